This design comes from an exercise in tuning for small area on the open sky130 flow, not from production work.
RTL that was checked went through simulation tests only; none was proved equivalent to the original.
Runs are listed by start time; runs that overlapped did not see each other's results, and the first one shown may already differ from the original design.
Some runs may be left out. An edit can pass the tests and still lose a function that they never use.
The RTL of runs 1 and 5 was laid out without a check of its function.
The clock port is modelled as an ideal driver; clocking choices that lean on that would not hold on a real chip.
Power is estimated from default activity; no workload was simulated.

### flow/run.sh
#!/bin/bash
# synth_recipe.tcl (not shown) runs the flow's synth.tcl, then flattens the netlist and writes it again
# the make line also repeats each setting of config.mk as NAME=value (left out here)
make -C /OpenROAD-flow-scripts/flow DESIGN_CONFIG=/design/flow/config.mk WORK_HOME=/design/flow/orfs CLKGATE_MAP_FILE= SYNTH_SCRIPT=/design/flow/synth_recipe.tcl finish
### flow/config.mk
export PLATFORM = sky130hd
export DESIGN_NAME = ev20registerBank
export DESIGN_NICKNAME = ev20registerBank
export VERILOG_FILES = /design/flow/design.v
export SDC_FILE = /design/flow/constraint.sdc
export NUM_CORES = 4
export LEC_CHECK = 0
export CAP_MARGIN = 20
export CORE_MARGIN = 2
export CORE_UTILIZATION = 40
export SLEW_MARGIN = 20
### flow/constraint.sdc
create_clock -name core_clock -period 12.0 [get_ports {CK5}]
set_input_delay 2.4000 -clock core_clock [delete_from_list [all_inputs] [get_ports {CK5}]]
set_output_delay 2.4000 -clock core_clock [all_outputs]
set_load 0.01 [all_outputs]
### flow/design.v
module ev20B3BUSA( input [4:0] inSel,
                   input [16*32-1:0] regs,
                   output [15:0] outputA );
	wire [15:0] l0 [0:15];
	wire [15:0] l1 [0:7];
	wire [15:0] l2 [0:3];
	wire [15:0] l3 [0:1];
	genvar i;
	generate
		for (i = 0; i < 16; i = i + 1) begin : lvl0
			assign l0[i] = inSel[0] ? regs[16*(2*i+1) +: 16] : regs[16*(2*i) +: 16];
		end
		for (i = 0; i < 8; i = i + 1) begin : lvl1
			assign l1[i] = inSel[1] ? l0[2*i+1] : l0[2*i];
		end
		for (i = 0; i < 4; i = i + 1) begin : lvl2
			assign l2[i] = inSel[2] ? l1[2*i+1] : l1[2*i];
		end
		for (i = 0; i < 2; i = i + 1) begin : lvl3
			assign l3[i] = inSel[3] ? l2[2*i+1] : l2[2*i];
		end
	endgenerate
	assign outputA = inSel[4] ? l3[1] : l3[0];
endmodule
module ev20B3BUSB( input [5:0] inSel,
                   input [16*36-1:0] regs,
                   output reg [15:0] outputB );
	always @(*) begin
		if (inSel < 6'd36)
			outputB = regs[16*inSel +: 16];
		else
			outputB = 16'h0000;
	end
endmodule
module ev20registerBank( input CK5,
                         input [4:0] selA,
                         input [5:0] selB,
                         input [5:0] selC,
                         input [15:0] Cbus,
                         input [15:0] ToW,
                         input MR,
                         output [15:0] toA,
                         output [15:0] toB,
                         output [15:0] FromW );
	wire [63:0] eq = 64'd1 << selC;
	wire enableW = MR | eq[34];
	wire [15:0] Win = MR ? ToW : Cbus;
	wire [16*36-1:0] regs;
	genvar i;
	generate
		for (i = 0; i < 36; i = i + 1) begin : r
			wire en = (i == 34) ? enableW : eq[i];
			wire [15:0] d = (i == 34) ? Win : Cbus;
			reg [15:0] first;
			reg [15:0] second;
			always @(posedge CK5)
				if (en) first <= d;
			always @(negedge CK5)
				if (en) second <= first;
			assign regs[16*i +: 16] = second;
		end
	endgenerate
	ev20B3BUSA busA( .inSel(selA), .regs(regs[16*32-1:0]), .outputA(toA) );
	ev20B3BUSB busB( .inSel(selB), .regs(regs), .outputB(toB) );
	assign FromW = regs[16*34 +: 16];
endmodule
==> impl_metrics.csv, run 1 <==
group,metric,value,unit
status,status,"timing/DRC/antenna clean",
clock_network,cts_resized,0,
synthesis,synthArstFlopShare,0,%
sta,setup_slack,0.308,ns
critical_path,slowest_stage,"a221oi_1",
sta,worst_pin_slew,1.17,ns
critical_path,crit_required,9.60,ns
synthesis,synth_warnings,3,
synthesis,synth_cell_types,40,
layout,area_growth,21.1,%
sta,hold_viol,0,
floorplan,rows,121,
floorplan,ios,99,
synthesis,syn_inst,1870,
synthesis,ys_seq_area_share,78.8,%
critical_path,startpoint_type,"flip-flop",
sta,drv_slew,0,
power,leakage,19.0,nW
grt,grt_max_degree,87,
grt,track_usage,19.6,%
power,pwr_density_cell,178,nW/um^2
clock_network,numCtsBuffers,118,
critical_path,criticalPathCategory,"reg2out",
grt,grt-busiest-layer,"met2",
synthesis,synth_area_per_cell,23.5,um^2
synthesis,synth_edf_count,1152,
grt,antenna_found_initial,5,
critical_path,critPathMaxStageDelay,0.63,ns
synthesis,synth.cell_area,43900,um^2
layout,nets,2672,
layout,drive_above_1_share,24.1,%
place,port_buffers,98,
sta,tns,0,ns
power,ir_drop,113,uV
drt,drt_iter0_markers,2522,
sta,rsz0062_at_grt,"no",
sta,slew_headroom,22.1,%
floorplan,die_y,335,um
critical_path,path_delay_family,"compound AO/OA/AOI/OAI gates",
grt,globalRouteMet1Util,27.6,%
grt,use_met3,3.93,%
clock_network,clkSlewWorstSetupHoldPaths,0.06,ns
flow_run,max-cap-violations,0,
clock_network,h-tree-depth,3,
critical_path,crit_fanout,2,
clock_network,cts_buffer_depth,3,
clock_network,clkLatencyLatePin,0.72,ns
hold_path,hold_class,"in2reg",
clock_network,cts_root_buffer,"clkbuf_16",
grt,grt_pass1_wl,158000,um
drt,drc,0,
floorplan,start_util,40.3,%
critical_path,cp_data_arrival_time,9.29,ns
grt,grt_pass1_vias,22500,
critical_path,path_cells,"mux4_2 > mux2_2 > a221oi_1 > o31ai_1 > clkdlybuf4s50_1",
sta,setup_viol,0,
drt,vias,22400,
drt,firstDrtPassIters,6,
place,dp_hpwl,65600,um
place,post-place-ws,0.938,ns
synthesis,ys_dominant_reg_cell,"edfxtp_1",
clock_network,clock_sinks,1152,
synthesis,synth-seq-cells,1152,
sta,clock-skew-final,0.0280,ns
floorplan,die_area,112000,um^2
clock_network,cts_setup_buffers,0,
drt,wl,109000,um
floorplan,dieWidth,335,um
layout,diodes,0,
drt,via_per_inst,5.41,
critical_path,critPathCaptureType,"primary output",
drt,wl_per_cell,26.4,um
grt,grt_use_met2,31.3,%
grt,grt.overflow.total,0,
drt,ant_nets,0,
floorplan,core-area,109000,um^2
critical_path,critPathBufInv,1,
clock_network,cts_hold_buf,0,
place,place_congestion,0.824,
clock_network,tritoncts,"yes",
## path summary, 6_finish.rpt
kind	startpoint	endpoint	slack (ns)	cells past startpoint
worst max-delay path	r[10].second[9]	toB[9]	0.31	5
worst min-delay path	Cbus[5]	r[32].first[5]	2.28	1
worst max register to register	r[7].first[9]	r[7].second[9]	5.32	0
worst min register to register	r[12].first[7]	r[12].second[7]	6.41	0
## cells by family (layout without fill, tap and decap cells)
logic type | count (synthesis) | in the layout | synth area share [%]
buffers and inverters | 118 | 974 | 1.36
flip-flops | 1152 | 1152 | 78.8
AO/OA/AOI/OAI | 101 | 101 | 1.81
AND/OR/NAND/NOR | 111 | 111 | 1.25
multiplexers | 388 | 388 | 16.8
## Yosys cell counts, types with 9 or more instances
cell / count / area (um^2)
edfxtp_1: 1152 / 34600
mux2_2: 62 / 698
clkbuf_1: 42 / 158
nor3_1: 11 / 55.1
o221ai_1: 16 / 140
mux2i_1: 52 / 521
o22ai_1: 10 / 62.6
mux4_2: 274 / 6170
buf_2: 30 / 150
o211a_1: 9 / 90.1
buf_4: 25 / 188
buf_1: 13 / 48.8
nand2b_1: 15 / 93.8
nor2_1: 32 / 120
a221oi_1: 12 / 105
nand2_1: 25 / 93.8
o21ai_0: 10 / 50.1
## report_power, final
| part | switching (mW) | internal (mW) |
|---|---|---|
| clock | 2.05 | 2.52 |
| combinational | 0.263 | 0.176 |
| sequential | 0.0107 | 4.46 |
## cell type report
type                    instances  area [um^2]
inverters                       4         15.0
multi-input cells             600         8990
clock buffers                 154         3400
repair buffers                169         1540
fillers                      8809        55600
clock inverters               647         2900
flip-flops and latches       1152        34600
well taps                    1414         1770
## registers in the layout, summed over array words and instances, names as in the netlist
| signal | cells |
|---|---|
| r.second | 576 |
| r.first | 576 |
## stage by stage
stage | total power [mW] | cell area, um^2 | std cells | hold slack, ns | util (%)
2_1_floorplan | 5.05 | 43900 | 1870 | 2.50 | -
3_3_place_gp | 5.26 | 46900 | 3340 | 3.02 | 43.1
3_5_place_dp | 5.27 | 46900 | 3340 | 3.04 | 43.1
4_1_cts | 9.55 | 53200 | 4140 | 2.27 | 48.9
5_1_grt | 9.87 | 53200 | 4140 | 2.32 | 48.9
6_report | 9.48 | 53200 | 4140 | 2.28 | 48.9
## cells in the final DEF, fill, tap and decap left out, types with 12 or more instances in the layout
cell type	netlist	layout
inv_1	4	589
clkbuf_1	42	16
mux2_2	62	62
buf_4	25	66
nand2b_1	15	15
clkdlybuf4s50_1	0	85
nand2_1	25	25
edfxtp_1	1152	1152
clkbuf_16	0	128
o221ai_1	16	16
bufinv_16	0	12
nor2_4	0	26
clkinv_2	0	13
mux4_2	274	274
mux2i_1	52	52
a221oi_1	12	12
## layer usage
| layer | vias up | wire length [um] |
|---|---|---|
| li1 | 9518 | - |
| met3 | 151 | 8600 |
| met4 | 4 | 2260 |
| met2 | 908 | 52600 |
| met5 | - | 29 |
| met1 | 11800 | 45900 |
==> run 2, diff against run 1 <==
==> flow/design.v (replaced) <==
module ev20aoi222( input a0, input s0, input a1, input s1, input a2, input s2,
                   output y );
	assign y = ~((a0 & s0) | (a1 & s1) | (a2 & s2));
endmodule
module ev20B3BUSA( input [4:0] inSel,
                   input [16*32-1:0] regs,
                   output [15:0] outputA );
	wire [32:0] sel;
	genvar i, b;
	generate
		for (i = 0; i < 32; i = i + 1) begin : dec
			assign sel[i] = (inSel == i);
		end
	endgenerate
	assign sel[32] = 1'b0;
	generate
		for (b = 0; b < 16; b = b + 1) begin : bt
			wire [32:0] d;
			wire [10:0] g;
			for (i = 0; i < 32; i = i + 1) begin : in
				assign d[i] = regs[16*i + b];
			end
			assign d[32] = 1'b0;
			for (i = 0; i < 11; i = i + 1) begin : grp
				ev20aoi222 u( .a0(d[3*i]), .s0(sel[3*i]), .a1(d[3*i+1]), .s1(sel[3*i+1]),
				              .a2(d[3*i+2]), .s2(sel[3*i+2]), .y(g[i]) );
			end
			assign outputA[b] = ~&g;
		end
	endgenerate
endmodule
module ev20B3BUSB( input [5:0] inSel,
                   input [16*36-1:0] regs,
                   output [15:0] outputB );
	wire [35:0] sel;
	genvar i, b;
	generate
		for (i = 0; i < 36; i = i + 1) begin : dec
			assign sel[i] = (inSel == i);
		end
		for (b = 0; b < 16; b = b + 1) begin : bt
			wire [35:0] d;
			wire [11:0] g;
			for (i = 0; i < 36; i = i + 1) begin : in
				assign d[i] = regs[16*i + b];
			end
			for (i = 0; i < 12; i = i + 1) begin : grp
				ev20aoi222 u( .a0(d[3*i]), .s0(sel[3*i]), .a1(d[3*i+1]), .s1(sel[3*i+1]),
				              .a2(d[3*i+2]), .s2(sel[3*i+2]), .y(g[i]) );
			end
			assign outputB[b] = ~&g;
		end
	endgenerate
endmodule
module ev20hold( input d, input en, input q, input en_n, output y );
	assign y = (d & en) | (q & en_n);
endmodule
module ev20registerBank( input CK5,
                         input [4:0] selA,
                         input [5:0] selB,
                         input [5:0] selC,
                         input [15:0] Cbus,
                         input [15:0] ToW,
                         input MR,
                         output [15:0] toA,
                         output [15:0] toB,
                         output [15:0] FromW );
	wire [16*36-1:0] regs;
	genvar i, b;
	generate
		for (i = 0; i < 36; i = i + 1) begin : r
			wire en = (i == 34) ? (MR | (selC == i)) : (selC == i);
			wire en_n = (i == 34) ? ~(MR | (selC == i)) : (selC != i);
			wire [15:0] d = (i == 34) ? (MR ? ToW : Cbus) : Cbus;
			wire [15:0] nx;
			reg [15:0] q;
			for (b = 0; b < 16; b = b + 1) begin : bt
				ev20hold h( .d(d[b]), .en(en), .q(q[b]), .en_n(en_n), .y(nx[b]) );
			end
			always @(negedge CK5)
				q <= nx;
			assign regs[16*i +: 16] = q;
		end
	endgenerate
	ev20B3BUSA busA( .inSel(selA), .regs(regs[16*32-1:0]), .outputA(toA) );
	ev20B3BUSB busB( .inSel(selB), .regs(regs), .outputB(toB) );
	assign FromW = regs[16*34 +: 16];
endmodule
--- a/flow/config.mk
+++ b/flow/config.mk
@@ -9,3 +9,4 @@
 export CORE_MARGIN = 2
 export CORE_UTILIZATION = 40
 export SLEW_MARGIN = 20
+export SYNTH_HIERARCHICAL = 1
==> run 2 against run 1 <==
  * Still clean on timing, DRC and antenna
  * Routed wire length decreased by 4.2%
  * First-iteration DRC count grew 110%
  * Non-clock buffer count grew 45
  * Synthesized cell count grew 0.37%
  * Core utilization up 4.7 points
  * Total power is 34% lower
  * Global-route usage is 16 points higher
  * Clock skew shrank 0.028 ns
  * Die area fell by 49%
  * Largest cell class unchanged
==> impl_metrics.csv, run 2 <==
group,metric,value,unit
power,pwr_density_cell,210,nW/um^2
sta,setup_viol,0,
critical_path,r2r-start,"r[8].q[6]",
power,power_frac_clock,47.5,%
drt,via_per_inst,7.05,
clock_network,h-tree-depth,3,
power,intPower,4.20,mW
critical_path,timing.rr.end,"r[8].q[6]",
layout,top_regs,"r.q x576",
power,p_sw,2.01,mW
grt,antenna_found_initial,4,
grt,grt.overflow.total,0,
sta,drv_slew,0,
drt,drt_iter0_markers,5275,
hold_path,holdPathEnd,"r[35].q[7]",
layout,stdcell_area,29500,um^2
synthesis,synth_commonest_cells,"576 x a22o_1, 576 x dfxtp_1, 368 x a222oi_1, 104 x nor2_1, 80 x nand4_1",
synthesis,synth-seq-cells,576,
clock_network,clock_sinks,576,
clock_network,cts_buffer_depth,3,
power,sequentialPowerShare,42.1,%
synthesis,synth.cell_area,22300,um^2
drt,wl_per_cell,29.6,um
synthesis,synth_top_area_cell,"dfxtp_1",
sta,worst_pin_slew,1.22,ns
clock_network,clkLatencyLatePin,0.64,ns
critical_path,critPathCaptureType,"primary output",
floorplan,dieWidth,240,um
grt,use_met3,15.3,%
critical_path,crit_fanout,3,
grt,track_usage,35.3,%
place,place_congestion,1.00,
place,port_buffers,98,
grt,grt-busiest-layer,"met2",
clock_network,tritoncts,"yes",
floorplan,core-area,55100,um^2
clock_network,cts_setup_buffers,0,
sta,tns,0,ns
hold_path,whs_path_depth,1,
critical_path,rr_worst_depth,1,
hold_path,min-delay-start,"r[35].q[7]",
synthesis,synth_warnings,7,
power,p_comb_share,10.4,%
floorplan,start_util,40.5,%
clock_network,clkSlewWorstSetupHoldPaths,0.04,ns
layout,fillers,5096,
grt,grt_pass1_wl,153000,um
status,status,"timing/DRC/antenna clean",
clock_network,cts_resized,0,
synthesis,ys_seq_area_share,51.7,%
layout,largest-register,"r.q",
floorplan,ios,99,
flow_run,max-cap-violations,0,
place,placed_area,25100,um^2
layout,largest_reg_flops,576,
synthesis,synthArstFlopShare,0,%
power,ir_drop,141,uV
floorplan,die_area,57700,um^2
sta,hold_viol,0,
synthesis,synth_area_per_cell,11.9,um^2
synthesis,synth_edf_count,0,
synthesis,yosys-top-cells-area,"dfxtp_1 52%, a22o_1 23%, a222oi_1 17%, nand4_1 2.2%, nor2_1 1.7%",
layout,final_common_cell,"inv_1",
drt,vias,24900,
critical_path,cp_data_arrival_time,9.48,ns
hold_path,hold_class,"reg2reg",
sta,rsz0062_at_grt,"no",
place,dp_hpwl,65500,um
drt,ant_nets,0,
critical_path,criticalPathCategory,"reg2out",
sta,clock-skew-final,0,ns
grt,grt_max_degree,37,
drt,drc,0,
grt,globalRouteMet1Util,46.2,%
floorplan,die_y,240,um
clock_network,cts_root_buffer,"clkbuf_16",
clock_network,numCtsBuffers,67,
layout,diodes,0,
clock_network,cts_hold_buf,0,
layout,area_growth,32.3,%
layout,final_cell_mix,"582 x inv_1, 576 x a22o_1, 576 x dfxtp_1",
synthesis,syn_inst,1877,
power,power.share.switching,32.4,%
sta,slew_headroom,18.8,%
drt,wl,105000,um
layout,nets,2797,
floorplan,rows,86,
grt,grt_use_met2,47.0,%
layout,drive_above_1_share,10.3,%
critical_path,crit_required,9.60,ns
synthesis,synth_top_area_share,51.7,%
synthesis,ys_dominant_reg_cell,"dfxtp_1",
drt,firstDrtPassIters,14,
power,leakage,14.0,nW
critical_path,startpoint_type,"flip-flop",
synthesis,synth_cell_types,31,
grt,grt_pass1_vias,24500,
critical_path,r2r_slack,11.32,ns
==> run 2: kinds of logic after synthesis <==
| group | Yosys count | share of synthesized area (%) |
|---|---|---|
| simple gates | 317 | 7.96 |
| mux | 16 | 0.807 |
| compound gates | 946 | 39.2 |
| flops | 576 | 51.7 |
| buf+inv | 21 | 0.387 |
| other cells | 1 | 0.0168 |
==> run 2: Yosys stat by module (local to each module, per instance) <==
module	times used	flip-flops and latches	cells inside
ev20B3BUSA	1	0	112
ev20hold	576	0	1
ev20aoi222	368	0	1
ev20registerBank	1	576	705
ev20B3BUSB	1	0	116
==> run 2: cell type report <==
| class | instances | area [um^2] | area share, % |
|---|---|---|---|
| clock buffer | 69 | 1730 | 5.85 |
| tap | 748 | 936 | 3.17 |
| timing repair buffer | 214 | 1780 | 6.01 |
| clock inverter | 617 | 2680 | 9.09 |
| sequential | 576 | 11500 | 39.1 |
| multi-input combinational | 1311 | 10900 | 36.8 |
==> run 2: stage by stage <==
step	total power [mW]	setup slack (ns)	util [%]	cells	hold WS, ns
2_1_floorplan	3.21	2.15	-	1908	0.442
3_3_place_gp	3.49	1.16	45.5	2849	0.456
3_5_place_dp	3.52	1.08	45.6	2850	0.456
4_1_cts	6.22	0.449	53.6	3535	0.471
5_1_grt	6.54	0.146	53.6	3535	0.484
6_report	6.21	0.125	53.6	3535	0.472
==> run 2: routing by layer <==
metal  share of wire, %  routed length (um)
met2                 41               42800
met4                5.6                5900
met5              0.020                  21
met1                 39               41000
met3                 14               15100
==> run 2: worst max-delay path by stage <==
stage	startpoint	end	slack (ns)	cells past startpoint
after floorplan	selC[0]	r[0].q[0]	2.15	5
after global placement	r[12].q[13]	toA[13]	1.16	4
after detailed placement	selC[5]	r[32].q[5]	1.08	4
after CTS	r[15].q[1]	toA[1]	0.45	4
after global routing	r[9].q[15]	toA[15]	0.15	4
final	r[9].q[15]	toA[15]	0.12	4
==> run 2: power groups by stage <==
stage / sequential [mW] / clock, mW / combinational, mW
final: 2.61 / 2.95 / 0.648
after global routing: 2.65 / 3.21 / 0.680
after CTS: 2.60 / 2.99 / 0.626
after detailed placement: 2.61 / 0.290 / 0.623
after global placement: 2.60 / 0.290 / 0.603
after floorplan: 2.54 / 0.290 / 0.388
==> run 2: critical path, cell delays in order (launching register included) <==
cell	delay (ns)
dfxtp_1	0.32
a222oi_1	1.01
nand4_1	0.43
or3_1	0.55
clkdlybuf4s50_1	0.53
==> run 3, diff against run 2 <==
--- a/flow/config.mk
+++ b/flow/config.mk
@@ -7,6 +7,8 @@
 export LEC_CHECK = 0
 export CAP_MARGIN = 20
 export CORE_MARGIN = 2
-export CORE_UTILIZATION = 40
+export CORE_UTILIZATION = 60
+export CTS_BUF_LIST = sky130_fd_sc_hd__clkbuf_4 sky130_fd_sc_hd__clkbuf_8
+export CTS_CLUSTER_SIZE = 30
 export SLEW_MARGIN = 20
 export SYNTH_HIERARCHICAL = 1
==> run 3 against run 2 <==
  * Non-clock buffer count decreased by 7
  * Final cell count decreased by 6.4%
  * Clock-buffer cell count increased by 29
  * Critical path depth unchanged
  * Largest cell class unchanged
  * Total power decreased by 6.8%
  * Core utilization increased by 25 points
  * Cell area decreased by 3.0%
  * Worst hold slack about the same
  * Global-route usage increased by 16 points
  * Sequential share of layout area increased by 1.2 points
  * Die area decreased by 33%
  * Worst setup slack improved by 0.0052 ns
==> impl_metrics.csv, run 3 <==
group,metric,value,unit
synthesis,yosys-top-cells-area,"dfxtp_1 52%, a22o_1 23%, a222oi_1 17%, nand4_1 2.2%, nor2_1 1.7%",
drt,drt_iter0_markers,6948,
place,place_congestion,1.04,
sta,drv_slew,0,
critical_path,path_cells,"a222oi_1 > nand4_1 > or3_1 > clkdlybuf4s50_1",
grt,grt_max_degree,37,
floorplan,core-area,36600,um^2
synthesis,synth_commonest_cells,"576 x a22o_1, 576 x dfxtp_1, 368 x a222oi_1, 104 x nor2_1, 80 x nand4_1",
place,port_buffers,98,
synthesis,synth.cell_area,22300,um^2
critical_path,critPathMaxStageDelay,0.88,ns
synthesis,syn_inst,1877,
status,status,"timing/DRC/antenna clean",
layout,final_common_cell,"inv_1",
synthesis,synth_area_per_cell,11.9,um^2
critical_path,criticalPathCategory,"reg2out",
drt,ant_nets,0,
critical_path,worst-path-stages,4,
layout,largest-register,"r.q",
flow_run,max-cap-violations,0,
clock_network,cts_resized,0,
place,dp_hpwl,61800,um
synthesis,synthArstFlopShare,0,%
synthesis,ys_dominant_reg_cell,"dfxtp_1",
layout,largest_reg_flops,576,
floorplan,ios,99,
clock_network,clock_sinks,576,
clock_network,clkLatencyLatePin,0.70,ns
clock_network,cts_root_buffer,"clkbuf_8",
floorplan,dieWidth,197,um
synthesis,synth_cell_types,31,
grt,grt.overflow.total,0,
drt,via_per_inst,7.85,
synthesis,yosys.area_share.simple,7.96,%
critical_path,timing.rr.end,"r[24].q[4]",
sta,worst_pin_slew,1.28,ns
critical_path,critPathCaptureType,"primary output",
grt,grt_pass1_wl,150000,um
synthesis,synth_top_area_share,51.7,%
power,pwr_density_cell,202,nW/um^2
critical_path,cp_data_arrival_time,9.47,ns
sta,setup_viol,0,
critical_path,critPathBufInv,1,
layout,drive_above_1_share,10.8,%
synthesis,synth_compound_area_share,39.2,%
critical_path,startpoint,"r[9].q[8]",
synthesis,synth-seq-cells,576,
synthesis,ys_seq_area_share,51.7,%
layout,final_util,78.2,%
synthesis,synth_top_family_by_area,"compound AO/OA/AOI/OAI gates",
layout,area_growth,28.2,%
grt,track_usage,51.7,%
grt,grt_pass1_vias,25300,
drt,firstDrtPassIters,22,
critical_path,crit_fanout,3,
clock_network,numCtsBuffers,96,
layout,nets,2819,
critical_path,startpoint_type,"flip-flop",
grt,antenna_found_initial,7,
sta,slew_headroom,14.5,%
sta,hold_viol,0,
sta,tns,0,ns
synthesis,synth_warnings,7,
floorplan,start_util,61.0,%
layout,top_regs,"r.q x576",
critical_path,rr_worst_depth,1,
critical_path,path_delay_family,"simple AND/OR/NAND/NOR gates",
clock_network,tritoncts,"yes",
synthesis,synthXorXnorAreaFrac,0,%
drt,drc,0,
layout,fillers,2451,
clock_network,h-tree-depth,3,
floorplan,die_y,197,um
clock_network,cts_hold_buf,0,
critical_path,r2r-start,"r[24].q[4]",
drt,wl,104000,um
critical_path,cp-endpoint,"toA[8]",
critical_path,slowest_stage,"a222oi_1",
sta,rsz0062_at_grt,"no",
critical_path,crit_required,9.60,ns
synthesis,synthAdderAreaFrac,0,%
clock_network,cts_setup_buffers,0,
floorplan,rows,70,
drt,wl_per_cell,31.6,um
clock_network,cts_buffer_depth,3,
power,leakage,13.8,nW
sta,clock-skew-final,0,ns
synthesis,synth_edf_count,0,
power,ir_drop,166,uV
layout,final_cell_mix,"617 x inv_1, 576 x a22o_1, 576 x dfxtp_1",
synthesis,synthMuxAreaShare,0.807,%
floorplan,die_area,38800,um^2
hold_path,hold_class,"reg2reg",
synthesis,synth_top_area_cell,"dfxtp_1",
critical_path,r2r_slack,11.32,ns
clock_network,clkSlewWorstSetupHoldPaths,0.05,ns
drt,vias,26000,
## run 3: layout make-up
type | count | area [um^2] | share of cell area [%]
Antenna cell | 4 | 10.0 | 0.0350
Clock buffer | 98 | 1350 | 4.71
Sequential cell | 576 | 11500 | 40.3
Tap cell | 468 | 586 | 2.05
Clock inverter | 643 | 2560 | 8.95
Multi-Input combinational cell | 1311 | 10900 | 38.0
Timing Repair Buffer | 207 | 1700 | 5.95
## run 3: routing by layer
layer	vias to the layer above	track usage, %	part of all wire, %
li1	10400	-	-
met1	12200	62.9	34
met2	2779	69.6	40
met3	544	27.4	19
met4	6	35.6	7.5
met5	-	1.53	0.065
## run 3: how the worst min path moves through the flow
stage	startpoint	end	depth (start not counted)	slack, ns
after floorplan	r[33].q[0]	r[33].q[0]	1	0.44
after global placement	r[33].q[11]	r[33].q[11]	1	0.46
after detailed placement	r[32].q[3]	r[32].q[3]	1	0.46
after CTS	r[32].q[6]	r[32].q[6]	1	0.47
after global routing	r[33].q[5]	r[33].q[5]	1	0.48
final	r[32].q[10]	r[32].q[10]	1	0.47
## run 3: Yosys stat by module, one instance, submodules excluded
module,copies in the design,cells inside,flip-flops and latches
ev20B3BUSA,1,112,0
ev20hold,576,1,0
ev20registerBank,1,705,576
ev20B3BUSB,1,116,0
ev20aoi222,368,1,0
## run 3: stage by stage
stage          setup slack [ns]  instance area [um^2]  cells  hold WS (ns)  total power, mW
2_1_floorplan              2.15                 22400   1908         0.442             3.21
3_3_place_gp               1.04                 24600   2552         0.456             3.47
3_5_place_dp              0.947                 24600   2555         0.457             3.51
4_1_cts                   0.434                 28500   3295         0.470             5.72
5_1_grt                   0.209                 28600   3304         0.482             6.05
6_report                  0.130                 28600   3307         0.472             5.79
## run 3: cell families after synthesis
kind of cell           after synthesis
AO/OA/AOI/OAI                      946
flip-flops                         576
AND/OR/NAND/NOR                    317
buffers and inverters               21
multiplexers                        16
other                                1
## run 3: where the power goes
group          total (mW)  leakage [nW]  switching [mW]  internal [mW]
sequential           2.62          4.80           0.313           2.31
clock                2.51          4.06            1.41           1.10
combinational       0.654          4.97           0.306          0.348
total                5.79          13.8            2.03           3.75
==> run 4, diff against run 3 <==
==> flow/flow/run.sh (new file) <==
#!/bin/bash
# Own flow: the standard layout (standard.sh) with these changes:
#  - the clock inverter is not cloned per register (pre_cts.tcl); CTS builds the
#    tree below the one inverter, with clkbuf_16 and no dummy loads;
#  - ports are buffered with buf_1.
# Every tool's output is in orfs/logs/...; make's own output goes to flow_make.log.
set -euo pipefail
W=$PWD
F=$W/flow
bash standard.sh \
  PRE_CTS_TCL=$F/pre_cts.tcl \
  "BUFFER_PORTS_ARGS=-buffer_cell sky130_fd_sc_hd__buf_1" \
  "CTS_ARGS=-sink_clustering_enable -repair_clock_nets -dont_use_dummy_load -buf_list sky130_fd_sc_hd__clkbuf_16 -sink_clustering_size 25 -sink_clustering_max_diameter 100" \
  finish > $W/flow_make.log 2>&1
==> flow/flow/pre_cts.tcl (new file) <==
# The registers load on the falling edge of CK5, so synthesis puts one inverter
# on the clock. Keep that single inverter as the root of the clock tree instead
# of cloning it next to every register (one inverter per flip-flop).
proc repair_clock_inverters {args} { puts "repair_clock_inverters: kept the single clock inverter" }
==> flow/standard.sh (new file) <==
#!/bin/bash
# synth_recipe.tcl (not shown) runs the flow's synth.tcl, then flattens the netlist and writes it again
# the make line also repeats each setting of config.mk as NAME=value (left out here)
make -C /OpenROAD-flow-scripts/flow DESIGN_CONFIG=/design/flow/config.mk WORK_HOME=/design/flow/orfs CLKGATE_MAP_FILE= SYNTH_SCRIPT=/design/flow/synth_recipe.tcl "${@:-finish}"
--- a/flow/config.mk
+++ b/flow/config.mk
@@ -8,7 +8,6 @@
 export CAP_MARGIN = 20
 export CORE_MARGIN = 2
 export CORE_UTILIZATION = 60
-export CTS_BUF_LIST = sky130_fd_sc_hd__clkbuf_4 sky130_fd_sc_hd__clkbuf_8
-export CTS_CLUSTER_SIZE = 30
+export GPL_TIMING_DRIVEN = 0
 export SLEW_MARGIN = 20
 export SYNTH_HIERARCHICAL = 1
removed: flow/run.sh
==> run 4 against run 3 <==
  * Synthesized area did not move
  * Via count shrank 14%
  * Worst setup slack better by 0.22 ns
  * Routed wire length is 9.5% lower
  * Die area stayed put
  * Combinational power decreased by 6.0%
  * Total power down 27%
  * Sequential cell count is the same
  * Non-clock buffer count down 68
  * Clock skew stayed put
  * Critical endpoint is now toA[15]
  * Highest routed layer unchanged
  * Sequential power is essentially flat
==> impl_metrics.csv, run 4 <==
group,metric,value,unit
synthesis,yosys-top-cells-area,"dfxtp_1 52%, a22o_1 23%, a222oi_1 17%, nand4_1 2.2%, nor2_1 1.7%",
floorplan,die_area,38800,um^2
drt,via_per_inst,8.84,
critical_path,cp_data_arrival_time,9.25,ns
synthesis,synth.cell_area,22300,um^2
grt,grt_max_degree,34,
status,status,"timing/DRC/antenna clean",
synthesis,ys_seq_area_share,51.7,%
layout,final_cell_mix,"576 x a22o_1, 576 x dfxtp_1, 368 x a222oi_1",
synthesis,synth_top_area_share,51.7,%
sta,worst_pin_slew,1.31,ns
synthesis,synth_edf_count,0,
synthesis,synth-seq-cells,576,
power,leakage,9.61,nW
layout,fillers,2795,
layout,area_growth,11.3,%
place,port_buffers,95,
synthesis,synth_commonest_cells,"576 x a22o_1, 576 x dfxtp_1, 368 x a222oi_1, 104 x nor2_1, 80 x nand4_1",
drt,drc,0,
floorplan,start_util,61.0,%
synthesis,synthArstFlopShare,0,%
hold_path,hold_class,"reg2reg",
layout,top_regs,"r.q x576",
sta,setup_viol,0,
floorplan,core-area,36600,um^2
drt,drt_iter0_markers,5842,
synthesis,synth_area_per_cell,11.9,um^2
grt,grt_pass1_wl,135000,um
sta,fin_hold_ws,0.481,ns
sta,setup_slack,0.354,ns
synthesis,synth_top_area_cell,"dfxtp_1",
synthesis,syn_inst,1877,
power,ir_drop,170,uV
drt,vias,22400,
clock_network,cts_hold_buf,0,
drt,firstDrtPassIters,14,
layout,drive_above_1_share,9.79,%
sta,clock-skew-final,0,ns
layout,stdcell_area,24800,um^2
sta,tns,0,ns
floorplan,ios,99,
sta,hold_viol,0,
drt,ant_nets,0,
clock_network,clkSlewWorstSetupHoldPaths,0.09,ns
drt,wl_per_cell,37.3,um
layout,multi_input_comb_area,11100,um^2
place,place_congestion,1.08,
grt,antenna_found_initial,8,
place,dp_hpwl,62000,um
critical_path,crit_fanout,3,
grt,track_usage,46.4,%
drt,wl,94400,um
critical_path,crit_required,9.60,ns
place,post-place-ws,1.38,ns
layout,largest-register,"r.q",
floorplan,rows,70,
place,placed_area,24100,um^2
critical_path,startpoint_type,"flip-flop",
layout,largest_reg_flops,576,
flow_run,max-cap-violations,0,
clock_network,clkLatencyLatePin,0.92,ns
critical_path,r2r_slack,11.30,ns
floorplan,die_y,197,um
sta,slew_headroom,12.4,%
clock_network,cts_setup_buffers,0,
sta,rsz0062_at_grt,"no",
critical_path,criticalPathCategory,"reg2out",
grt,grt.overflow.total,0,
clock_network,clock_sinks,576,
layout,regArea,11500,um^2
clock_network,tritoncts,"yes",
floorplan,dieWidth,197,um
power,pwr_density_cell,170,nW/um^2
clock_network,cts_resized,0,
sta,drv_slew,0,
grt,grt_pass1_vias,20100,
clock_network,numCtsBuffers,27,
synthesis,synth_warnings,7,
synthesis,synth_cell_types,31,
synthesis,ys_dominant_reg_cell,"dfxtp_1",
power,power,4.23,mW
critical_path,critPathCaptureType,"primary output",
layout,nets,2107,
-- run 4: worst paths after layout --
kind | endpoint | depth (start not counted) | start
worst max register to register | r[34].q[8] | 1 | r[34].q[8]
worst min register to register | r[33].q[2] | 1 | r[33].q[2]
worst min-delay path | r[33].q[2] | 1 | r[33].q[2]
worst max-delay path | toA[15] | 4 | r[15].q[15]
-- run 4: worst max-delay path, cell delays in order (launching register included) --
cell and delay (ns):
dfxtp_1 0.34, a222oi_1 1.01, nand4_1 0.35, or3_1 0.48, buf_1 0.15
-- run 4: power breakdown --
| part | switching [mW] | internal (mW) |
|---|---|---|
| clock network | 0.619 | 0.402 |
| registers | 0.301 | 2.29 |
| logic | 0.295 | 0.320 |
-- run 4: kinds of logic after synthesis --
group | synth area share [%]
AOI/OAI and AO/OA | 39.2
DFF | 51.7
and+or+nand+nor | 7.96
buffers and inverters | 0.387
muxes | 0.807
other | 0.0168
-- run 4: final cells by class --
cell class | instances | area share [%]
flip-flops and latches | 576 | 46.4
multi-input cells | 1311 | 44.5
repair buffers | 119 | 3.50
clock buffers | 27 | 2.72
well taps | 468 | 2.36
plain buffers | 20 | 0.333
diodes | 9 | 0.0907
inverters | 1 | 0.0151
-- run 4: layer usage --
layer | up-vias | part of all wire (%) | track usage [%]
met3 | 336 | 17 | 15.1
li1 | 8896 | - | -
met5 | - | 0.090 | 1.66
met1 | 10900 | 36 | 62.9
met4 | 2 | 6.7 | 24.4
met2 | 2238 | 41 | 65.5
-- run 4: through the flow --
stage	utilization (%)	instances
floorplan	-	1908
global placement	63.9	2471
detailed placement	65.8	2493
CTS	67.6	2520
global route	67.8	2530
finish	67.8	2531
-- run 4: Yosys stat by module (local to each module, per instance) --
module            cells inside  flip-flops and latches  copies in the design  area (um^2)
ev20registerBank           705                     576                     1        12300
ev20B3BUSB                 116                       0                     1          678
ev20B3BUSA                 112                       0                     1          606
ev20aoi222                   1                       0                   368         10.0
ev20hold                     1                       0                   576         8.76
==> run 5, diff against run 4 <==
==> flow/design.v (replaced) <==
module ev20aoi222( input a0, input s0, input a1, input s1, input a2, input s2,
                   output y );
	assign y = ~((a0 & s0) | (a1 & s1) | (a2 & s2));
endmodule
module ev20aoi22( input a0, input s0, input a1, input s1, output y );
	assign y = ~((a0 & s0) | (a1 & s1));
endmodule
module ev20B3BUSA( input [4:0] inSel,
                   input [16*32-1:0] regs,
                   input pol,
                   output [15:0] outputA );
	wire [31:0] sel;
	genvar i, b;
	generate
		for (i = 0; i < 32; i = i + 1) begin : dec
			assign sel[i] = (inSel == i);
		end
		for (b = 0; b < 16; b = b + 1) begin : bt
			wire [31:0] d;
			wire [10:0] g;
			for (i = 0; i < 32; i = i + 1) begin : in
				assign d[i] = regs[16*i + b];
			end
			for (i = 0; i < 10; i = i + 1) begin : grp
				ev20aoi222 u( .a0(d[3*i]), .s0(sel[3*i]), .a1(d[3*i+1]), .s1(sel[3*i+1]),
				              .a2(d[3*i+2]), .s2(sel[3*i+2]), .y(g[i]) );
			end
			ev20aoi22 ul( .a0(d[30]), .s0(sel[30]), .a1(d[31]), .s1(sel[31]), .y(g[10]) );
			assign outputA[b] = (~&g) ^ pol;
		end
	endgenerate
endmodule
module ev20B3BUSB( input [5:0] inSel,
                   input [16*36-1:0] regs,
                   input pol,
                   output [15:0] outputB );
	wire [35:0] sel;
	wire polv = pol & (inSel < 6'd36);
	genvar i, b;
	generate
		for (i = 0; i < 36; i = i + 1) begin : dec
			assign sel[i] = (inSel == i);
		end
		for (b = 0; b < 16; b = b + 1) begin : bt
			wire [35:0] d;
			wire [11:0] g;
			for (i = 0; i < 36; i = i + 1) begin : in
				assign d[i] = regs[16*i + b];
			end
			for (i = 0; i < 12; i = i + 1) begin : grp
				ev20aoi222 u( .a0(d[3*i]), .s0(sel[3*i]), .a1(d[3*i+1]), .s1(sel[3*i+1]),
				              .a2(d[3*i+2]), .s2(sel[3*i+2]), .y(g[i]) );
			end
			assign outputB[b] = (~&g) ^ polv;
		end
	endgenerate
endmodule
module ev20hold( input dn, input en, input s, input en_n, output y );
	assign y = ~((s | en) & (dn | en_n));
endmodule
module ev20registerBank( input CK5,
                         input [4:0] selA,
                         input [5:0] selB,
                         input [5:0] selC,
                         input [15:0] Cbus,
                         input [15:0] ToW,
                         input MR,
                         output [15:0] toA,
                         output [15:0] toB,
                         output [15:0] FromW );
	reg pol;
	always @(negedge CK5)
		pol <= ~pol;
	wire [15:0] dnC = Cbus ^ {16{pol}};
	wire [15:0] dnW = (MR ? ToW : Cbus) ^ {16{pol}};
	wire [16*36-1:0] regs;
	genvar i, b;
	generate
		for (i = 0; i < 36; i = i + 1) begin : r
			wire en = (i == 34) ? (MR | (selC == i)) : (selC == i);
			wire en_n = (i == 34) ? ~(MR | (selC == i)) : (selC != i);
			wire [15:0] dn = (i == 34) ? dnW : dnC;
			wire [15:0] nx;
			reg [15:0] q;
			for (b = 0; b < 16; b = b + 1) begin : bt
				ev20hold h( .dn(dn[b]), .en(en), .s(q[b]), .en_n(en_n), .y(nx[b]) );
			end
			always @(negedge CK5)
				q <= nx;
			assign regs[16*i +: 16] = q;
		end
	endgenerate
	ev20B3BUSA busA( .inSel(selA), .regs(regs[16*32-1:0]), .pol(pol), .outputA(toA) );
	ev20B3BUSB busB( .inSel(selB), .regs(regs), .pol(pol), .outputB(toB) );
	assign FromW = regs[16*34 +: 16] ^ {16{pol}};
endmodule
==> flow/flow/run.sh (replaced) <==
#!/bin/bash
# Own flow: the standard layout (standard.sh, standard synthesis) with:
#  - ports buffered with buf_1;
#  - before repair_design, gates put back to their smallest size (pre_resize.tcl);
#  - the clock inverter (the registers load on the falling edge) kept as the one
#    root of the clock tree instead of being cloned next to every register
#    (pre_cts.tcl); CTS builds the tree below it with clkbuf_16, no dummy loads.
# Each tool's full log is in orfs/logs/...; make's own output is in flow_make.log.
set -euo pipefail
W=$PWD
F=$W/flow
bash standard.sh \
  PRE_RESIZE_TCL=$F/pre_resize.tcl \
  PRE_CTS_TCL=$F/pre_cts.tcl \
  "BUFFER_PORTS_ARGS=-buffer_cell sky130_fd_sc_hd__buf_1" \
  "CTS_ARGS=-sink_clustering_enable -repair_clock_nets -dont_use_dummy_load -buf_list sky130_fd_sc_hd__clkbuf_16 -sink_clustering_size 25 -sink_clustering_max_diameter 100" \
  finish > $W/flow_make.log 2>&1
==> flow/flow/pre_resize.tcl (new file) <==
# Before repair_design: Yosys/ABC sized some gates up for loads it guessed.
# Put every combinational gate back to its smallest size and keep repair_design
# to drive strengths up to 2, so it repairs slew and capacitance with small
# buffers and sizes where the placed loads need them. Setup timing is
# repaired after CTS as usual (this don't-use list only holds for this step).
set_dont_use [get_lib_cells {sky130_fd_sc_hd__*_4 sky130_fd_sc_hd__*_6 sky130_fd_sc_hd__*_8 sky130_fd_sc_hd__*_12 sky130_fd_sc_hd__*_16}]
set n 0
foreach inst [get_cells *] {
  set m [get_property $inst ref_name]
  if {[regexp {^(sky130_fd_sc_hd__[a-z0-9]+)_([0-9]+)$} $m -> base sz] && $sz > 1} {
    if {[string match *clk* $base] || [string match *tap* $base] || [string match *df* $base] || [string match *conb* $base]} continue
    set lc [get_lib_cells -quiet ${base}_1]
    if {$lc == ""} { set lc [get_lib_cells -quiet ${base}_0] }
    if {$lc != ""} { replace_cell $inst $lc; incr n }
  }
}
puts "pre_resize: downsized $n instances"
--- a/flow/config.mk
+++ b/flow/config.mk
@@ -5,9 +5,9 @@
 export SDC_FILE = /design/flow/constraint.sdc
 export NUM_CORES = 4
 export LEC_CHECK = 0
-export CAP_MARGIN = 20
+export CAP_MARGIN = 0
 export CORE_MARGIN = 2
-export CORE_UTILIZATION = 60
+export CORE_UTILIZATION = 50
 export GPL_TIMING_DRIVEN = 0
-export SLEW_MARGIN = 20
+export SLEW_MARGIN = 0
 export SYNTH_HIERARCHICAL = 1
==> run 5 against run 4 <==
  * Synthesized area is 3.2% lower
  * The layout now fails its checks (capacitance limit, slew limit)
  * Synthesized cell count is 5.3% higher
  * Worst setup slack worse by 0.33 ns
  * Critical path type unchanged
  * Cell area is 4.9% lower
  * First-iteration DRC count is 5.7% lower
==> impl_metrics.csv, run 5 <==
group,metric,value,unit
clock_network,clock_sinks,577,
floorplan,core-area,42900,um^2
drt,drc,0,
critical_path,r2r_slack,8.60,ns
sta,drv_slew,34,
layout,area_growth,9.23,%
synthesis,synth_edf_count,0,
critical_path,crit_required,9.60,ns
synthesis,yosys-top-cells-area,"dfxtp_1 53%, o22ai_1 17%, a222oi_1 16%, nand4_1 2.3%, xor2_1 1.9%",
clock_network,clkSlewWorstSetupHoldPaths,0.11,ns
clock_network,numCtsBuffers,27,
clock_network,clkLatencyLatePin,0.97,ns
critical_path,cp_data_arrival_time,9.57,ns
clock_network,cts_hold_buf,0,
critical_path,crit_fanout,3,
synthesis,synth_top_area_cell,"dfxtp_1",
flow_run,max-cap-violations,2,
status,status,"complete, but fails checks",
floorplan,die_area,44900,um^2
grt,track_usage,42.4,%
drt,wl_per_cell,36.4,um
power,ir_drop,134,uV
critical_path,slowest_stage,"a222oi_1",
floorplan,rows,76,
drt,ant_nets,0,
synthesis,ys_dominant_reg_cell,"dfxtp_1",
synthesis,synth_commonest_cells,"577 x dfxtp_1, 576 x o22ai_1, 352 x a222oi_1, 107 x nor2_1, 80 x nand4_1",
layout,top_regs,"r.q x576, pol x1",
synthesis,syn_inst,1976,
grt,grt_pass1_wl,139000,um
clock_network,cts_setup_buffers,0,
critical_path,startpoint_type,"flip-flop",
drt,drt_iter0_markers,5508,
layout,final_common_cell,"dfxtp_1",
drt,via_per_inst,8.21,
grt,grt.overflow.total,0,
synthesis,synthArstFlopShare,0,%
layout,largest-register,"r.q",
layout,final_cell_mix,"577 x dfxtp_1, 576 x o22ai_1, 352 x a222oi_1",
synthesis,synth_top_area_share,53.5,%
floorplan,dieWidth,212,um
sta,setup_viol,0,
place,dp_hpwl,67100,um
hold_path,hold_class,"reg2reg",
sta,fin_hold_ws,0.453,ns
critical_path,critPathMaxStageDelay,0.80,ns
drt,wl_met1,38200,um
drt,route.met3.wl,14500,um
power,pwr_density_cell,186,nW/um^2
floorplan,start_util,50.4,%
synthesis,ys_seq_area_share,53.5,%
drt,firstDrtPassIters,13,
drt,wl,98900,um
clock_network,tritoncts,"yes",
sta,tns,0,ns
synthesis,synth_area_per_cell,10.9,um^2
synthesis,synth_cell_types,39,
drt,met2_wirelength,40200,um
critical_path,path_cells,"a222oi_1 > nand4_1 > nor3_1 > xor2_1 > buf_1",
status,violations,"capacitance limit, slew limit",
synthesis,synth-seq-cells,577,
sta,hold_viol,0,
synthesis,synth.most_common_cell,"dfxtp_1",
synthesis,synth.cell_area,21600,um^2
grt,antenna_found_initial,0,
layout,largest_reg_flops,576,
place,place_congestion,1.05,
sta,worst_pin_slew,1.56,ns
drt,top_layer_used,"met5",
grt,grt_max_degree,26,
layout,nets,2187,
critical_path,path_delay_family,"simple AND/OR/NAND/NOR gates",
power,leakage,7.90,nW
floorplan,die_y,212,um
clock_network,cts_resized,0,
sta,slew_headroom,-4.55,%
sta,rsz0062_at_grt,"no",
critical_path,critPathCaptureType,"primary output",
drt,vias,22300,
synthesis,synth_warnings,7,
layout,final_util,55.0,%
floorplan,ios,99,
critical_path,criticalPathCategory,"reg2out",
sta,clock-skew-final,0.0593,ns
critical_path,critPathBufInv,1,
layout,drive_above_1_share,5.11,%
place,port_buffers,95,
grt,grt_pass1_vias,20000,
[run 5: cell types whose count changed after synthesis, sizes merged, moves of 32 or more]
cell,change
a22o,-576
nor3,+33
o22ai,+576
or3,-32
xnor2,+32
xor2,+48
[run 5: final timing paths]
path,start,depth (start not counted),end
max,r[15].q[5],5,toB[5]
min,r[33].q[9],1,r[33].q[9]
max reg2reg,pol,5,r[17].q[11]
min reg2reg,r[33].q[9],1,r[33].q[9]
[run 5: worst register-to-register path, cell delays in order, from the launching register on]
cell and delay [ns]:
dfxtp_1 0.57, clkbuf_1 0.20, buf_1 0.83, xor2_2 0.89
buf_2 0.58, o22ai_1 0.16
[run 5: layer usage]
metal | track usage, % | up-vias
met3 | 11.5 | 254
li1 | - | 9159
met4 | 20.1 | 2
met5 | 2.11 | -
met1 | 60.8 | 11000
met2 | 58.4 | 1930
[run 5: layout make-up]
class / count / area, um^2
tap: 585 / 732
multi-input combinational: 1367 / 9980
clock buffer: 27 / 676
sequential: 577 / 11600
timing repair buffer: 131 / 542
antenna: 1 / 2.50
buffer: 29 / 109
fill: 3869 / 19300
inverter: 3 / 11.3
[run 5: power breakdown]
group / leakage, nW / switching, mW / internal, mW
registers: 4.95 / 0.346 / 2.38
clock network: 0.338 / 0.634 / 0.402
logic: 2.62 / 0.358 / 0.273
[run 5: logic make-up (layout without fill, tap and decap cells)]
family	Yosys count	in the layout	share of synthesized area, %
AO/OA/AOI/OAI	947	947	34.0
XOR/XNOR	80	80	3.24
buffers and inverters	32	190	0.712
flip-flops	577	577	53.5
multiplexers	16	16	0.741
other	0	1	0
AND/OR/NAND/NOR	324	324	7.81
[run 5: metrics by stage]
stage               setup WS [ns]  area, um^2  instances  power, mW
global placement            0.216       22700       2656       3.59
global route               0.0126       23600       2719       4.53
detailed placement          0.697       22800       2690       3.64
finish                     0.0258       23600       2720       4.39
CTS                         0.211       23500       2717       4.34
floorplan                    1.99       21600       1976       3.37
[run 5: modules after synthesis, one instance, submodules excluded]
module / cells / flops+latches / times used / area [um^2]
ev20B3BUSB: 141 / 0 / 1 / 807
ev20hold: 1 / 0 / 576 / 6.26
ev20B3BUSA: 130 / 0 / 1 / 731
ev20aoi22: 1 / 0 / 16 / 12.5
ev20registerBank: 761 / 577 / 1 / 12700
ev20aoi222: 1 / 0 / 352 / 10.0
==> run 6, diff against run 5 <==
--- a/flow/design.v
+++ b/flow/design.v
@@ -35,7 +35,7 @@
                    input pol,
                    output [15:0] outputB );
 	wire [35:0] sel;
-	wire polv = pol & (inSel < 6'd36);
+	wire polv = pol & (inSel < 6'd36) & (inSel != 6'd34);
 	genvar i, b;
 	generate
 		for (i = 0; i < 36; i = i + 1) begin : dec
@@ -58,6 +58,9 @@
 module ev20hold( input dn, input en, input s, input en_n, output y );
 	assign y = ~((s | en) & (dn | en_n));
 endmodule
+module ev20holdw( input d, input en, input q, input en_n, output y );
+	assign y = (d & en) | (q & en_n);
+endmodule
 module ev20registerBank( input CK5,
                          input [4:0] selA,
                          input [5:0] selB,
@@ -72,18 +75,21 @@
 	always @(negedge CK5)
 		pol <= ~pol;
 	wire [15:0] dnC = Cbus ^ {16{pol}};
-	wire [15:0] dnW = (MR ? ToW : Cbus) ^ {16{pol}};
+	wire [15:0] dW = MR ? ToW : Cbus;
 	wire [16*36-1:0] regs;
 	genvar i, b;
 	generate
 		for (i = 0; i < 36; i = i + 1) begin : r
 			wire en = (i == 34) ? (MR | (selC == i)) : (selC == i);
 			wire en_n = (i == 34) ? ~(MR | (selC == i)) : (selC != i);
-			wire [15:0] dn = (i == 34) ? dnW : dnC;
 			wire [15:0] nx;
 			reg [15:0] q;
 			for (b = 0; b < 16; b = b + 1) begin : bt
-				ev20hold h( .dn(dn[b]), .en(en), .s(q[b]), .en_n(en_n), .y(nx[b]) );
+				if (i == 34) begin : w
+					ev20holdw h( .d(dW[b]), .en(en), .q(q[b]), .en_n(en_n), .y(nx[b]) );
+				end else begin : p
+					ev20hold h( .dn(dnC[b]), .en(en), .s(q[b]), .en_n(en_n), .y(nx[b]) );
+				end
 			end
 			always @(negedge CK5)
 				q <= nx;
@@ -92,5 +98,5 @@
 	endgenerate
 	ev20B3BUSA busA( .inSel(selA), .regs(regs[16*32-1:0]), .pol(pol), .outputA(toA) );
 	ev20B3BUSB busB( .inSel(selB), .regs(regs), .pol(pol), .outputB(toB) );
-	assign FromW = regs[16*34 +: 16] ^ {16{pol}};
+	assign FromW = regs[16*34 +: 16];
 endmodule
--- a/flow/flow/pre_resize.tcl
+++ b/flow/flow/pre_resize.tcl
@@ -3,7 +3,7 @@
 # to drive strengths up to 2, so it repairs slew and capacitance with small
 # buffers and sizes where the placed loads need them. Setup timing is
 # repaired after CTS as usual (this don't-use list only holds for this step).
-set_dont_use [get_lib_cells {sky130_fd_sc_hd__*_4 sky130_fd_sc_hd__*_6 sky130_fd_sc_hd__*_8 sky130_fd_sc_hd__*_12 sky130_fd_sc_hd__*_16}]
+set_dont_use [get_lib_cells {sky130_fd_sc_hd__*_6 sky130_fd_sc_hd__*_8 sky130_fd_sc_hd__*_12 sky130_fd_sc_hd__*_16}]
 set n 0
 foreach inst [get_cells *] {
   set m [get_property $inst ref_name]
--- a/flow/config.mk
+++ b/flow/config.mk
@@ -5,9 +5,9 @@
 export SDC_FILE = /design/flow/constraint.sdc
 export NUM_CORES = 4
 export LEC_CHECK = 0
-export CAP_MARGIN = 0
+export CAP_MARGIN = 15
 export CORE_MARGIN = 2
 export CORE_UTILIZATION = 50
 export GPL_TIMING_DRIVEN = 0
-export SLEW_MARGIN = 0
+export SLEW_MARGIN = 15
 export SYNTH_HIERARCHICAL = 1
==> run 6 against run 5 <==
  * Fails layout checks on setup timing
  * Synthesized area down 1.1%
  * Synthesized cell count down 1.8%
  * Final cell count down 2.8%
  * Critical path depth unchanged
  * Sequential cell count unchanged
  * Worst setup slack worse by 0.073 ns
  * Via count down 0.93%
  * Cell area up 0.30%
  * Sequential share of layout area down 0.14 points
  * Routed wire length down 1.5%
==> impl_metrics.csv, run 6 <==
group,metric,value,unit
sta,rsz0062_at_grt,"no",
hold_path,whs_path_depth,1,
critical_path,critPathMaxStageDelay,0.87,ns
critical_path,cp_data_arrival_time,9.65,ns
synthesis,synth_commonest_cells,"577 x dfxtp_1, 560 x o22ai_1, 352 x a222oi_1, 107 x nor2_1, 80 x nand4_1",
drt,wl,97400,um
drt,ant_nets,0,
layout,largest_reg_flops,576,
status,violations,"setup timing",
critical_path,crit_fanout,3,
synthesis,synth.cell_area,21400,um^2
layout,final_common_cell,"dfxtp_1",
critical_path,path_delay_family,"simple AND/OR/NAND/NOR gates",
sta,worst_pin_slew,1.34,ns
place,dp_hpwl,68000,um
layout,final_cell_mix,"577 x dfxtp_1, 560 x o22ai_1, 352 x a222oi_1",
sta,clock-skew-final,0.0579,ns
floorplan,rows,75,
layout,top_regs,"r.q x576, pol x1",
grt,grt_pass1_wl,137000,um
synthesis,synth_warnings,7,
clock_network,clkLatencyLatePin,0.97,ns
sta,setup_viol,1,
critical_path,path_cells,"a222oi_1 > nand4_1 > nor3_1 > xnor2_1 > buf_1",
critical_path,critPathBufInv,1,
hold_path,hold_class,"reg2reg",
synthesis,ys_dominant_reg_cell,"dfxtp_1",
hold_path,holdPathEnd,"r[32].q[10]",
synthesis,synth_top_area_share,54.0,%
synthesis,synth_area_per_cell,11.0,um^2
power,pwr_density_cell,185,nW/um^2
synthesis,synthArstFlopShare,0,%
sta,setup_slack,-0.0472,ns
layout,drive_above_1_share,7.32,%
synthesis,synth_cell_types,38,
clock_network,cts_setup_buffers,0,
critical_path,crit_required,9.60,ns
critical_path,rr_worst_depth,5,
critical_path,startpoint_type,"flip-flop",
layout,area_growth,10.8,%
sta,hold_viol,0,
layout,diodes,0,
layout,stdcell_area,23700,um^2
drt,drt_iter0_markers,5254,
floorplan,start_util,50.8,%
critical_path,timing.rr.end,"r[21].q[6]",
synthesis,synth_edf_count,0,
drt,wl_per_cell,36.8,um
grt,grt.overflow.total,0,
critical_path,criticalPathCategory,"reg2out",
layout,largest-register,"r.q",
synthesis,yosys-top-cells-area,"dfxtp_1 54%, a222oi_1 16%, o22ai_1 16%, nand4_1 2.3%, nor2_1 1.9%",
sta,slew_headroom,10.0,%
clock_network,numCtsBuffers,27,
clock_network,cts_hold_buf,0,
sta,fin_hold_ws,0.453,ns
clock_network,clkSlewWorstSetupHoldPaths,0.11,ns
drt,drc,0,
clock_network,cts_resized,0,
clock_network,clock_sinks,577,
layout,nets,2157,
place,placed_area,22900,um^2
synthesis,ys_seq_area_share,54.0,%
layout,fillers,3759,
grt,grt_max_degree,26,
clock_network,tritoncts,"yes",
place,port_buffers,95,
flow_run,max-cap-violations,0,
grt,track_usage,41.8,%
floorplan,die_area,44400,um^2
critical_path,r2r-start,"pol",
floorplan,core-area,42000,um^2
sta,drv_slew,0,
grt,grt_pass1_vias,19800,
critical_path,slowest_stage,"a222oi_1",
drt,vias,22100,
synthesis,synth-seq-cells,577,
hold_path,min-delay-start,"r[32].q[10]",
drt,firstDrtPassIters,13,
floorplan,ios,99,
power,leakage,7.86,nW
critical_path,critPathCaptureType,"primary output",
floorplan,die_y,211,um
drt,via_per_inst,8.37,
status,status,"complete, but fails checks",
synthesis,synth.most_common_cell,"dfxtp_1",
synthesis,synth_top_area_cell,"dfxtp_1",
grt,antenna_found_initial,0,
synthesis,syn_inst,1940,
critical_path,r2r_slack,8.67,ns
place,place_congestion,1.04,
floorplan,dieWidth,211,um
power,ir_drop,121,uV
==> run 6: worst max path at each step <==
stage / startpoint / end / slack, ns / cells past startpoint
floorplan: selC[5] / r[16].q[15] / 1.99 / 3
global placement: Cbus[0] / r[16].q[0] / 0.09 / 3
detailed placement: selC[3] / r[11].q[11] / 0.76 / 5
CTS: r[12].q[14] / toA[14] / 0.13 / 5
global route: r[12].q[14] / toA[14] / 0.09 / 5
finish: r[15].q[14] / toA[14] / -0.05 / 5
==> run 6: logic make-up (layout without fill, tap and decap cells) <==
| family | Yosys count | count (layout) | synth area share [%] |
|---|---|---|---|
| xor gates and xnor gates | 48 | 48 | 1.97 |
| muxes | 16 | 16 | 0.843 |
| AOI/OAI and AO/OA | 947 | 947 | 34.6 |
| and+or+nand+nor | 325 | 325 | 7.88 |
| DFF | 577 | 577 | 54.0 |
| buffers and inverters | 27 | 191 | 0.650 |
==> run 6: per-module statistics from Yosys (local to each module, per instance) <==
module / area, um^2 / cells
ev20aoi22: 12.5 / 1
ev20aoi222: 10.0 / 1
ev20hold: 6.26 / 1
ev20registerBank: 12500 / 725
ev20B3BUSA: 731 / 130
ev20B3BUSB: 812 / 141
ev20holdw: 8.76 / 1
==> run 6: routing by layer <==
layer  GRT usage [%]  wire [um]  vias to the layer above
li1                -          -                     9095
met1            58.0      36800                    11000
met2            59.0      40400                     1789
met3            13.6      14800                      226
met4            18.4       5290                        2
met5            1.67         77                        -
==> run 6: report_power, final <==
group / switching (mW) / internal (mW) / total, mW / leakage (nW)
clock: 0.630 / 0.403 / 1.03 / 0.338
sequential: 0.348 / 2.38 / 2.72 / 4.95
combinational: 0.360 / 0.273 / 0.633 / 2.57
==> run 6: final cells by class <==
class                   instances  area (um^2)  area share, %
flip-flops and latches        577        11600           48.8
multi-input cells            1336        10000           42.4
plain buffers                  25         96.3          0.407
clock buffers                  27          676           2.85
well taps                     539          674           2.85
repair buffers                137          629           2.66
inverters                       2         7.51         0.0317
==> run 6: through the flow <==
step           util [%]  TNS (ns)  instances  power, mW  setup slack (ns)
2_1_floorplan         -         0       1940       3.36              1.99
3_3_place_gp       53.3         0       2574       3.59            0.0938
3_5_place_dp       54.5         0       2612       3.64             0.764
4_1_cts            56.1         0       2639       4.35             0.126
5_1_grt            56.3         0       2643       4.54            0.0928
6_report           56.3   -0.0472       2643       4.39           -0.0472
==> run 7, diff against run 6 <==
--- a/flow/flow/run.sh
+++ b/flow/flow/run.sh
@@ -4,7 +4,7 @@
 #  - before repair_design, gates put back to their smallest size (pre_resize.tcl);
 #  - the clock inverter (the registers load on the falling edge) kept as the one
 #    root of the clock tree instead of being cloned next to every register
-#    (pre_cts.tcl); CTS builds the tree below it with clkbuf_16, no dummy loads.
+#    (pre_cts.tcl), as a clkinv_4; CTS builds the tree below it with clkbuf_16, no dummy loads.
 # Each tool's full log is in orfs/logs/...; make's own output is in flow_make.log.
 set -euo pipefail
 W=$PWD
==> flow/flow/pre_cts.tcl (replaced) <==
# The registers load on the falling edge of CK5, so synthesis puts one inverter
# on the clock. Keep that single inverter as the root of the clock tree instead
# of cloning it next to every register (one inverter per flip-flop), and give
# it the drive of a clkinv_4 for the clock tree it now drives.
proc repair_clock_inverters {args} { puts "repair_clock_inverters: kept the single clock inverter" }
set ck [[ord::get_db_block] findNet CK5]
foreach it [$ck getITerms] {
  set inst [$it getInst]
  if {[string match sky130_fd_sc_hd__*inv_* [[$inst getMaster] getName]]} {
    puts "pre_cts: clock inverter [$inst getName] [[$inst getMaster] getName] -> clkinv_4"
    replace_cell [get_cells [$inst getName]] [get_lib_cells sky130_fd_sc_hd__clkinv_4]
  }
}
--- a/flow/flow/pre_resize.tcl
+++ b/flow/flow/pre_resize.tcl
@@ -1,6 +1,6 @@
 # Before repair_design: Yosys/ABC sized some gates up for loads it guessed.
 # Put every combinational gate back to its smallest size and keep repair_design
-# to drive strengths up to 2, so it repairs slew and capacitance with small
+# to drive strengths up to 4, so it repairs slew and capacitance with small
 # buffers and sizes where the placed loads need them. Setup timing is
 # repaired after CTS as usual (this don't-use list only holds for this step).
 set_dont_use [get_lib_cells {sky130_fd_sc_hd__*_6 sky130_fd_sc_hd__*_8 sky130_fd_sc_hd__*_12 sky130_fd_sc_hd__*_16}]
--- a/flow/config.mk
+++ b/flow/config.mk
@@ -5,9 +5,10 @@
 export SDC_FILE = /design/flow/constraint.sdc
 export NUM_CORES = 4
 export LEC_CHECK = 0
-export CAP_MARGIN = 15
+export CAP_MARGIN = 20
 export CORE_MARGIN = 2
 export CORE_UTILIZATION = 50
 export GPL_TIMING_DRIVEN = 0
-export SLEW_MARGIN = 15
+export SETUP_SLACK_MARGIN = 0.6
+export SLEW_MARGIN = 20
 export SYNTH_HIERARCHICAL = 1
==> run 7 against run 6 <==
  * Largest power group unchanged
  * Routed wire length down 0.10%
  * Clock power hardly changed
  * First-iteration DRC count decreased by 5.3%
  * The run now finishes clean
  * Critical path type unchanged
==> impl_metrics.csv, run 7 <==
group,metric,value,unit
floorplan,rows,75,
power,power.share.switching,30.5,%
critical_path,criticalPathCategory,"reg2out",
place,place_congestion,1.04,
drt,via_per_inst,8.40,
clock_network,clock_sinks,577,
layout,regArea,11600,um^2
critical_path,crit_required,9.60,ns
grt,antenna_found_initial,2,
synthesis,synth_commonest_cells,"577 x dfxtp_1, 560 x o22ai_1, 352 x a222oi_1, 107 x nor2_1, 80 x nand4_1",
clock_network,clkLatencyLatePin,0.70,ns
drt,ant_nets,0,
flow_run,max-cap-violations,0,
hold_path,whs_path_depth,1,
layout,final_cell_mix,"577 x dfxtp_1, 560 x o22ai_1, 352 x a222oi_1",
sta,hold_viol,0,
synthesis,synth_edf_count,0,
synthesis,yosys-top-cells-area,"dfxtp_1 54%, a222oi_1 16%, o22ai_1 16%, nand4_1 2.3%, nor2_1 1.9%",
place,post-place-ws,0.753,ns
layout,final_util,56.5,%
synthesis,synth_top_area_share,54.0,%
grt,grt.overflow.total,0,
synthesis,ys_seq_area_share,54.0,%
synthesis,synth_top_area_cell,"dfxtp_1",
layout,largest-register,"r.q",
drt,wl,97300,um
hold_path,hold_class,"reg2reg",
power,ir_drop,125,uV
clock_network,clkSlewWorstSetupHoldPaths,0.10,ns
layout,multi_input_comb_area,10200,um^2
synthesis,synth.most_common_cell,"dfxtp_1",
power,intPower,3.06,mW
synthesis,ys_dominant_reg_cell,"dfxtp_1",
grt,grt_max_degree,26,
critical_path,timing.rr.end,"r[21].q[6]",
floorplan,dieWidth,211,um
synthesis,synth_area_per_cell,11.0,um^2
power,sequentialPowerShare,61.9,%
critical_path,rr_worst_depth,5,
layout,top_regs,"r.q x576, pol x1",
critical_path,critPathCaptureType,"primary output",
drt,firstDrtPassIters,14,
power,power_frac_clock,23.5,%
synthesis,synth.cell_area,21400,um^2
layout,area_growth,11.1,%
clock_network,cts_hold_buf,0,
synthesis,synth_cell_types,38,
critical_path,startpoint_type,"flip-flop",
layout,final_common_cell,"dfxtp_1",
power,leakage,7.79,nW
sta,rsz0062_at_grt,"yes",
floorplan,core-area,42000,um^2
grt,grt_pass1_vias,19900,
floorplan,die_y,211,um
drt,drt_iter0_markers,4976,
hold_path,min-delay-start,"r[32].q[1]",
hold_path,holdPathEnd,"r[32].q[1]",
power,p_sw,1.34,mW
sta,setup_slack,0.355,ns
status,status,"timing/DRC/antenna clean",
drt,wl_per_cell,37.0,um
drt,vias,22100,
floorplan,ios,99,
place,dp_hpwl,67600,um
critical_path,r2r-start,"pol",
power,pwr_density_cell,185,nW/um^2
layout,drive_above_1_share,8.86,%
layout,nets,2141,
synthesis,syn_inst,1940,
clock_network,numCtsBuffers,27,
synthesis,synth_warnings,7,
critical_path,cp_data_arrival_time,9.24,ns
sta,drv_slew,0,
floorplan,die_area,44400,um^2
clock_network,cts_setup_buffers,0,
sta,clock-skew-final,0.0584,ns
sta,worst_pin_slew,1.26,ns
sta,tns,0,ns
drt,drc,0,
synthesis,synth-seq-cells,577,
clock_network,tritoncts,"yes",
sta,slew_headroom,14.6,%
layout,fillers,3733,
place,port_buffers,95,
synthesis,synthArstFlopShare,0,%
grt,grt_pass1_wl,138000,um
critical_path,crit_fanout,3,
grt,track_usage,41.9,%
layout,diodes,0,
sta,setup_viol,0,
critical_path,r2r_slack,8.68,ns
layout,largest_reg_flops,576,
floorplan,start_util,50.8,%
power,p_comb_share,14.5,%
[run 7: cell counts after synthesis]
No cell type changed its count.
[run 7: cells by family (layout without fill, tap and decap cells)]
family,after synthesis,count (layout),share of synthesized area (%)
compound gates,947,947,34.6
flops,577,577,54.0
simple gates,325,325,7.88
xor+xnor,48,48,1.97
buf+inv,27,175,0.650
mux,16,16,0.843
[run 7: worst max-delay path, cell delays in order (launching register included)]
cell and delay, ns:
dfxtp_1 0.34, a222oi_1 0.97, nand4_1 0.48, nor3_4 0.41, xnor2_1 0.16, buf_1 0.18
[run 7: what timing repair did]
item	in CTS	in global routing
pin swaps	2	12
endpoints found under the setup margin	5	7
gates resized for setup	4	9
cloned	0	0
[run 7: per-layer routing]
metal,routed length [um],GRT usage [%],vias up
li1,-,-,9078
met1,38100,58.5,11000
met2,39700,58.7,1749
met3,13500,12.7,244
met4,5860,20.2,4
met5,25,1.22,-
[run 7: metrics by stage]
| stage | instances | area (um^2) | power, mW | hold slack [ns] |
|---|---|---|---|---|
| floorplan | 1940 | 21400 | 3.36 | 0.421 |
| global placement | 2574 | 22400 | 3.59 | 0.429 |
| detailed placement | 2600 | 22900 | 3.64 | 0.438 |
| CTS | 2627 | 23600 | 4.34 | 0.443 |
| global route | 2627 | 23700 | 4.54 | 0.451 |
| finish | 2627 | 23700 | 4.39 | 0.446 |
[run 7: worst max-delay path by stage]
stage | from | endpoint | slack (ns) | cells past startpoint
after detailed placement | selC[3] | r[11].q[11] | 0.75 | 5
after global placement | Cbus[0] | r[16].q[0] | 0.09 | 3
after floorplan | selC[5] | r[16].q[15] | 1.99 | 3
after CTS | r[15].q[12] | toA[12] | 0.61 | 5
final | r[15].q[11] | toA[11] | 0.36 | 5
after global routing | r[12].q[14] | toA[14] | 0.56 | 5
[run 7: area by class of cell]
class | count | share of cell area (%)
Buffer | 25 | 0.411
Clock buffer | 27 | 2.85
Sequential cell | 577 | 48.7
Inverter | 2 | 0.0527
Timing Repair Buffer | 121 | 2.28
Tap cell | 539 | 2.84
Multi-Input combinational cell | 1336 | 42.9
[run 7: power groups by stage]
stage	clock, mW	sequential, mW	combinational (mW)
after floorplan	0.290	2.67	0.402
after global placement	0.290	2.73	0.572
after detailed placement	0.290	2.75	0.606
after CTS	1.03	2.71	0.605
after global routing	1.09	2.78	0.670
final	1.03	2.72	0.639
[run 7: per-module statistics from Yosys (local to each module, per instance)]
module	cells inside	area (um^2)	times used
ev20holdw	1	8.76	16
ev20aoi22	1	12.5	16
ev20hold	1	6.26	560
ev20aoi222	1	10.0	352
ev20B3BUSA	130	731	1
ev20registerBank	725	12500	1
ev20B3BUSB	141	812	1
==> run 8, diff against run 7 <==
==> flow/config.mk (replaced) <==
export PLATFORM = sky130hd
export DESIGN_NAME = ev20registerBank
export DESIGN_NICKNAME = ev20registerBank
export VERILOG_FILES = /design/flow/design.v
export SDC_FILE = /design/flow/constraint.sdc
export NUM_CORES = 4
export LEC_CHECK = 0
export CAP_MARGIN = 15
export CORE_MARGIN = 2
export CORE_UTILIZATION = 50
export GPL_TIMING_DRIVEN = 0
export SETUP_SLACK_MARGIN = 0.3
export SLEW_MARGIN = 15
export SYNTH_HIERARCHICAL = 1
==> run 8 against run 7 <==
  * Cell area shrank 0.25%
  * Clock skew shrank 0.0014 ns
  * First-iteration DRC count increased by 5.5%
  * Combinational power shrank 0.9%
  * Routed wire length is essentially flat
  * Via count up 0.55%
  * Total power barely moved
==> impl_metrics.csv, run 8 <==
group,metric,value,unit
status,status,"timing/DRC/antenna clean",
critical_path,timing.rr.end,"r[21].q[6]",
hold_path,hold_class,"reg2reg",
clock_network,cts_resized,0,
power,ir_drop,121,uV
layout,final_cells,2643,
synthesis,synth_commonest_cells,"577 x dfxtp_1, 560 x o22ai_1, 352 x a222oi_1, 107 x nor2_1, 80 x nand4_1",
place,placed_cells,2612,
synthesis,ys_seq_area_share,54.0,%
place,placed_area,22900,um^2
grt,grt_pass1_wl,137000,um
hold_path,holdPathEnd,"r[32].q[10]",
grt,grt_max_degree,26,
layout,drive_above_1_share,7.37,%
place,dp_hpwl,68000,um
floorplan,core-area,42000,um^2
sta,hold_viol,0,
synthesis,ys_dominant_reg_cell,"dfxtp_1",
layout,fillers,3758,
sta,clock-skew-final,0.0570,ns
layout,largest-register,"r.q",
synthesis,synth_warnings,7,
synthesis,syn_inst,1940,
grt,grt_pass1_vias,19800,
sta,fin_hold_ws,0.453,ns
synthesis,synth_top_area_share,54.0,%
power,p_sw,1.34,mW
sta,setup_viol,0,
critical_path,crit_required,9.60,ns
grt,antenna_found_initial,0,
layout,top_regs,"r.q x576, pol x1",
sta,drv_slew,0,
synthesis,synth_area_per_cell,11.0,um^2
grt,grt.overflow.total,0,
sta,worst_pin_slew,1.29,ns
clock_network,clkLatencyLatePin,0.70,ns
layout,largest_reg_flops,576,
clock_network,clkSlewWorstSetupHoldPaths,0.11,ns
clock_network,numCtsBuffers,27,
layout,final_cell_mix,"577 x dfxtp_1, 560 x o22ai_1, 352 x a222oi_1",
grt,track_usage,41.8,%
critical_path,critPathMaxStageDelay,0.89,ns
sta,tns,0,ns
flow_run,max-cap-violations,0,
critical_path,r2r_slack,8.66,ns
power,power.share.switching,30.5,%
critical_path,crit_fanout,3,
hold_path,min-delay-start,"r[32].q[10]",
floorplan,die_y,211,um
layout,diodes,0,
critical_path,r2r-start,"pol",
synthesis,yosys-top-cells-area,"dfxtp_1 54%, a222oi_1 16%, o22ai_1 16%, nand4_1 2.3%, nor2_1 1.9%",
sta,slew_headroom,12.7,%
critical_path,cp_data_arrival_time,9.36,ns
drt,wl,97300,um
power,p_comb_share,14.4,%
layout,stdcell_area,23700,um^2
synthesis,synth.cell_area,21400,um^2
power,pwr_density_cell,185,nW/um^2
layout,nets,2157,
floorplan,ios,99,
critical_path,slowest_stage,"a222oi_1",
synthesis,synth_top_area_cell,"dfxtp_1",
critical_path,worst-path-stages,5,
clock_network,cts_setup_buffers,0,
power,power,4.39,mW
place,place_congestion,1.04,
place,port_buffers,95,
power,sequentialPowerShare,62.0,%
critical_path,criticalPathCategory,"reg2out",
floorplan,dieWidth,211,um
synthesis,synth.most_common_cell,"dfxtp_1",
floorplan,start_util,50.8,%
drt,wl_per_cell,36.8,um
critical_path,path_delay_family,"simple AND/OR/NAND/NOR gates",
critical_path,critPathBufInv,1,
layout,final_common_cell,"dfxtp_1",
drt,ant_nets,0,
drt,vias,22200,
drt,via_per_inst,8.40,
clock_network,clock_sinks,577,
clock_network,cts_hold_buf,0,
synthesis,synth-seq-cells,577,
floorplan,die_area,44400,um^2
synthesis,synth_edf_count,0,
critical_path,startpoint_type,"flip-flop",
critical_path,critPathCaptureType,"primary output",
drt,firstDrtPassIters,14,
clock_network,tritoncts,"yes",
floorplan,rows,75,
hold_path,whs_path_depth,1,
layout,area_growth,10.8,%
power,power_frac_clock,23.5,%
synthesis,synth_cell_types,38,
power,leakage,7.86,nW
power,intPower,3.05,mW
drt,drc,0,
critical_path,path_cells,"a222oi_1 > nand4_1 > nor3_1 > xnor2_1 > buf_1",
sta,rsz0062_at_grt,"no",
synthesis,synthArstFlopShare,0,%
critical_path,rr_worst_depth,5,
drt,drt_iter0_markers,5251,
==> run 8: cell counts after synthesis <==
Identical to the previous run, type by type.
==> run 8: kinds of logic (layout without fill, tap and decap cells) <==
logic type / after synthesis / after routing / share of synthesized area (%)
AOI/OAI and AO/OA: 947 / 947 / 34.6
DFF: 577 / 577 / 54.0
and+or+nand+nor: 325 / 325 / 7.88
xor gates and xnor gates: 48 / 48 / 1.97
buffers and inverters: 27 / 191 / 0.650
muxes: 16 / 16 / 0.843
==> run 8: metrics by stage <==
step | util [%] | setup WS (ns)
CTS | 56.1 | 0.427
global route | 56.3 | 0.367
global placement | 53.3 | 0.0938
detailed placement | 54.5 | 0.764
finish | 56.3 | 0.236
floorplan | - | 1.99
==> run 8: cell type report <==
class / count / area [um^2] / share of cell area, %
Buffer: 25 / 96.3 / 0.407
Multi-Input combinational cell: 1336 / 10000 / 42.4
Tap cell: 539 / 674 / 2.85
Timing Repair Buffer: 137 / 629 / 2.66
Inverter: 2 / 12.5 / 0.0528
Clock buffer: 27 / 676 / 2.85
Sequential cell: 577 / 11600 / 48.8
==> run 8: layer usage <==
layer	track usage, %	wire, um	up-vias
met2	59.0	40100	1843
met4	18.4	5270	2
met3	13.6	14700	231
met1	58.0	37200	11000
li1	-	-	9089
met5	1.67	77	-
==> run 8: worst register-to-register path: cells and delay by family (launching register included) <==
| kind | cells | cell delay, ns |
|---|---|---|
| buffers and inverters | 3 | 1.75 |
| DFF | 1 | 0.64 |
| xor gates and xnor gates | 1 | 0.68 |
| AOI/OAI and AO/OA | 1 | 0.13 |
==> run 8: how the worst max path moves through the flow <==
stage	startpoint	endpoint	slack, ns
finish	r[15].q[14]	toA[14]	0.24
global route	r[12].q[14]	toA[14]	0.37
CTS	r[12].q[14]	toA[14]	0.43
detailed placement	selC[3]	r[11].q[11]	0.76
global placement	Cbus[0]	r[16].q[0]	0.09
floorplan	selC[5]	r[16].q[15]	1.99
==> run 8: per-module statistics from Yosys, one instance, submodules excluded <==
module,times used,area [um^2],cells
ev20B3BUSB,1,812,141
ev20B3BUSA,1,731,130
ev20aoi22,16,12.5,1
ev20hold,560,6.26,1
ev20registerBank,1,12500,725
ev20holdw,16,8.76,1
ev20aoi222,352,10.0,1
==> run 8: power by group through the flow <==
stage / sequential (mW) / clock [mW] / combinational, mW
2_1_floorplan: 2.67 / 0.290 / 0.402
3_3_place_gp: 2.73 / 0.290 / 0.572
3_5_place_dp: 2.75 / 0.290 / 0.605
4_1_cts: 2.71 / 1.04 / 0.602
5_1_grt: 2.77 / 1.10 / 0.661
6_report: 2.72 / 1.03 / 0.633
==> run 9, diff against run 8 <==
--- a/flow/flow/pre_resize.tcl
+++ b/flow/flow/pre_resize.tcl
@@ -4,6 +4,7 @@
 # buffers and sizes where the placed loads need them. Setup timing is
 # repaired after CTS as usual (this don't-use list only holds for this step).
 set_dont_use [get_lib_cells {sky130_fd_sc_hd__*_6 sky130_fd_sc_hd__*_8 sky130_fd_sc_hd__*_12 sky130_fd_sc_hd__*_16}]
+set_dont_use [get_lib_cells {sky130_fd_sc_hd__xor2_2 sky130_fd_sc_hd__xor2_4 sky130_fd_sc_hd__xnor2_2 sky130_fd_sc_hd__xnor2_4}]
 set n 0
 foreach inst [get_cells *] {
   set m [get_property $inst ref_name]
==> run 9 against run 8 <==
  * Combinational power barely moved
  * Cell area fell by 0.40%
  * Register-to-register slack got worse by 0.32 ns
  * Global-route usage rose by 0.31 points
  * Still clean
  * Sequential share of layout area rose by 0.20 points
  * Synthesized cell count did not move
  * Routed wire length rose by 0.80%
  * Largest cell class unchanged
  * Sequential cell count did not move
  * Critical endpoint unchanged
  * Total power barely moved
==> impl_metrics.csv, run 9 <==
group,metric,value,unit
status,status,"timing/DRC/antenna clean",
power,ir_drop,105,uV
layout,area_growth,10.3,%
synthesis,synth.most_common_cell,"dfxtp_1",
critical_path,r2r_slack,8.34,ns
layout,drive_above_1_share,8.83,%
sta,tns,0,ns
synthesis,synth_top_family_by_area,"compound AO/OA/AOI/OAI gates",
layout,diodes,0,
hold_path,min-delay-start,"r[35].q[14]",
synthesis,synth_compound_area_share,34.6,%
grt,grt_max_degree,26,
floorplan,ios,99,
layout,top_regs,"r.q x576, pol x1",
synthesis,ys_dominant_reg_cell,"dfxtp_1",
layout,fillers,3788,
clock_network,cts_hold_buf,0,
drt,drt_iter0_markers,5124,
drt,firstDrtPassIters,17,
grt,grt.overflow.total,0,
hold_path,hold_class,"reg2reg",
layout,final_cell_mix,"577 x dfxtp_1, 560 x o22ai_1, 352 x a222oi_1",
synthesis,synthMuxAreaShare,0.843,%
synthesis,synth_edf_count,0,
hold_path,holdPathEnd,"r[35].q[14]",
sta,clock-skew-final,0.0557,ns
sta,setup_slack,0.156,ns
sta,slew_headroom,7.51,%
hold_path,whs_path_depth,1,
drt,wl,98100,um
synthesis,yosys-top-cells-area,"dfxtp_1 54%, a222oi_1 16%, o22ai_1 16%, nand4_1 2.3%, nor2_1 1.9%",
synthesis,synth_top_area_cell,"dfxtp_1",
critical_path,criticalPathCategory,"reg2out",
place,port_buffers,95,
critical_path,rr_worst_depth,7,
critical_path,crit_required,9.60,ns
synthesis,yosys.area_share.simple,7.88,%
floorplan,rows,75,
drt,ant_nets,0,
sta,worst_pin_slew,1.38,ns
synthesis,synthXorXnorAreaFrac,1.97,%
sta,hold_viol,0,
place,post-place-ws,0.813,ns
synthesis,ys_seq_area_share,54.0,%
synthesis,synth_warnings,7,
synthesis,synthAdderAreaFrac,0,%
drt,via_per_inst,8.29,
clock_network,clkSlewWorstSetupHoldPaths,0.11,ns
synthesis,synth_top_area_share,54.0,%
critical_path,critPathCaptureType,"primary output",
grt,grt_pass1_wl,139000,um
power,leakage,7.97,nW
drt,drc,0,
critical_path,r2r-start,"pol",
synthesis,syn_inst,1940,
synthesis,synth.cell_area,21400,um^2
synthesis,synthArstFlopShare,0,%
clock_network,numCtsBuffers,27,
synthesis,synth_commonest_cells,"577 x dfxtp_1, 560 x o22ai_1, 352 x a222oi_1, 107 x nor2_1, 80 x nand4_1",
grt,antenna_found_initial,0,
critical_path,cp_data_arrival_time,9.44,ns
clock_network,clock_sinks,577,
layout,nets,2204,
floorplan,die_y,211,um
sta,rsz0062_at_grt,"no",
floorplan,start_util,50.8,%
drt,vias,22300,
synthesis,synth_area_per_cell,11.0,um^2
drt,wl_per_cell,36.5,um
place,place_congestion,1.04,
clock_network,clkLatencyLatePin,0.69,ns
clock_network,tritoncts,"yes",
clock_network,cts_setup_buffers,0,
sta,fin_hold_ws,0.448,ns
critical_path,timing.rr.end,"r[1].q[14]",
floorplan,die_area,44400,um^2
grt,track_usage,42.1,%
grt,grt_pass1_vias,20000,
power,pwr_density_cell,186,nW/um^2
layout,largest-register,"r.q",
synthesis,synth_cell_types,38,
place,dp_hpwl,69000,um
clock_network,cts_resized,0,
layout,largest_reg_flops,576,
critical_path,crit_fanout,3,
floorplan,core-area,42000,um^2
floorplan,dieWidth,211,um
synthesis,synth-seq-cells,577,
critical_path,startpoint_type,"flip-flop",
layout,final_common_cell,"dfxtp_1",
sta,setup_viol,0,
flow_run,max-cap-violations,0,
sta,drv_slew,0,
run 9: cell counts after synthesis:
No cell type changed its count.
run 9: layer usage:
| metal | share of wire (%) | GRT usage (%) |
|---|---|---|
| met1 | 38 | 58.6 |
| met2 | 41 | 60.1 |
| met3 | 15 | 13.4 |
| met4 | 5.4 | 17.4 |
| met5 | 0 | 0 |
run 9: layout make-up:
type | instances | area (um^2) | share of cell area, %
tap | 539 | 674 | 2.86
timing repair buffer | 184 | 822 | 3.49
buffer | 25 | 93.8 | 0.398
inverter | 2 | 12.5 | 0.0531
sequential | 577 | 11600 | 49.0
multi-input combinational | 1336 | 9750 | 41.4
clock buffer | 27 | 676 | 2.86
run 9: metrics by stage:
step / power (mW) / utilization, % / area [um^2] / instances
2_1_floorplan: 3.36 / - / 21400 / 1940
3_3_place_gp: 3.59 / 53.3 / 22400 / 2574
3_5_place_dp: 3.64 / 54.3 / 22800 / 2661
4_1_cts: 4.34 / 55.9 / 23500 / 2688
5_1_grt: 4.54 / 56.1 / 23600 / 2690
6_report: 4.39 / 56.1 / 23600 / 2690
run 9: per-module statistics from Yosys, one instance, submodules excluded:
module,times used,flip-flops and latches,cell area (um^2)
ev20holdw,16,0,8.76
ev20hold,560,0,6.26
ev20B3BUSB,1,0,812
ev20B3BUSA,1,0,731
ev20registerBank,1,577,12500
ev20aoi22,16,0,12.5
ev20aoi222,352,0,10.0
run 9: power breakdown:
group          leakage, nW  switching [mW]  total, mW  internal, mW
clock network        0.337           0.626       1.03         0.405
registers             4.95           0.350       2.72          2.38
logic                 2.69           0.358      0.633         0.274
run 9: worst max-delay path by stage:
stage                      startpoint           to  slack, ns  cells after the start
after floorplan               selC[5]  r[16].q[15]       1.99                      3
after global placement        Cbus[0]   r[16].q[0]       0.09                      3
after detailed placement      selC[3]   r[9].q[10]       0.81                      5
after CTS                 r[12].q[14]      toA[14]       0.43                      5
after global routing      r[15].q[11]      toA[11]       0.33                      5
final                     r[15].q[14]      toA[14]       0.16                      5
run 9: kinds of logic (layout without fill, tap and decap cells):
group | count (synthesis) | in the layout
buffers and inverters | 27 | 238
XOR/XNOR | 48 | 48
multiplexers | 16 | 16
flip-flops | 577 | 577
AO/OA/AOI/OAI | 947 | 947
AND/OR/NAND/NOR | 325 | 325
run 9: critical path, stage by stage (launching register included):
cell and delay [ns]:
dfxtp_1 0.34, a222oi_1 0.90, nand4_1 0.41, nor3_1 0.71, xnor2_1 0.20, buf_1 0.17
==> run 10, diff against run 9 <==
==> flow/design.v (replaced) <==
module ev20aoi222( input a0, input s0, input a1, input s1, input a2, input s2,
                   output y );
	assign y = ~((a0 & s0) | (a1 & s1) | (a2 & s2));
endmodule
module ev20aoi22( input a0, input s0, input a1, input s1, output y );
	assign y = ~((a0 & s0) | (a1 & s1));
endmodule
module ev20B3BUSA( input [4:0] inSel,
                   input [16*32-1:0] regs,
                   output [15:0] outputA );
	wire [31:0] sel;
	genvar i, b;
	generate
		for (i = 0; i < 32; i = i + 1) begin : dec
			assign sel[i] = (inSel == i);
		end
	endgenerate
	generate
		for (b = 0; b < 16; b = b + 1) begin : bt
			wire [31:0] d;
			wire [10:0] g;
			for (i = 0; i < 32; i = i + 1) begin : in
				assign d[i] = regs[16*i + b];
			end
			for (i = 0; i < 10; i = i + 1) begin : grp
				ev20aoi222 u( .a0(d[3*i]), .s0(sel[3*i]), .a1(d[3*i+1]), .s1(sel[3*i+1]),
				              .a2(d[3*i+2]), .s2(sel[3*i+2]), .y(g[i]) );
			end
			ev20aoi22 ul( .a0(d[30]), .s0(sel[30]), .a1(d[31]), .s1(sel[31]), .y(g[10]) );
			assign outputA[b] = ~&g;
		end
	endgenerate
endmodule
module ev20B3BUSB( input [5:0] inSel,
                   input [16*36-1:0] regs,
                   output [15:0] outputB );
	wire [35:0] sel;
	genvar i, b;
	generate
		for (i = 0; i < 36; i = i + 1) begin : dec
			assign sel[i] = (inSel == i);
		end
		for (b = 0; b < 16; b = b + 1) begin : bt
			wire [35:0] d;
			wire [11:0] g;
			for (i = 0; i < 36; i = i + 1) begin : in
				assign d[i] = regs[16*i + b];
			end
			for (i = 0; i < 12; i = i + 1) begin : grp
				ev20aoi222 u( .a0(d[3*i]), .s0(sel[3*i]), .a1(d[3*i+1]), .s1(sel[3*i+1]),
				              .a2(d[3*i+2]), .s2(sel[3*i+2]), .y(g[i]) );
			end
			assign outputB[b] = ~&g;
		end
	endgenerate
endmodule
module ev20hold( input d, input en, input q, input en_n, output y );
	assign y = (d & en) | (q & en_n);
endmodule
module ev20registerBank( input CK5,
                         input [4:0] selA,
                         input [5:0] selB,
                         input [5:0] selC,
                         input [15:0] Cbus,
                         input [15:0] ToW,
                         input MR,
                         output [15:0] toA,
                         output [15:0] toB,
                         output [15:0] FromW );
	wire [16*36-1:0] regs;
	genvar i, b;
	generate
		for (i = 0; i < 36; i = i + 1) begin : r
			wire en = (i == 34) ? (MR | (selC == i)) : (selC == i);
			wire en_n = (i == 34) ? ~(MR | (selC == i)) : (selC != i);
			wire [15:0] d = (i == 34) ? (MR ? ToW : Cbus) : Cbus;
			wire [15:0] nx;
			reg [15:0] q;
			for (b = 0; b < 16; b = b + 1) begin : bt
				ev20hold h( .d(d[b]), .en(en), .q(q[b]), .en_n(en_n), .y(nx[b]) );
			end
			always @(negedge CK5)
				q <= nx;
			assign regs[16*i +: 16] = q;
		end
	endgenerate
	ev20B3BUSA busA( .inSel(selA), .regs(regs[16*32-1:0]), .outputA(toA) );
	ev20B3BUSB busB( .inSel(selB), .regs(regs), .outputB(toB) );
	assign FromW = regs[16*34 +: 16];
endmodule
==> run 10 against run 9 <==
  * Still clean
  * Register-to-register slack gained 3.0 ns
  * Synthesized cell count down 3.3%
  * Combinational power decreased by 6.0%
  * First-iteration DRC count decreased by 6.5%
  * Synthesized area rose by 4.6%
  * Sequential power is 5% lower
  * Worst setup slack improved by 0.37 ns
  * Critical endpoint is now toB[5]
  * Highest routed layer is now met5
==> impl_metrics.csv, run 10 <==
group,metric,value,unit
status,status,"timing/DRC/antenna clean",
synthesis,synthArstFlopShare,0,%
hold_path,min-delay-start,"r[33].q[11]",
synthesis,synth_cell_types,31,
floorplan,die_area,46400,um^2
layout,area_growth,9.25,%
critical_path,crit_required,9.60,ns
critical_path,r2r-start,"r[26].q[14]",
critical_path,criticalPathCategory,"reg2out",
critical_path,r2r_slack,11.32,ns
grt,grt_pass1_vias,19300,
critical_path,crit_fanout,3,
critical_path,critPathCaptureType,"primary output",
sta,hold_viol,0,
place,dp_hpwl,64200,um
power,ir_drop,108,uV
critical_path,path_cells,"a222oi_1 > nand4_1 > or3_1 > buf_1",
grt,track_usage,39.3,%
clock_network,clkSlewWorstSetupHoldPaths,0.10,ns
drt,vias,21500,
clock_network,tritoncts,"yes",
grt,grt.overflow.total,0,
drt,drc,0,
critical_path,slowest_stage,"a222oi_1",
layout,final_cell_mix,"576 x a22o_1, 576 x dfxtp_1, 352 x a222oi_1",
synthesis,synth_top_area_cell,"dfxtp_1",
floorplan,die_y,215,um
drt,via_per_inst,8.22,
clock_network,cts_resized,0,
grt,antenna_found_initial,8,
hold_path,holdPathEnd,"r[33].q[11]",
synthesis,yosys-top-cells-area,"dfxtp_1 52%, a22o_1 23%, a222oi_1 16%, nand4_1 2.2%, nor2_1 1.7%",
synthesis,synth-seq-cells,576,
synthesis,synth_edf_count,0,
layout,largest-register,"r.q",
layout,multi_input_comb_area,10800,um^2
hold_path,whs_path_depth,1,
grt,grt_pass1_wl,137000,um
synthesis,ys_seq_area_share,51.6,%
floorplan,rows,77,
grt,grt_max_degree,34,
critical_path,startpoint_type,"flip-flop",
critical_path,cp_data_arrival_time,9.08,ns
power,power,4.21,mW
layout,fillers,3816,
grt,grt-busiest-layer,"met1",
power,pwr_density_cell,173,nW/um^2
power,leakage,9.37,nW
drt,wl,96200,um
clock_network,numCtsBuffers,27,
grt,globalRouteMet1Util,55.5,%
clock_network,clkLatencyLatePin,0.70,ns
hold_path,hold_class,"reg2reg",
floorplan,start_util,50.6,%
synthesis,synth_top_area_share,51.6,%
sta,setup_slack,0.523,ns
grt,grt_use_met2,55.0,%
drt,firstDrtPassIters,13,
sta,rsz0062_at_grt,"no",
layout,nets,2074,
place,port_buffers,95,
synthesis,synth_area_per_cell,11.9,um^2
sta,slew_headroom,16.6,%
grt,use_met3,11.5,%
layout,largest_reg_flops,576,
place,place_congestion,1.07,
layout,drive_above_1_share,7.87,%
synthesis,synth_commonest_cells,"576 x a22o_1, 576 x dfxtp_1, 352 x a222oi_1, 104 x nor2_1, 80 x nand4_1",
sta,setup_viol,0,
clock_network,cts_setup_buffers,0,
sta,worst_pin_slew,1.25,ns
synthesis,syn_inst,1876,
sta,clock-skew-final,0,ns
layout,regArea,11500,um^2
sta,fin_hold_ws,0.482,ns
critical_path,rr_worst_depth,1,
drt,ant_nets,0,
clock_network,cts_hold_buf,0,
layout,top_regs,"r.q x576",
synthesis,synth.cell_area,22400,um^2
floorplan,ios,99,
sta,tns,0,ns
drt,wl_per_cell,36.7,um
flow_run,max-cap-violations,0,
place,post-place-ws,1.02,ns
clock_network,clock_sinks,576,
drt,drt_iter0_markers,4793,
synthesis,ys_dominant_reg_cell,"dfxtp_1",
critical_path,critPathMaxStageDelay,0.94,ns
critical_path,timing.rr.end,"r[26].q[14]",
floorplan,core-area,44200,um^2
sta,drv_slew,0,
synthesis,synth_warnings,7,
floorplan,dieWidth,215,um
run 10: changes by cell type in the layout (fill, tap and decap cells not counted), moves of 16 or more:
cell	before	now
a22o_1	16	576
o22ai_1	560	0
buf_2	81	18
nor3_1	33	0
or3_1	1	33
xor2_1	32	0
nor2_1	36	14
buf_1	106	85
nor2_2	71	90
xnor2_1	16	0
run 10: cells by family after synthesis:
family / Yosys count / synth area share (%)
AND/OR/NAND/NOR: 317 / 7.94
buffers and inverters: 21 / 0.386
multiplexers: 16 / 0.806
AO/OA/AOI/OAI: 946 / 39.3
flip-flops: 576 / 51.6
run 10: power breakdown:
| group | total (mW) | leakage (nW) | internal, mW | switching [mW] |
|---|---|---|---|---|
| Clock | 1.04 | 0.337 | 0.405 | 0.632 |
| Combinational | 0.595 | 4.24 | 0.307 | 0.288 |
| Sequential | 2.58 | 4.80 | 2.29 | 0.293 |
run 10: worst max path at each step:
stage,startpoint,end,slack (ns),depth (start not counted)
6_report,r[12].q[5],toB[5],0.52,4
5_1_grt,r[12].q[8],toA[8],0.33,4
4_1_cts,r[12].q[8],toA[8],0.57,4
3_5_place_dp,selC[2],r[4].q[13],1.02,5
3_3_place_gp,selC[2],r[1].q[11],1.17,5
2_1_floorplan,selC[0],r[0].q[0],2.15,5
run 10: Yosys stat by module, one instance, submodules excluded:
module | area [um^2] | cells inside | times used
ev20B3BUSA | 602 | 111 | 1
ev20aoi22 | 12.5 | 1 | 16
ev20hold | 8.76 | 1 | 576
ev20registerBank | 12300 | 705 | 1
ev20B3BUSB | 678 | 116 | 1
ev20aoi222 | 10.0 | 1 | 352
run 10: cell type report:
cell class                      instances  share of cell area (%)
Inverter                                1                  0.0359
Timing Repair Buffer                  118                    2.23
Clock buffer                           27                    2.77
Tap cell                              592                    3.03
Multi-Input combinational cell       1279                    44.4
Antenna cell                            5                  0.0512
Buffer                                 20                   0.307
Sequential cell                       576                    47.2
run 10: stage by stage:
step                cell area (um^2)  instances  utilization [%]
floorplan                      22400       1876                -
finish                         24400       2618             55.2
CTS                            24300       2608             54.9
global placement               23500       2563             53.0
detailed placement             23600       2581             53.4
global route                   24400       2616             55.2
run 10: critical path, delay by kind of cell, from the launching register on:
kind	cells	cell delay, ns
compound gates	1	0.94
simple gates	2	0.94
flops	1	0.34
buf+inv	1	0.14
run 10: per-layer routing:
layer	part of all wire, %	up-vias
li1	-	8844
met2	41	1739
met5	0.11	-
met4	5.3	2
met1	39	10700
met3	14	203
==> run 11, diff against run 10 <==
==> flow/design.v: back to that of run 6 <==
--- a/flow/flow/run.sh
+++ b/flow/flow/run.sh
@@ -13,5 +13,5 @@
   PRE_RESIZE_TCL=$F/pre_resize.tcl \
   PRE_CTS_TCL=$F/pre_cts.tcl \
   "BUFFER_PORTS_ARGS=-buffer_cell sky130_fd_sc_hd__buf_1" \
-  "CTS_ARGS=-sink_clustering_enable -repair_clock_nets -dont_use_dummy_load -buf_list sky130_fd_sc_hd__clkbuf_16 -sink_clustering_size 25 -sink_clustering_max_diameter 100" \
+  "CTS_ARGS=-sink_clustering_enable -repair_clock_nets -dont_use_dummy_load -buf_list sky130_fd_sc_hd__clkbuf_16 -sink_clustering_size 27 -sink_clustering_max_diameter 100" \
   finish > $W/flow_make.log 2>&1
==> run 11 against run 10 <==
  * Sequential cell count up 1
  * Core utilization up 0.75 points
  * Total power up 3.3%
==> impl_metrics.csv, run 11 <==
group,metric,value,unit
critical_path,crit_fanout,3,
grt,grt_pass1_vias,20000,
grt,grt.overflow.total,0,
sta,fin_hold_ws,0.450,ns
grt,use_met3,13.2,%
grt,grt_pass1_wl,138000,um
synthesis,yosys-top-cells-area,"dfxtp_1 54%, a222oi_1 16%, o22ai_1 16%, nand4_1 2.3%, nor2_1 1.9%",
place,post-place-ws,0.813,ns
critical_path,startpoint,"r[15].q[14]",
critical_path,cp_data_arrival_time,9.52,ns
grt,track_usage,42.1,%
layout,top_regs,"r.q x576, pol x1",
clock_network,numCtsBuffers,25,
layout,multi_input_comb_area,9750,um^2
synthesis,synth_top_area_cell,"dfxtp_1",
floorplan,die_y,211,um
synthesis,synth.cell_area,21400,um^2
grt,grt_use_met2,59.7,%
critical_path,crit_required,9.60,ns
grt,antenna_found_initial,0,
drt,firstDrtPassIters,14,
sta,setup_viol,0,
layout,largest-register,"r.q",
synthesis,synthArstFlopShare,0,%
critical_path,timing.rr.end,"r[10].q[14]",
drt,drt_iter0_markers,5346,
drt,vias,22300,
clock_network,tritoncts,"yes",
layout,drive_above_1_share,8.70,%
layout,final_cells,2688,
synthesis,ys_seq_area_share,54.0,%
sta,setup_slack,0.0838,ns
drt,via_per_inst,8.28,
clock_network,cts_hold_buf,0,
power,leakage,7.95,nW
sta,slew_headroom,6.15,%
power,ir_drop,115,uV
synthesis,synth_top_area_share,54.0,%
floorplan,core-area,42000,um^2
critical_path,cp-endpoint,"toA[14]",
layout,final_cell_mix,"577 x dfxtp_1, 560 x o22ai_1, 352 x a222oi_1",
layout,final_common_cell,"dfxtp_1",
place,port_buffers,95,
synthesis,synth.most_common_cell,"dfxtp_1",
layout,area_growth,10.1,%
layout,largest_reg_flops,576,
floorplan,start_util,50.8,%
synthesis,synth_warnings,7,
critical_path,criticalPathCategory,"reg2out",
synthesis,syn_inst,1940,
grt,globalRouteMet1Util,58.7,%
drt,wl,97900,um
layout,regArea,11600,um^2
clock_network,clkLatencyLatePin,0.70,ns
critical_path,critPathCaptureType,"primary output",
power,pwr_density_cell,185,nW/um^2
drt,drc,0,
synthesis,ys_dominant_reg_cell,"dfxtp_1",
floorplan,die_area,44400,um^2
flow_run,max-cap-violations,0,
critical_path,startpoint_type,"flip-flop",
sta,clock-skew-final,0.0381,ns
critical_path,r2r-start,"pol",
synthesis,synth_edf_count,0,
sta,hold_viol,0,
sta,drv_slew,0,
place,placed_cells,2661,
sta,worst_pin_slew,1.40,ns
drt,ant_nets,0,
layout,nets,2202,
synthesis,synth_cell_types,38,
place,placed_area,22800,um^2
sta,rsz0062_at_grt,"no",
hold_path,hold_class,"reg2reg",
floorplan,ios,99,
floorplan,rows,75,
place,dp_hpwl,69000,um
layout,stdcell_area,23500,um^2
synthesis,synth_commonest_cells,"577 x dfxtp_1, 560 x o22ai_1, 352 x a222oi_1, 107 x nor2_1, 80 x nand4_1",
clock_network,cts_setup_buffers,0,
critical_path,r2r_slack,8.23,ns
critical_path,rr_worst_depth,7,
status,status,"timing/DRC/antenna clean",
grt,grt_max_degree,28,
sta,tns,0,ns
floorplan,dieWidth,211,um
synthesis,synth-seq-cells,577,
synthesis,synth_area_per_cell,11.0,um^2
grt,grt-busiest-layer,"met2",
drt,wl_per_cell,36.4,um
clock_network,cts_resized,0,
layout,fillers,3793,
clock_network,clkSlewWorstSetupHoldPaths,0.11,ns
layout,diodes,0,
clock_network,clock_sinks,577,
place,place_congestion,1.04,
run 11: critical path: stages, from the launching register on:
cell and delay (ns):
dfxtp_1 0.35, a222oi_1 0.94, nand4_1 0.41, nor3_1 0.73
xnor2_1 0.20, buf_1 0.18
run 11: worst min path at each step:
stage | from | endpoint | slack, ns | cells after the start
CTS | r[32].q[9] | r[32].q[9] | 0.45 | 1
detailed placement | r[33].q[5] | r[33].q[5] | 0.44 | 1
finish | r[32].q[9] | r[32].q[9] | 0.45 | 1
global placement | r[33].q[4] | r[33].q[4] | 0.43 | 1
global route | r[33].q[7] | r[33].q[7] | 0.46 | 1
floorplan | r[33].q[0] | r[33].q[0] | 0.42 | 1
run 11: modules after synthesis (local to each module, per instance):
module            cell area [um^2]  cells inside  flip-flops and latches  times used
ev20B3BUSA                     731           130                       0           1
ev20aoi222                    10.0             1                       0         352
ev20aoi22                     12.5             1                       0          16
ev20holdw                     8.76             1                       0          16
ev20registerBank             12500           725                     577           1
ev20B3BUSB                     812           141                       0           1
ev20hold                      6.26             1                       0         560
run 11: layout make-up:
type                    instances  share of cell area [%]
plain buffers                  25                   0.399
multi-input cells            1336                    41.4
clock buffers                  25                    2.66
repair buffers                184                    3.49
inverters                       2                  0.0532
well taps                     539                    2.87
flip-flops and latches        577                    49.1
run 11: logic make-up after synthesis:
logic type      share of synthesized area (%)
flops                                    54.0
buf+inv                                 0.650
mux                                     0.843
xor+xnor                                 1.97
compound gates                           34.6
simple gates                             7.88
run 11: per-stage QoR:
stage	total power, mW	utilization, %
after floorplan	3.36	-
after global placement	3.59	53.3
after detailed placement	3.64	54.3
after CTS	4.30	55.8
after global routing	4.50	56.0
final	4.35	56.0
run 11: power by group:
group          total (mW)  internal (mW)  leakage (nW)  switching (mW)
sequential           2.72           2.38          4.95           0.349
combinational       0.634          0.274          2.69           0.359
clock               0.997          0.377         0.312           0.619
total                4.35           3.03          7.95            1.33
run 11: routing by layer:
layer / up-vias / wire, um
li1: 9176 / -
met1: 11000 / 37400
met2: 1854 / 40600
met3: 235 / 14600
met4: 2 / 5220
met5: - / 99
